Background: an optimization exercise with open tools, aiming at small area. Do not read the settings as production practice. RTL that was checked went through simulation tests only; none was proved equivalent to the original. Order is by start time. A run may have started before the one above it ended, and the first run may already hold edits. Some runs may be left out. An edit can pass the tests and still lose a function that they never use. For run 4, only the layout was checked, not whether the RTL still works. The clock cells of run 14 come from the design's own scripts or RTL, not from TritonCTS. The clock input has no modelled driver; a real chip could not lean on it and would need a root buffer or a full tree.

--- flow/config.mk ---
export PLATFORM = sky130hd
export DESIGN_NAME = onewire_controller
export DESIGN_NICKNAME = onewire_controller
export VERILOG_FILES = /design/flow/design.v
export SDC_FILE = /design/flow/constraint.sdc
export NUM_CORES = 4
export LEC_CHECK = 0
export CAP_MARGIN = 20
export CORE_MARGIN = 2
export CORE_UTILIZATION = 40
export SLEW_MARGIN = 20
--- flow/constraint.sdc ---
create_clock -name core_clock -period 10.0 [get_ports {clk}]
set_input_delay 2.0000 -clock core_clock [delete_from_list [all_inputs] [get_ports {clk}]]
set_output_delay 2.0000 -clock core_clock [all_outputs]
set_load 0.01 [all_outputs]
--- flow/design.v ---
module onewire_master_Tx_Rx( 
    input       clk, 
    input       rst, 
    input [1:0] cmd,      
    input       start,    
    output reg  busy,     
    output reg  done,     
    output reg  presence, 
    input  wire dq_in,    
    output wire dq_oe,    
    output reg  data_out  
); 
    parameter IDLE            = 3'd0; 
    parameter RESET_LOW       = 3'd1; 
    parameter PRESENCE_DETECT = 3'd2; 
    parameter WRITE_SLOT      = 3'd3; 
    parameter READ_SLOT       = 3'd4; 
    parameter DONE            = 3'd5; 
    localparam integer t_resetL  = 480;  
    localparam integer t_resetH  = 480; 
    localparam integer t_write1L = 1;      
    localparam integer t_write0L = 60;     
    localparam integer t_slot    = 70;     
    localparam integer t_rdSamp  = 15;     
    reg dq_out_en; 
    assign dq_oe = dq_out_en; 
    reg [2:0] current_state, next_state; 
    reg [31:0] timer; 
    always @(posedge clk or posedge rst) begin 
        if(rst) 
            current_state <= IDLE; 
        else 
            current_state <= next_state; 
    end 
    always @(*) begin 
        next_state = current_state; 
        case(current_state) 
            IDLE: begin 
                if(start) begin 
                    case(cmd) 
                        2'b00: next_state = RESET_LOW; 
                        2'b01: next_state = WRITE_SLOT; 
                        2'b10: next_state = WRITE_SLOT; 
                        2'b11: next_state = READ_SLOT; 
                    endcase 
                end  
            end 
            RESET_LOW: 
                if(timer >= t_resetL) 
                    next_state = PRESENCE_DETECT; 
            PRESENCE_DETECT: 
                if(timer >= t_resetH) 
                    next_state = DONE; 
            WRITE_SLOT: 
                if(timer >= t_slot) 
                    next_state = DONE; 
            READ_SLOT: 
                if(timer >= t_slot) 
                    next_state = DONE; 
            DONE: 
                next_state = IDLE; 
            default: 
                next_state = IDLE; 
        endcase 
    end 
    always @(posedge clk or posedge rst) begin 
        if(rst) begin 
            presence <= 0; 
            data_out <= 0; 
        end else begin 
            case(current_state) 
                RESET_LOW: 
                    presence <= 0;   
                PRESENCE_DETECT: 
                    if(!dq_in) presence <= 1;  
                READ_SLOT: 
                    if(timer == t_rdSamp) data_out <= dq_in;  
            endcase 
        end 
    end 
    always @(*) begin 
        dq_out_en = 0; 
        busy      = 0; 
        done      = 0; 
        case(current_state) 
            RESET_LOW: begin 
                dq_out_en = 1;  
                busy      = 1; 
            end 
            PRESENCE_DETECT: 
                busy = 1; 
            WRITE_SLOT: begin 
                busy = 1; 
                if(cmd==2'b01) dq_out_en = (timer < t_write1L);  
                else if(cmd==2'b10) dq_out_en = (timer < t_write0L);  
            end 
            READ_SLOT: begin 
                busy      = 1; 
                dq_out_en = (timer < t_write1L);  
            end 
            DONE: 
                done = 1; 
        endcase 
    end 
    always @(posedge clk or posedge rst) begin 
        if (rst)  
            timer <= 0; 
        else if(current_state != next_state) 
            timer <= 0; 
        else if(current_state != IDLE) 
            timer <= timer + 1; 
    end 
endmodule
module onewire_controller (
    input        clk,
    input        rst,
    input        start,         
    input        led_on,        
    input [55:0] rom_code,      
    output reg   busy,
    output reg   done,
    output reg   error,         
    input  wire  dq_in,         
    output wire  dq_oe          
);
    reg [1:0] cmd;
    reg       cmd_start;
    wire      cmd_busy, cmd_done;
    wire      presence;
    wire      data_out;
    onewire_master_Tx_Rx bit_fsm (
        .clk(clk),
        .rst(rst),
        .cmd(cmd),
        .start(cmd_start),
        .busy(cmd_busy),
        .done(cmd_done),
        .presence(presence),
        .dq_in(dq_in),
        .dq_oe(dq_oe),
        .data_out(data_out)
    );
       parameter IDLE          = 4'd0;
       parameter RESET_PULSE   = 4'd1;
       parameter CHECK_PRES    = 4'd2;
       parameter SEND_MATCHROM = 4'd3;
       parameter SEND_ROM      = 4'd4;
       parameter SEND_CRC      = 4'd5;
       parameter WAIT_SLAVE    = 4'd6;
       parameter SEND_COMMAND  = 4'd7;
       parameter FINISH        = 4'd8;
       parameter ERROR_STATE   = 4'd9;
    reg [3:0] current_state, next_state;
    localparam [7:0]  MATCH_ROM = 8'h55;
    reg [5:0] bit_cnt;
    reg [55:0] rom_shift;
    reg [7:0] crc;             
    wire issue_ok = !cmd_busy && !cmd_start;
    always @(posedge clk or posedge rst) begin
        if (rst) current_state <= IDLE;
        else     current_state <= next_state;
    end
    always @(*) begin
        next_state = current_state;
        case (current_state)
            IDLE: if (start) next_state = RESET_PULSE;
            RESET_PULSE: if (cmd_done) next_state = CHECK_PRES;
            CHECK_PRES: begin
                if (!presence) next_state = ERROR_STATE;
                else           next_state = SEND_MATCHROM;
            end
            SEND_MATCHROM: if (bit_cnt==8 && cmd_done) next_state = SEND_ROM;
            SEND_ROM: if (bit_cnt==56 && cmd_done) next_state = SEND_CRC;
            SEND_CRC: if (bit_cnt==8 && cmd_done) next_state = WAIT_SLAVE;
            WAIT_SLAVE: next_state = SEND_COMMAND;  
            SEND_COMMAND: if (bit_cnt==8 && cmd_done) next_state = FINISH;
            FINISH: next_state = IDLE;
            ERROR_STATE: next_state = IDLE;
            default: next_state = IDLE;
        endcase
    end
    always @(posedge clk or posedge rst) begin
        if (rst) begin
            busy   <= 0;
            done   <= 0;
            error  <= 0;
            cmd    <= 0;
            cmd_start <= 0;
            bit_cnt   <= 0;
            rom_shift <= 0;
            crc       <= 0;
        end else begin
            cmd_start <= 0;
            done <= 0;
            case (current_state)
                IDLE: begin
                    busy <= 0;
                    error <= 0;
                    if (start) begin
                        busy      <= 1;
                        cmd       <= 2'b00;   
                        cmd_start <= 1;
                        bit_cnt   <= 0;
                        rom_shift <= rom_code;
                        crc       <= 0;
                    end
                end
                RESET_PULSE: begin
                    busy <= 1;
                end
                CHECK_PRES: begin
                    if (!presence) error <= 1;
                end
                SEND_MATCHROM: begin
                    if (issue_ok && bit_cnt < 8) begin
                        cmd <= (MATCH_ROM[bit_cnt[2:0]]) ? 2'b01 : 2'b10;
                        cmd_start <= 1;
                        bit_cnt <= bit_cnt + 1;
                    end
                    if (bit_cnt==8 && cmd_done) bit_cnt <= 0;
                end
                SEND_ROM: begin
                    if (issue_ok && bit_cnt < 56) begin
                        cmd <= (rom_shift[0]) ? 2'b01 : 2'b10;
                        cmd_start <= 1;
                        rom_shift <= rom_shift >> 1;
                        crc <= (crc >> 1) ^ ((crc[0] ^ rom_shift[0]) ? 8'h8C : 8'h00);
                        bit_cnt <= bit_cnt + 1;
                    end
                    if (bit_cnt==56 && cmd_done) bit_cnt <= 0;
                end
                SEND_CRC: begin
                    if (issue_ok && bit_cnt < 8) begin
                        cmd <= (crc[bit_cnt[2:0]]) ? 2'b01 : 2'b10;
                        cmd_start <= 1;
                        bit_cnt <= bit_cnt + 1;
                    end
                    if (bit_cnt==8 && cmd_done) bit_cnt <= 0;
                end
                WAIT_SLAVE: begin
                    bit_cnt <= 0;
                end
                SEND_COMMAND: begin
                    if (issue_ok && bit_cnt < 8) begin
                        cmd <= (led_on)? 2'b01 : 2'b10;
                        cmd_start <= 1;
                        bit_cnt <= bit_cnt + 1;
                    end
                end
                FINISH: begin
                    busy <= 0;
                    done <= 1;
                end
                ERROR_STATE: begin
                    busy <= 0;
                    error <= 1;
                end
            endcase
        end
    end
endmodule
--- flow/run.sh ---
#!/bin/bash
# synth_recipe.tcl (not shown) runs the flow's synth.tcl, then flattens the netlist and writes it again
# the make line also repeats each setting of config.mk as NAME=value (left out here)
make -C /OpenROAD-flow-scripts/flow DESIGN_CONFIG=/design/flow/config.mk WORK_HOME=/design/flow/orfs CLKGATE_MAP_FILE= SYNTH_SCRIPT=/design/flow/synth_recipe.tcl finish
==> flow_summary.json, run 1 <==
{
  "die_w_um": 128,
  "clk_latency_ns": 0.42,
  "avgSynthCellArea_um2": 9.51,
  "syn2layout_area_growth_pct": 21.6,
  "cts_tree": "yes",
  "io_pins": 65,
  "postRouteAntennaNets": 0,
  "async_reset_ff_share_pct": 100,
  "num-nets-final": 758,
  "cts_buffers": 17,
  "cts.repair.resized": 0,
  "antenna_cells": 0,
  "finalCritPeriodShare_pct": 45.0,
  "routabilityCongestion": 0.818,
  "gr-total-overflow": 0,
  "max_freq_ghz": 0.222,
  "syn-num-nets": 719,
  "outcome": "timing/DRC/antenna clean",
  "grt_pass1_vias": 4590,
  "synth_seq_cells": 116,
  "setup_viol": 0,
  "yosysUniqueCellTypes": 64,
  "synth_ff_type": "dfrtp_1",
  "start_util_pct": 40.7,
  "netlist_area_um2": 6170,
  "drt_iter0_markers": 370,
  "synth_edf_count": 0,
  "cts.sinks": 116,
  "drc_errors": 0,
  "period_needed_ns": 4.50,
  "rsz0062_at_grt": "no",
  "clkSlewWorstSetupHoldPaths_ns": 0.06,
  "finalMaxSlewViolations": 0,
  "synth_cells": 649,
  "dieHeight_um": 128,
  "slew_headroom_pct": 28.5,
  "wl_per_cell_um": 14.4,
  "cts_root_buf": "clkbuf_16",
  "cts_hold_buf": 0,
  "cts_buffer_depth": 2,
  "required_ns": 8.00,
  "port_buffers": 64,
  "hp-class": "register to register",
  "antenna_found_initial": 0,
  "worst_slew_pin_slew_ns": 1.07,
  "finalHoldViolCount": 0,
  "skew_ns": 0.00755,
  "htreeDepth": 4,
  "drive_above_1_share_pct": 7.28,
  "worstSetupStartpointType": "register",
  "std_cell_rows": 45,
  "ys_warn_count": 2,
  "cp_max_fo": 8,
  "drt-total-wl_mm": 12.8,
  "grt_pass1_wl_mm": 22.1,
  "hpwl_mm": 8.60,
  "vias": 4722,
  "crit_type": "register to output port",
  "die_area_um2": 16400,
  "post_drt_via_cell_ratio": 5.31,
  "cp.arrival_ns": 2.50,
  "core_area_um2": 15100,
  "setup-tns-final_ns": 0,
  "cap_violations": 0,
  "postCtsSetupRepairBufs": 0,
  "grt_max_degree": 129,
  "grt_use_total_pct": 16.7,
  "ys_seq_area_share_pct": 47.0,
  "endpoint_kind": "output port",
  "dr.pass1.iters": 5
}
[stage by stage]
stage,hold WS (ns),instances,instance area (um2),worst slack [ns],util (%)
detailed placement,0.475,857,6900,5.75,45.6
global route,0.507,889,7500,5.27,49.5
CTS,0.488,889,7500,5.51,49.5
floorplan,0.455,649,6170,4.93,-
finish,0.481,889,7500,5.50,49.5
global placement,0.465,857,6900,5.78,45.6
[sequential cells by signal, indices dropped and copies added (netlist names)]
signal	flops
bit_fsm.presence	1
bit_fsm.timer	32
crc	8
busy	1
cmd_start	1
current_state	4
cmd	2
done	1
error	1
bit_cnt	6
rom_shift	56
bit_fsm.current_state	3
[final timing paths]
check	startpoint	end	cells past startpoint	slack, ns
worst max-delay path	bit_fsm.timer[18]	dq_oe	5	5.50
worst min-delay path	rom_shift[9]	rom_shift[9]	2	0.48
worst max register to register	current_state[0]	bit_cnt[2]	5	7.21
worst min register to register	rom_shift[9]	rom_shift[9]	2	0.48
max in group asynchronous	rst	bit_fsm.timer[13]	3	6.68
min in group asynchronous	rst	rom_shift[34]	2	1.97
[synthesized netlist by cell type, types with 3 or more instances]
cell	number	area, um2
o31ai_1	6	45.0
nand3_1	14	70.1
o21ai_0	11	55.1
buf_2	6	30.0
xnor2_1	24	210
nand4bb_1	3	33.8
buf_1	5	18.8
and3_1	9	56.3
nand2b_1	8	50.1
nor3_1	23	115
clkbuf_1	34	128
nand4_1	7	43.8
nor4_1	11	68.8
inv_1	14	52.6
ha_1	9	113
a21oi_1	12	60.1
nor2_1	54	203
o21ai_1	65	325
nor3b_1	4	30.0
a31oi_1	4	25.0
nand2_1	88	330
xor2_1	7	61.3
dfrtp_1	116	2900
nor2b_1	4	25.0
a22o_1	4	35.0
mux2i_1	57	571
[worst max-delay path, stage by stage, from the launching register on]
cell	delay, ns
dfrtp_1	0.46
nor4_1	0.32
nand4_1	0.34
nor2_1	0.26
a31o_2	0.17
clkdlybuf4s50_1	0.53
[layout make-up]
type	count	area, um2
clock inverters	11	125
multi-input cells	471	3040
repair buffers	67	667
inverters	15	58.8
flip-flops and latches	116	2900
fillers	1397	7640
clock buffers	21	470
well taps	188	235
[layout by cell type, fill, tap and decap left out, types with 8 or more instances in the layout]
cell / Yosys / layout
xnor2_1: 24 / 24
nor4_1: 11 / 11
nor3_1: 23 / 23
o21ai_1: 65 / 65
nand2_1: 88 / 88
ha_1: 9 / 9
clkbuf_16: 0 / 17
o21ai_0: 11 / 11
mux2i_1: 57 / 57
nand2b_1: 8 / 8
nor2_1: 54 / 54
nand3_1: 14 / 14
and3_1: 9 / 9
a21oi_1: 12 / 12
clkdlybuf4s50_1: 0 / 64
inv_1: 14 / 13
dfrtp_1: 116 / 116
[logic make-up (layout without fill, tap and decap cells)]
kind of cell	Yosys count	in the layout	synth area share [%]
AND/OR/NAND/NOR	241	241	19.2
AO/OA/AOI/OAI	130	130	13.3
flip-flops	116	116	47.0
buffers and inverters	62	114	4.03
multiplexers	60	60	10.2
XOR/XNOR	31	31	4.40
adder cells (fa/ha/maj)	9	9	1.82
[per-layer routing]
layer  vias up  GRT usage, %  part of all wire [%]  wire length (um)
met5         -             0                     0                 0
met3        10          6.93                   7.5               964
met2       122          25.3                    45              5780
met1      2224          22.0                    46              5950
met4         0          4.91                  0.91               116
li1       2366             -                     -                 -
Power of run 1 is not shown: the default activity estimate is doubtful for this run.
==> run 2: changes to the inputs <==
==> flow/design.v (replaced) <==
module onewire_controller (
    input        clk,
    input        rst,
    input        start,
    input        led_on,
    input [55:0] rom_code,
    output reg   busy,
    output reg   done,
    output reg   error,
    input  wire  dq_in,
    output wire  dq_oe
);
    reg [6:0] t;
    reg [6:0] b;
    reg [7:0] crc;
    reg       pres;
    wire wrap = t[6] & t[3] & ~t[2];             
    wire rph  = b[6] & b[5];                      
    wire [63:0] tbl = {rom_code, 8'h55};
    wire dbit = b[6] ? (b[3] ? led_on : crc[0]) : tbl[b[5:0]];
    wire fb = (crc[0] ^ dbit) & (b[6:3] != 4'd0);
    reg [6:0] reload;
    always @(*) begin
        case (b)
            7'd118, 7'd119: reload = 7'd30;
            7'd126:         reload = 7'd69;
            7'd7, 7'd63:    reload = 7'd127;
            7'd71:          reload = 7'd126;
            default:        reload = 7'd0;
        endcase
    end
    wire end_ok  = (b == 7'd79) & wrap;
    wire b127    = (b == 7'd127);
    wire end_err = b127 & (t == 7'd71) & ~pres;
    always @(posedge clk) begin
        if (!busy) begin
            t <= 7'd72;
            b <= 7'd112;
        end else begin
            t <= wrap ? reload : t + 7'd1;
            b <= b + {6'd0, wrap};
        end
        if (wrap)    
            crc <= {fb, crc[7:5], crc[4:3] ^ {2{fb}}, crc[2:1]};
        pres <= (b[5:3] == 3'b111) & (pres | (~dq_in & (b[2:0] != 3'b111)));
    end
    always @(posedge clk or posedge rst) begin
        if (rst) begin
            busy  <= 1'b0;
            done  <= 1'b0;
            error <= 1'b0;
        end else begin
            busy  <= busy ? ~(end_ok | end_err) : start;
            done  <= busy & end_ok;
            error <= busy & b127 & ~pres & ((t == 7'd70) | (t == 7'd71));
        end
    end
    wire rst_pulse = rph & ~b[3] & (b[2:0] != 3'd0);
    wire slot_oe = ~rph & ((t == 7'd0) | (~dbit & ~t[6] & ~(t[5] & t[4] & t[3] & t[2])));
    assign dq_oe = busy & (rst_pulse | slot_oe);
endmodule
--- a/flow/config.mk
+++ b/flow/config.mk
@@ -5,6 +5,7 @@
 export SDC_FILE = /design/flow/constraint.sdc
 export NUM_CORES = 4
 export LEC_CHECK = 0
+export ABC_AREA = 1
 export CAP_MARGIN = 20
 export CORE_MARGIN = 2
 export CORE_UTILIZATION = 40
==> run 2 against run 1 <==
Against the previous run:
- still clean on timing, DRC and antenna
- setup slack got worse by 1.5 ns
- sequential share of layout area fell by 16 points
- wire length fell by 58%
- largest cell class unchanged
==> flow_summary.json, run 2 <==
{
  "io_pins": 65,
  "required_ns": 8.00,
  "cp_max_fo": 3,
  "seq_area_um2": 616,
  "cap_violations": 0,
  "skew_ns": 0.00697,
  "rr_endpoint": "crc[3]",
  "final_cell_mix": "nand2_1, clkdlybuf4s50_1, inv_1",
  "final.fill_count": 468,
  "path_cells": "clkdlybuf4s50_1 > nand2_1 > nand2_1 > nand2_1 > nand2_1 > nand2_1 > nand2_1 > nor2_1 > nor2_1 > nand2_1 > nand2_1 > nand2_1 > nand3_1 > nand2_1 > nand2_1 > a21oi_1 > clkdlybuf4s50_1",
  "period_needed_ns": 5.99,
  "drt_iter0_markers": 91,
  "synth_top_family_by_area": "simple AND/OR/NAND/NOR gates",
  "largest_register_ffs": 8,
  "dieHeight_um": 74.0,
  "cp.depth": 17,
  "netlist_area_um2": 1960,
  "worst_slew_pin_slew_ns": 0.794,
  "cts.repair.resized": 0,
  "cts_tree": "yes",
  "die_w_um": 74.0,
  "synth_seq_cells": 26,
  "antenna_found_initial": 0,
  "worstReg2RegStart": "b[1]",
  "grt_use_total_pct": 21.0,
  "slew_headroom_pct": 47.0,
  "top_register": "crc",
  "dr.pass1.iters": 4,
  "dp_cells": 447,
  "setup-tns-final_ns": 0,
  "cts_hold_buf": 0,
  "synth_common_cells": "nand2_1, inv_1, nor2_1",
  "wl_per_cell_um": 12.0,
  "multi_input_area_um2": 1110,
  "core_area_um2": 4720,
  "yosysMostFrequentCell": "nand2_1",
  "clkSlewWorstSetupHoldPaths_ns": 0.08,
  "async_reset_ff_share_pct": 11.5,
  "hpwl_mm": 4.09,
  "finalCritPeriodShare_pct": 59.9,
  "reg2regPathDepth": 13,
  "post_drt_via_cell_ratio": 4.82,
  "worstSetupStartpointType": "input pin",
  "grt_pass1_vias": 2006,
  "synth_fa_ha_area_share_pct": 3.19,
  "avgSynthCellArea_um2": 6.00,
  "num-nets-final": 451,
  "routabilityCongestion": 0.877,
  "hp-class": "register to register",
  "ys_seq_area_share_pct": 31.4,
  "drc_errors": 0,
  "vias": 2176,
  "synth_top_cells_by_area": "nand2_1, dfxtp_1, edfxtp_1, inv_1, nand3_1",
  "outcome": "timing/DRC/antenna clean",
  "crit_path_end": "dq_oe",
  "syn2layout_area_growth_pct": 37.3,
  "port_buffers": 64,
  "std_cell_rows": 25,
  "critPathBufInv": 2,
  "synthMuxAreaShare_pct": 0,
  "instances_no_fill": 451,
  "gr-total-overflow": 0,
  "ys_warn_count": 1,
  "cts_buffer_depth": 2,
  "synth_top_area_share_pct": 22.6,
  "postRouteAntennaNets": 0,
  "antenna_cells": 0,
  "die_area_um2": 5480,
  "crit_top_cell": "nand2_1",
  "postCtsSetupRepairBufs": 0,
  "synth_cells": 327,
  "cts_buffers": 3,
  "yosys.area_share.simple_pct": 41.5,
  "endpoint_kind": "output port",
  "r2r_slack_ns": 7.37,
  "syn-num-nets": 393,
  "synth_edf_count": 8,
  "setup_viol": 0,
  "final_common_cell": "nand2_1",
  "cts.sinks": 26,
  "synth_xor_area_share_pct": 0.893,
  "grt_pass1_wl_mm": 8.97,
  "start_util_pct": 41.5,
  "grt_max_degree": 34,
  "max_freq_ghz": 0.167,
  "synth_area_leader_cell": "nand2_1",
  "largestRegisters": "crc: 8 flops, b: 7 flops, t: 7 flops",
  "synth_ff_type": "dfxtp_1",
  "finalMaxSlewViolations": 0,
  "finalHoldViolCount": 0,
  "cp.arrival_ns": 3.99,
  "yosysUniqueCellTypes": 31,
  "synth_compound_area_share_pct": 11.0,
  "cp_slowest_cell": "clkdlybuf4s50_1",
  "drt-total-wl_mm": 5.40,
  "rsz0062_at_grt": "no",
  "worstSetupStartpoint": "rom_code[7]",
  "crit_family": "buffers and inverters",
  "htreeDepth": 1,
  "cts_root_buf": "clkbuf_8",
  "cpPeakStageDelay_ns": 0.56,
  "clk_latency_ns": 0.27,
  "drive_above_1_share_pct": 4.17,
  "crit_type": "input pin to output port"
}
==> run 2: kinds of logic (layout without fill, tap and decap cells) <==
logic type / Yosys count / after routing
DFF: 26 / 26
and+or+nand+nor: 196 / 196
AOI/OAI and AO/OA: 39 / 39
xor gates and xnor gates: 2 / 2
buffers and inverters: 59 / 116
adders and majority gates: 5 / 5
==> run 2: final cells by class <==
cell class	instances	area share (%)
clock buffer	4	2.04
inverter	46	6.41
multi-input combinational	242	41.2
sequential	26	22.9
tap	67	3.11
timing repair buffer	66	24.3
==> run 2: metal layers <==
metal	share of wire [%]	global-route usage (%)	vias up	wire length, um
li1	-	-	1150	-
met1	49	28.0	987	2660
met2	46	35.8	34	2510
met3	3.5	3.25	5	188
met4	0.78	5.05	0	42
met5	0	0	-	0
==> run 2: how the worst min path moves through the flow <==
stage	start	endpoint	slack (ns)	depth (start not counted)
3_3_place_gp	crc[7]	crc[6]	0.40	0
5_1_grt	crc[6]	crc[5]	0.44	0
3_5_place_dp	crc[7]	crc[6]	0.41	0
2_1_floorplan	crc[1]	crc[0]	0.40	0
4_1_cts	crc[2]	crc[1]	0.43	0
6_report	crc[2]	crc[1]	0.42	0
==> run 2: per-stage QoR <==
stage                     hold WS (ns)  utilization [%]  worst slack, ns  area (um2)
after floorplan                  0.400                -             5.00        1960
after global placement           0.404             55.9             4.01        2640
after detailed placement         0.406             55.9             3.99        2640
after CTS                        0.425             57.0             3.99        2690
after global routing             0.444             57.0             3.76        2690
final                            0.423             57.0             4.01        2690
Power of run 2 is not shown: the default activity estimate is doubtful for this run.
==> run 3: changes to the inputs <==
==> flow/flow/run.sh (new file) <==
#!/bin/bash
# Standard ORFS layout, with the ports buffered by the smallest buffer (buf_1)
# instead of the default clkdlybuf4s50_1.
set -euo pipefail
bash standard.sh 'BUFFER_PORTS_ARGS=-buffer_cell sky130_fd_sc_hd__buf_1' finish > make_finish.log 2>&1
==> flow/standard.sh (new file) <==
#!/bin/bash
# synth_recipe.tcl (not shown) runs the flow's synth.tcl, then flattens the netlist and writes it again
# the make line also repeats each setting of config.mk as NAME=value (left out here)
make -C /OpenROAD-flow-scripts/flow DESIGN_CONFIG=/design/flow/config.mk WORK_HOME=/design/flow/orfs CLKGATE_MAP_FILE= SYNTH_SCRIPT=/design/flow/synth_recipe.tcl "${@:-finish}"
removed: flow/run.sh
==> run 3 against run 2 <==
Against the previous run:
- still clean
- critical endpoint unchanged
- final area fell by 14%
- highest routed layer unchanged
- clock skew rose by 0.0082 ns
- fmax rose by 14%
- synthesized area did not move
- critical path depth did not move
==> flow_summary.json, run 3 <==
{
  "vias": 2164,
  "max_freq_ghz": 0.190,
  "setup-tns-final_ns": 0,
  "die_w_um": 74.0,
  "grt_pass1_wl_mm": 8.51,
  "top_register": "crc",
  "synth_common_cells": "nand2_1, inv_1, nor2_1",
  "synth_edf_count": 8,
  "dr.pass1.iters": 4,
  "num-nets-final": 451,
  "drt-total-wl_mm": 4.97,
  "worstSetupStartpointType": "input pin",
  "synth_top_area_share_pct": 22.6,
  "cts_hold_buf": 0,
  "cts_buffers": 3,
  "endpoint_kind": "output port",
  "port_buffers": 64,
  "clkSlewWorstSetupHoldPaths_ns": 0.08,
  "crit_type": "input pin to output port",
  "drive_above_1_share_pct": 4.17,
  "cts_buffer_depth": 2,
  "period_needed_ns": 5.26,
  "drc_errors": 0,
  "skew_ns": 0.0152,
  "cp_max_fo": 3,
  "gr-total-overflow": 0,
  "clk_latency_ns": 0.28,
  "seq_area_um2": 616,
  "final_cell_mix": "nand2_1, buf_1, inv_1",
  "grt_pass1_vias": 2009,
  "ys_warn_count": 1,
  "synth_fa_ha_area_share_pct": 3.19,
  "synth_seq_cells": 26,
  "routabilityCongestion": 0.837,
  "slew_headroom_pct": 50.2,
  "finalHoldViolCount": 0,
  "multi_input_area_um2": 1110,
  "wl_per_cell_um": 11.0,
  "core_area_um2": 4720,
  "syn-num-nets": 393,
  "outcome": "timing/DRC/antenna clean",
  "postRouteAntennaNets": 0,
  "finalCritPeriodShare_pct": 52.6,
  "syn2layout_area_growth_pct": 17.5,
  "die_area_um2": 5480,
  "largest_register_ffs": 8,
  "netlist_area_um2": 1960,
  "hpwl_mm": 3.76,
  "yosys.area_share.simple_pct": 41.5,
  "synth_top_cells_by_area": "nand2_1, dfxtp_1, edfxtp_1, inv_1, nand3_1",
  "avgSynthCellArea_um2": 6.00,
  "htreeDepth": 1,
  "synthMuxAreaShare_pct": 0,
  "required_ns": 8.00,
  "cts.repair.resized": 0,
  "yosysMostFrequentCell": "nand2_1",
  "largestRegisters": "crc: 8 flops, b: 7 flops, t: 7 flops",
  "setup_viol": 0,
  "worst_hold_slack_ns": 0.427,
  "synth_top_family_by_area": "simple AND/OR/NAND/NOR gates",
  "antenna_cells": 0,
  "cts_root_buf": "clkbuf_8",
  "final_common_cell": "nand2_1",
  "synth_area_leader_cell": "nand2_1",
  "grt_use_total_pct": 19.5,
  "cap_violations": 0,
  "async_reset_ff_share_pct": 11.5,
  "cp.arrival_ns": 3.26,
  "postCtsSetupRepairBufs": 0,
  "yosysUniqueCellTypes": 31,
  "cts.sinks": 26,
  "post_drt_via_cell_ratio": 4.80,
  "start_util_pct": 41.5,
  "synth_compound_area_share_pct": 11.0,
  "std_cell_rows": 25,
  "synth_ff_type": "dfxtp_1",
  "ys_seq_area_share_pct": 31.4,
  "dieHeight_um": 74.0,
  "rsz0062_at_grt": "no",
  "synth_cells": 327,
  "worst_slew_pin_slew_ns": 0.747,
  "io_pins": 65,
  "finalMaxSlewViolations": 0,
  "final.fill_count": 522,
  "cts_tree": "yes",
  "hp-class": "register to register",
  "synth_xor_area_share_pct": 0.893,
  "drt_iter0_markers": 135,
  "antenna_found_initial": 0,
  "grt_max_degree": 34
}
[run 3: cell families (layout without fill, tap and decap cells)]
family,count (synthesis),after routing
adders and majority gates,5,5
xor gates and xnor gates,2,2
and+or+nand+nor,196,196
AOI/OAI and AO/OA,39,39
DFF,26,26
buffers and inverters,59,116
[run 3: worst max-delay path, stage by stage]
cell and delay, ns:
buf_1 0.07, inv_1 0.05, nand2_1 0.04, nand3_1 0.09, nand2_1 0.07, nand2_1 0.08, nand2_1 0.05, nor2_1 0.09
nor2_1 0.04, nand2_1 0.06, nand2_1 0.06, nand2_1 0.09, nand3_1 0.07, nand2_1 0.06, nand2_1 0.04, a21oi_1 0.12
buf_1 0.17
[run 3: worst paths after layout]
kind / start / endpoint / slack [ns] / cells past startpoint
worst max-delay path: rom_code[5] / dq_oe / 4.74 / 17
worst min-delay path: crc[2] / crc[1] / 0.43 / 0
worst max register to register: b[1] / crc[3] / 7.46 / 13
worst min register to register: crc[2] / crc[1] / 0.43 / 0
max in group asynchronous: rst / done / 8.31 / 2
min in group asynchronous: rst / error / 1.54 / 2
[run 3: layout make-up]
cell class                      instances  share of cell area [%]
Clock buffer                            4                    2.88
Inverter                               46                    7.49
Multi-Input combinational cell        242                    48.2
Sequential cell                        26                    26.7
Tap cell                               67                    3.64
Timing Repair Buffer                   66                    11.1
[run 3: layer usage]
layer  track usage (%)  routed length (um)  up-vias
met1              26.2                2420      950
met4              4.44                  48        0
met5                 0                   0        -
li1                  -                   -     1148
met3              4.07                 244        6
met2              32.2                2260       60
[run 3: metrics by stage]
step	std cells	setup WS, ns	area [um2]	utilization [%]
floorplan	327	5.00	1960	-
finish	451	4.74	2300	48.8
global route	451	4.49	2300	48.8
global placement	447	4.72	2240	47.4
CTS	451	4.70	2300	48.8
detailed placement	447	4.71	2240	47.4
Power of run 3 is not shown: the default activity estimate is doubtful for this run.
==> run 4: changes to the inputs <==
--- a/flow/design.v
+++ b/flow/design.v
@@ -5,8 +5,8 @@
     input        led_on,
     input [55:0] rom_code,
     output reg   busy,
-    output reg   done,
-    output reg   error,
+    output wire  done,
+    output wire  error,
     input  wire  dq_in,
     output wire  dq_oe
 );
@@ -32,29 +32,25 @@
     wire end_ok  = (b == 7'd79) & wrap;
     wire b127    = (b == 7'd127);
     wire end_err = b127 & (t == 7'd71) & ~pres;
+    wire [6:0] b_next = busy ? b + {6'd0, wrap} : 7'd112;
     always @(posedge clk) begin
-        if (!busy) begin
-            t <= 7'd72;
-            b <= 7'd112;
-        end else begin
-            t <= wrap ? reload : t + 7'd1;
-            b <= b + {6'd0, wrap};
-        end
+        t <= busy ? (wrap ? reload : t + 7'd1) : 7'd72;
+        {b[6:5], b[3:0]} <= {b_next[6:5], b_next[3:0]};
         if (wrap)    
             crc <= {fb, crc[7:5], crc[4:3] ^ {2{fb}}, crc[2:1]};
         pres <= (b[5:3] == 3'b111) & (pres | (~dq_in & (b[2:0] != 3'b111)));
     end
     always @(posedge clk or posedge rst) begin
         if (rst) begin
-            busy  <= 1'b0;
-            done  <= 1'b0;
-            error <= 1'b0;
+            busy <= 1'b0;
+            b[4] <= 1'b0;
         end else begin
-            busy  <= busy ? ~(end_ok | end_err) : start;
-            done  <= busy & end_ok;
-            error <= busy & b127 & ~pres & ((t == 7'd70) | (t == 7'd71));
+            busy <= busy ? ~(end_ok | end_err) : start;
+            b[4] <= b_next[4];
         end
     end
+    assign done  = b[6] & ~b[5] & b[4];
+    assign error = b127 & ~pres & (t[3] | (t[1] & t[0]));
     wire rst_pulse = rph & ~b[3] & (b[2:0] != 3'd0);
     wire slot_oe = ~rph & ((t == 7'd0) | (~dbit & ~t[6] & ~(t[5] & t[4] & t[3] & t[2])));
     assign dq_oe = busy & (rst_pulse | slot_oe);
==> flow/flow/run.sh (replaced) <==
#!/bin/bash
# Standard ORFS layout with an own combinational mapping in synthesis
# (flow/synth.tcl) and the ports buffered by buf_1.
set -euo pipefail
HERE=$(cd "$(dirname "${BASH_SOURCE[0]}")" && pwd)
export FLOW_SYNTH_TCL=$PWD/synth_recipe.tcl
bash standard.sh "SYNTH_SCRIPT=$HERE/synth.tcl" 'BUFFER_PORTS_ARGS=-buffer_cell sky130_fd_sc_hd__buf_1' 'CTS_ARGS=-sink_clustering_enable -repair_clock_nets -dont_use_dummy_load -buf_list sky130_fd_sc_hd__clkbuf_4 -root_buf sky130_fd_sc_hd__clkbuf_4 -sink_clustering_size 30' finish > make_finish.log 2>&1
==> flow/flow/abc.script (new file) <==
strash; dch -f; amap; strash; dch -f; amap
==> flow/flow/mux4map.v (new file) <==
module \$_MUX4_ (A, B, C, D, S, T, Y);
input A, B, C, D, S, T; output Y;
sky130_fd_sc_hd__mux4_2 _TECHMAP_REPLACE_ (.A0(A), .A1(B), .A2(C), .A3(D), .S0(S), .S1(T), .X(Y));
endmodule
==> flow/flow/synth.tcl (new file) <==
# The standard synthesis (synth_recipe.tcl), with two changes to the
# combinational mapping: 4:1 multiplexers are mapped to mux4 cells before ABC,
# and ABC runs an area-oriented script (abc.script beside this file).
set ::own_dir [file dirname [file normalize [info script]]]
proc abc {args} {
  yosys muxcover -mux4=200 -nopartial -nodecode
  yosys techmap -map $::own_dir/mux4map.v
  set i [lsearch -exact $args -script]
  if { $i >= 0 } { set args [lreplace $args [expr {$i + 1}] [expr {$i + 1}] $::own_dir/abc.script] }
  yosys abc {*}$args
}
source $::env(FLOW_SYNTH_TCL)
==> run 4 against run 3 <==
Against the previous run:
- sequential share of layout area is 3.7 points higher
- still clean
- synthesized cell count fell by 53%
- highest routed layer unchanged
- die area shrank 19%
- critical path depth shrank 8
==> flow_summary.json, run 4 <==
{
  "critPathBufInv": 2,
  "synth_compound_area_share_pct": 13.5,
  "worst_slew_pin_slew_ns": 0.769,
  "top_register": "crc",
  "clk_latency_ns": 0.31,
  "syn-num-nets": 218,
  "final_cell_mix": "buf_1, nor2_1, clkinv_1, mux4_2, dfxtp_1",
  "cts_hold_buf": 0,
  "finalCritPeriodShare_pct": 64.0,
  "cts.sinks": 24,
  "hold_end": "crc[1]",
  "largestRegisters": "crc: 8 flops, b: 7 flops, t: 7 flops",
  "cts_buffers": 3,
  "synth_top_cells_by_area": "mux4_2, dfxtp_1, edfxtp_1, nor2_1, clkinv_1",
  "setup-tns-final_ns": 0,
  "ys_seq_area_share_pct": 36.6,
  "htreeDepth": 1,
  "slew_headroom_pct": 48.6,
  "vias": 1493,
  "post_drt_via_cell_ratio": 5.57,
  "finalMaxSlewViolations": 0,
  "cp_slowest_cell": "mux4_2",
  "drt-total-wl_mm": 3.99,
  "worstReg2RegStart": "b[0]",
  "syn2layout_area_growth_pct": 20.8,
  "cpPeakStageDelay_ns": 0.49,
  "grt_pass1_wl_mm": 7.15,
  "async_reset_ff_share_pct": 8.33,
  "cp_max_fo": 3,
  "finalHoldViolCount": 0,
  "dr.pass1.iters": 4,
  "clkSlewWorstSetupHoldPaths_ns": 0.12,
  "gr-total-overflow": 0,
  "synth_fa_ha_area_share_pct": 3.21,
  "synth_ff_type": "dfxtp_1",
  "postCtsSetupRepairBufs": 0,
  "synth_cells": 153,
  "holdCritStartpoint": "crc[2]",
  "cts_buffer_depth": 2,
  "grt_pass1_vias": 1594,
  "crit_top_cell": "mux4_2",
  "drt_iter0_markers": 159,
  "reg2regPathDepth": 8,
  "grt_max_degree": 20,
  "num-nets-final": 287,
  "rr_endpoint": "crc[3]",
  "cts_root_buf": "clkbuf_4",
  "yosysUniqueCellTypes": 27,
  "final.fill_count": 370,
  "worstSetupStartpointType": "input pin",
  "required_ns": 8.00,
  "cp.arrival_ns": 4.40,
  "synth_seq_cells": 24,
  "die_area_um2": 4410,
  "dieHeight_um": 66.4,
  "synth_area_leader_cell": "mux4_2",
  "rsz0062_at_grt": "no",
  "hpwl_mm": 3.18,
  "start_util_pct": 42.0,
  "antenna_cells": 0,
  "setup_viol": 0,
  "yosysMostFrequentCell": "nor2_1",
  "instances_no_fill": 268,
  "drc_errors": 0,
  "core_area_um2": 3720,
  "endpoint_kind": "output port",
  "synth_top_area_share_pct": 26.0,
  "routabilityCongestion": 0.925,
  "wl_per_cell_um": 14.9,
  "outcome": "timing/DRC/antenna clean",
  "cts.repair.resized": 0,
  "path_cells": "buf_1 > mux4_2 > mux4_2 > mux4_2 > a21oi_1 > a21oi_1 > o32a_1 > nor2_1 > buf_1",
  "synth_top_family_by_area": "multiplexers",
  "std_cell_rows": 22,
  "grt_use_total_pct": 21.2,
  "cap_violations": 0,
  "largest_register_ffs": 8,
  "synth_edf_count": 8,
  "hp-class": "register to register",
  "dp_cells": 265,
  "synth_common_cells": "nor2_1, clkinv_1, mux4_2",
  "ys_warn_count": 1,
  "cts_tree": "yes",
  "drive_above_1_share_pct": 10.0,
  "r2r_slack_ns": 6.79,
  "avgSynthCellArea_um2": 10.2,
  "antenna_found_initial": 0,
  "synthMuxAreaShare_pct": 26.0,
  "port_buffers": 64,
  "die_w_um": 66.4,
  "max_freq_ghz": 0.156,
  "period_needed_ns": 6.40,
  "final_common_cell": "buf_1",
  "postLayoutCoreUtil_pct": 50.7,
  "skew_ns": 0.00707,
  "postRouteAntennaNets": 0,
  "io_pins": 65,
  "synth_xor_area_share_pct": 0,
  "netlist_area_um2": 1560,
  "yosys.area_share.simple_pct": 16.4,
  "crit_type": "input pin to output port",
  "hold-path-cell-count": 0,
  "crit_family": "multiplexers"
}
run 4: changes by cell type after synthesis, moves of 5 or more:
| cell | delta |
|---|---|
| nand3_1 | -22 |
| o21ai_0 | -7 |
| buf_2 | -8 |
| inv_1 | -37 |
| inv_2 | -8 |
| nand2_1 | -106 |
| clkinv_1 | +17 |
| nand4_1 | -5 |
| nor2_1 | -10 |
| mux4_2 | +18 |
| a21oi_1 | -6 |
run 4: stage by stage:
step	hold WS, ns	instance area (um2)	setup WS, ns
finish	0.438	1880	3.60
global route	0.445	1880	3.50
CTS	0.442	1880	3.59
detailed placement	0.411	1860	3.59
global placement	0.404	1860	3.61
floorplan	0.400	1560	3.92
run 4: worst max path at each step:
stage / startpoint / to / cells past startpoint
after global routing: rom_code[38] / dq_oe / 9
after detailed placement: rom_code[38] / dq_oe / 9
final: rom_code[36] / dq_oe / 9
after CTS: rom_code[38] / dq_oe / 9
after floorplan: rom_code[55] / dq_oe / 7
after global placement: rom_code[51] / dq_oe / 9
run 4: cell families (layout without fill, tap and decap cells):
| family | count (synthesis) | in the layout |
|---|---|---|
| and+or+nand+nor | 57 | 57 |
| AOI/OAI and AO/OA | 32 | 32 |
| DFF | 24 | 24 |
| muxes | 18 | 18 |
| buffers and inverters | 18 | 85 |
| adders and majority gates | 4 | 4 |
run 4: layout make-up:
class                           count  area [um2]  area share [%]
Multi-Input combinational cell    111         921            48.9
Sequential cell                    24         572            30.4
Timing Repair Buffer               64         240            12.8
Inverter                           18        67.6            3.59
Tap cell                           48        60.1            3.19
Clock buffer                        3        22.5            1.20
run 4: metal layers:
metal  GRT usage, %  part of all wire (%)
met1           26.1                    44
met2           35.9                    50
met3           5.11                   4.1
met4           7.65                   1.8
met5              0                     0
Power of run 4 is not shown: the default activity estimate is doubtful for this run.
==> run 5: changes to the inputs <==
==> flow/design.v (replaced) <==
module onewire_controller (
    input        clk,
    input        rst,
    input        start,
    input        led_on,
    input [55:0] rom_code,
    output reg   busy,
    output wire  done,
    output wire  error,
    input  wire  dq_in,
    output wire  dq_oe
);
    reg [6:0] t;
    reg [6:0] b;
    reg [7:0] crc;
    reg       pres;
    wire wrap   = t[6] & t[3] & ~t[2];                
    wire rph    = b[6] & b[5];                         
    wire window = rph & b[4] & (b[3] | b[2] | (b[1] & b[0]));    
    wire pulse  = rph & ~window;                       
    wire ext    = b[2] & b[1] & b[0] & ((b[5] & b[4] & b[3]) | ~(b[5] | b[4] | b[3]));
    wire [63:0] tbl = {rom_code, 8'h55};
    wire dbit = b[6] ? (b[3] ? led_on : crc[0]) : tbl[b[5:0]];
    wire fb   = (crc[0] ^ dbit) & (b[6] | b[5] | b[4] | b[3]);
    wire [6:0] reload = {ext, ext | rph, ext, ext, ext | rph, ext & ~rph, ext & ~b[6]};
    wire b0      = ~(b[6] | b[5] | b[4] | b[3] | b[2] | b[1] | b[0]);
    wire end_ok  = b[6] & ~b[5] & b[3] & b[2] & b[1] & b[0] & wrap;    
    wire late    = b0 & t[6] & t[5] & t[1];                            
    wire end_err = late & ~t[0] & ~pres;
    wire [6:0] b_next = busy ? b + {6'd0, wrap} : 7'd102;
    always @(posedge clk) begin
        t <= busy ? (wrap ? reload : t + 7'd1) : 7'd35;
        {b[6], b[4:0]} <= {b_next[6], b_next[4:0]};
        if (wrap)    
            crc <= {fb, crc[7:5], crc[4:3] ^ {2{fb}}, crc[2:1]};
        pres <= ~busy | (~pulse & (pres | (~dq_in & window)));
    end
    always @(posedge clk or posedge rst) begin
        if (rst) begin
            busy <= 1'b0;
            b[5] <= 1'b1;
        end else begin
            busy <= busy ? ~(end_ok | end_err) : start;
            b[5] <= b_next[5];
        end
    end
    assign done  = b[6] & ~b[5] & b[4];        
    assign error = late & ~pres;
    wire slot_oe = ~rph & ((t == 7'd0) | (~dbit & ~t[6] & ~(t[5] & t[4] & t[3] & t[2])));
    assign dq_oe = busy & ((pulse & ~pres) | slot_oe);
endmodule
==> flow/flow/run.sh (replaced) <==
#!/bin/bash
# Standard ORFS layout with an own combinational mapping in synthesis
# (flow/synth.tcl) and the ports buffered by buf_1.
set -euo pipefail
HERE=$(cd "$(dirname "${BASH_SOURCE[0]}")" && pwd)
export FLOW_SYNTH_TCL=$PWD/synth_recipe.tcl
bash standard.sh "SYNTH_SCRIPT=$HERE/synth.tcl" 'BUFFER_PORTS_ARGS=-buffer_cell sky130_fd_sc_hd__buf_1' 'CTS_ARGS=-sink_clustering_enable -repair_clock_nets -dont_use_dummy_load -buf_list sky130_fd_sc_hd__clkbuf_8 -root_buf sky130_fd_sc_hd__clkbuf_8' finish > make_finish.log 2>&1
==> run 5 against run 4 <==
Against the previous run:
- still clean on timing, DRC and antenna
- sequential cell count stayed put
- core utilization rose by 0.32 points
- hold slack about the same
- non-clock buffer count unchanged
- via count shrank 0.60%
- critical endpoint unchanged
- global-route usage decreased by 1.2 points
- fmax increased by 1.0%
- cell count down 1.9%
- die area is 2.1% lower
- critical path depth rose by 3
- highest routed layer unchanged
- first-iteration DRC count is 64% lower
- register-to-register slack got worse by 0.35 ns
==> flow_summary.json, run 5 <==
{
  "dr.pass1.iters": 4,
  "required_ns": 8.00,
  "start_util_pct": 41.6,
  "hpwl_mm": 3.10,
  "endpoint_kind": "output port",
  "cts_tree": "yes",
  "final_common_cell": "buf_1",
  "wl_per_cell_um": 14.6,
  "clkSlewWorstSetupHoldPaths_ns": 0.09,
  "yosys.area_share.simple_pct": 14.0,
  "finalMaxSlewViolations": 0,
  "crit_type": "input pin to output port",
  "cts.repair.resized": 0,
  "finalHoldViolCount": 0,
  "skew_ns": 0.0131,
  "ys_seq_area_share_pct": 37.5,
  "outcome": "timing/DRC/antenna clean",
  "clk_latency_ns": 0.27,
  "postPlaceCellArea_um2": 1820,
  "cts_root_buf": "clkbuf_8",
  "dieHeight_um": 65.7,
  "syn-num-nets": 213,
  "period_needed_ns": 6.34,
  "drt-total-wl_mm": 3.84,
  "grt_use_total_pct": 20.0,
  "synth_seq_cells": 24,
  "yosysMostFrequentCell": "clkinv_1",
  "grt_pass1_vias": 1492,
  "synth_xor_area_share_pct": 0.575,
  "synth_compound_area_share_pct": 12.9,
  "synth_top_area_share_pct": 26.6,
  "synth_cells": 148,
  "max_freq_ghz": 0.158,
  "avgSynthCellArea_um2": 10.3,
  "ys_warn_count": 1,
  "port_buffers": 64,
  "synth_area_leader_cell": "mux4_2",
  "yosysUniqueCellTypes": 26,
  "synth_fa_ha_area_share_pct": 3.28,
  "std_cell_rows": 22,
  "num-nets-final": 282,
  "vias": 1484,
  "synth_edf_count": 8,
  "grt_max_degree": 19,
  "gr-total-overflow": 0,
  "largestRegisters": "crc: 8 flops, b: 7 flops, t: 7 flops",
  "cts_buffers": 3,
  "syn2layout_area_growth_pct": 22.5,
  "synth_top_family_by_area": "multiplexers",
  "drive_above_1_share_pct": 10.7,
  "finalCritPeriodShare_pct": 63.4,
  "antenna_found_initial": 0,
  "cap_violations": 0,
  "top_register": "crc",
  "async_reset_ff_share_pct": 8.33,
  "netlist_area_um2": 1520,
  "worst_slew_pin_slew_ns": 0.750,
  "routabilityCongestion": 0.832,
  "htreeDepth": 1,
  "setup-tns-final_ns": 0,
  "antenna_cells": 0,
  "drt_iter0_markers": 57,
  "postCtsSetupRepairBufs": 0,
  "cp.arrival_ns": 4.34,
  "synth_common_cells": "clkinv_1, mux4_2, nor2_1",
  "slew_headroom_pct": 49.9,
  "die_area_um2": 4320,
  "cts.sinks": 24,
  "post_drt_via_cell_ratio": 5.64,
  "cts_hold_buf": 0,
  "postRouteAntennaNets": 0,
  "cts_buffer_depth": 2,
  "die_w_um": 65.7,
  "core_area_um2": 3660,
  "largest_register_ffs": 8,
  "postLayoutCoreUtil_pct": 51.0,
  "setup_viol": 0,
  "drc_errors": 0,
  "fin_area_um2": 1870,
  "io_pins": 65,
  "synth_top_cells_by_area": "mux4_2, dfxtp_1, edfxtp_1, clkinv_1, nor2_1",
  "final_cell_mix": "buf_1, clkinv_1, nor2_1, mux4_2, dfxtp_1",
  "worstSetupStartpointType": "input pin",
  "grt_pass1_wl_mm": 6.69,
  "rsz0062_at_grt": "no",
  "hp-class": "register to register",
  "cp_max_fo": 3,
  "synth_ff_type": "dfxtp_1",
  "synthMuxAreaShare_pct": 26.6
}
==> run 5: area by class of cell <==
type / count / area [um2]
multi-input combinational: 103 / 873
fill: 359 / 1790
tap: 48 / 60.1
timing repair buffer: 64 / 240
sequential: 24 / 573
inverter: 21 / 78.8
clock buffer: 3 / 41.3
==> run 5: final timing paths <==
path,from,end,slack [ns],depth (start not counted)
setup / recovery,rom_code[35],dq_oe,3.66,12
hold reg to reg,crc[7],crc[6],0.44,0
hold / removal,crc[7],crc[6],0.44,0
setup reg to reg,b[0],crc[3],6.44,7
max in group asynchronous,rst,b[5],8.28,2
min in group asynchronous,rst,busy,1.53,2
==> run 5: metal layers <==
metal,wire (um),track usage (%)
met1,1600,25.2
met2,2010,35.2
met3,194,3.42
met4,31,5.47
met5,0,0
==> run 5: cell families after synthesis <==
group	Yosys count
XOR/XNOR	1
buffers and inverters	21
flip-flops	24
AO/OA/AOI/OAI	32
multiplexers	18
adder cells (fa/ha/maj)	4
AND/OR/NAND/NOR	48
==> run 5: critical path: stages <==
cell and delay, ns:
buf_1 0.08, mux4_2 0.46, mux4_2 0.46, mux4_2 0.47, nand2_1 0.06, o21ai_0 0.15, nor2_1 0.13, a31oi_1 0.05
nor3_1 0.13, a21oi_1 0.06, nor2_1 0.11, buf_1 0.16
==> run 5: stage by stage <==
stage               hold slack [ns]  instances  setup slack, ns
floorplan                     0.400        148             3.98
global placement              0.405        260             3.71
detailed placement            0.406        260             3.67
CTS                           0.441        263             3.67
global route                  0.447        263             3.48
finish                        0.438        263             3.66
Power of run 5 is not shown: the default activity estimate is doubtful for this run.
==> run 6: changes to the inputs <==
==> flow/flow/run.sh (replaced) <==
#!/bin/bash
# Standard ORFS layout (standard.sh) with these changes:
#  - synthesis: flow/synth.tcl maps 4:1 multiplexers to mux4 cells and runs an
#    area-oriented ABC script; no adder extraction (ADDER_MAP_FILE empty), so ABC
#    maps the counters' incrementers itself;
#  - ports are buffered by buf_1 instead of clkdlybuf4s50_1;
#  - the clock tree is built from clkbuf_8 only, without dummy loads.
set -euo pipefail
HERE=$(cd "$(dirname "${BASH_SOURCE[0]}")" && pwd)
export FLOW_SYNTH_TCL=$PWD/synth_recipe.tcl
bash standard.sh \
  "SYNTH_SCRIPT=$HERE/synth.tcl" \
  'ADDER_MAP_FILE=' \
  'BUFFER_PORTS_ARGS=-buffer_cell sky130_fd_sc_hd__buf_1' \
  'CTS_ARGS=-sink_clustering_enable -repair_clock_nets -dont_use_dummy_load -buf_list sky130_fd_sc_hd__clkbuf_8 -root_buf sky130_fd_sc_hd__clkbuf_8' \
  finish > make_finish.log 2>&1
==> run 6 against run 5 <==
Against the previous run:
- highest routed layer unchanged
- critical endpoint unchanged
- count of clock-buffer cells in the layout did not move
- hold slack lost 0.0067 ns
- synthesized cell count fell by 4.7%
- global-route usage decreased by 2.5 points
- critical path type unchanged
- still clean
- via count fell by 7.3%
- wire length decreased by 11%
==> flow_summary.json, run 6 <==
{
  "outcome": "timing/DRC/antenna clean",
  "synth_ff_type": "dfxtp_1",
  "num-nets-final": 272,
  "grt_use_total_pct": 17.5,
  "largest_register_ffs": 8,
  "synth_cells": 141,
  "cpPeakStageDelay_ns": 0.48,
  "synth_edf_count": 8,
  "rsz0062_at_grt": "no",
  "antenna_cells": 0,
  "finalHoldViolCount": 0,
  "htreeDepth": 1,
  "postCtsSetupRepairBufs": 0,
  "post_drt_via_cell_ratio": 5.40,
  "syn2layout_area_growth_pct": 24.0,
  "required_ns": 8.00,
  "finalMaxSlewViolations": 0,
  "hold_end": "crc[6]",
  "hp-class": "register to register",
  "drt-total-wl_mm": 3.41,
  "path_cells": "buf_1 > mux4_2 > mux4_2 > mux4_2 > a21oi_1 > clkinv_1 > o21a_1 > nor4_1 > a21oi_1 > nor2_1 > buf_1",
  "worstSetupStartpointType": "input pin",
  "cp_slowest_cell": "mux4_2",
  "routabilityCongestion": 0.899,
  "start_util_pct": 42.5,
  "async_reset_ff_share_pct": 8.33,
  "die_area_um2": 4130,
  "crit_top_cell": "mux4_2",
  "setup_viol": 0,
  "period_needed_ns": 6.61,
  "drive_above_1_share_pct": 11.5,
  "holdCritStartpoint": "crc[7]",
  "multi_input_area_um2": 793,
  "cts_root_buf": "clkbuf_8",
  "synth_top_area_share_pct": 27.9,
  "postLayoutCoreUtil_pct": 52.7,
  "cp_max_fo": 3,
  "vias": 1376,
  "std_cell_rows": 21,
  "finalCritPeriodShare_pct": 66.1,
  "synth_top_cells_by_area": "mux4_2, dfxtp_1, edfxtp_1, nor2_1, clkinv_1",
  "synth_area_leader_cell": "mux4_2",
  "grt_max_degree": 20,
  "worst_slew_pin_slew_ns": 0.680,
  "cts_hold_buf": 0,
  "max_freq_ghz": 0.151,
  "port_buffers": 64,
  "ys_seq_area_share_pct": 39.4,
  "synth_common_cells": "nor2_1, clkinv_1, mux4_2",
  "crit_type": "input pin to output port",
  "cap_violations": 0,
  "final_cell_mix": "buf_1, nor2_1, clkinv_1",
  "cts_buffers": 3,
  "cts.repair.resized": 0,
  "yosysUniqueCellTypes": 24,
  "slew_headroom_pct": 54.6,
  "cts_buffer_depth": 2,
  "yosysMostFrequentCell": "nor2_1",
  "dieHeight_um": 64.2,
  "seq_area_um2": 573,
  "syn-num-nets": 202,
  "top_register": "crc",
  "drt_iter0_markers": 107,
  "clkSlewWorstSetupHoldPaths_ns": 0.08,
  "gr-total-overflow": 0,
  "cp.arrival_ns": 4.61,
  "dr.pass1.iters": 4,
  "worstSetupStartpoint": "rom_code[55]",
  "io_pins": 65,
  "setup-tns-final_ns": 0,
  "synth_seq_cells": 24,
  "clk_latency_ns": 0.26,
  "largestRegisters": "crc: 8 flops, b: 7 flops, t: 7 flops",
  "cts_tree": "yes",
  "ys_warn_count": 1,
  "hold-path-cell-count": 0,
  "skew_ns": 0.00959,
  "avgSynthCellArea_um2": 10.3,
  "reg2regPathDepth": 7,
  "final.fill_count": 344,
  "netlist_area_um2": 1450,
  "endpoint_kind": "output port",
  "worstReg2RegStart": "b[0]",
  "cts.sinks": 24,
  "antenna_found_initial": 0,
  "drc_errors": 0,
  "wl_per_cell_um": 13.4,
  "final_common_cell": "buf_1",
  "grt_pass1_wl_mm": 5.76,
  "postRouteAntennaNets": 0,
  "grt_pass1_vias": 1360,
  "die_w_um": 64.2,
  "core_area_um2": 3420,
  "rr_endpoint": "crc[3]",
  "hpwl_mm": 2.79,
  "r2r_slack_ns": 6.51
}
run 6: kinds of logic (layout without fill, tap and decap cells):
kind of cell	count (synthesis)	count (layout)	synth area share (%)
buffers and inverters	23	91	5.95
AOI/OAI and AO/OA	33	33	14.0
muxes	18	18	27.9
DFF	24	24	39.4
and+or+nand+nor	43	43	12.8
run 6: stage by stage:
stage | hold WS, ns | instances | instance area [um2] | worst slack, ns
2_1_floorplan | 0.400 | 141 | 1450 | 3.74
3_3_place_gp | 0.402 | 252 | 1760 | 3.44
3_5_place_dp | 0.413 | 252 | 1760 | 3.39
4_1_cts | 0.438 | 255 | 1800 | 3.38
5_1_grt | 0.455 | 255 | 1800 | 3.14
6_report | 0.431 | 255 | 1800 | 3.39
run 6: worst max path at each step:
stage,depth (start not counted),endpoint,slack (ns)
after floorplan,9,dq_oe,3.74
after global placement,11,dq_oe,3.44
after detailed placement,11,dq_oe,3.39
after CTS,11,dq_oe,3.38
after global routing,11,dq_oe,3.14
final,11,dq_oe,3.39
run 6: area by class of cell:
cell class                      count  area share [%]
Tap cell                           46            3.20
Sequential cell                    24            31.8
Timing Repair Buffer               65            13.8
Clock buffer                        3            2.29
Inverter                           23            4.80
Multi-Input combinational cell     94            44.1
run 6: worst max-delay path, delay by kind of cell:
| kind | cells | cell delay, ns |
|---|---|---|
| and+or+nand+nor | 2 | 0.33 |
| buffers and inverters | 3 | 0.38 |
| muxes | 3 | 1.41 |
| AOI/OAI and AO/OA | 3 | 0.48 |
run 6: routing by layer:
layer	vias up	wire length, um	global-route usage (%)
met3	6	217	1.94
met4	0	44	6.91
met5	-	0	0
met1	637	1400	21.8
li1	669	-	-
met2	64	1740	31.1
Power of run 6 is not shown: the default activity estimate is doubtful for this run.
==> run 7: changes to the inputs <==
--- a/flow/design.v
+++ b/flow/design.v
@@ -4,7 +4,7 @@
     input        start,
     input        led_on,
     input [55:0] rom_code,
-    output reg   busy,
+    output wire  busy,
     output wire  done,
     output wire  error,
     input  wire  dq_in,
@@ -14,6 +14,7 @@
     reg [6:0] b;
     reg [7:0] crc;
     reg       pres;
+    reg       run;      
     wire wrap   = t[6] & t[3] & ~t[2];                
     wire rph    = b[6] & b[5];                         
     wire window = rph & b[4] & (b[3] | b[2] | (b[1] & b[0]));    
@@ -23,9 +24,7 @@
     wire dbit = b[6] ? (b[3] ? led_on : crc[0]) : tbl[b[5:0]];
     wire fb   = (crc[0] ^ dbit) & (b[6] | b[5] | b[4] | b[3]);
     wire [6:0] reload = {ext, ext | rph, ext, ext, ext | rph, ext & ~rph, ext & ~b[6]};
-    wire b0      = ~(b[6] | b[5] | b[4] | b[3] | b[2] | b[1] | b[0]);
-    wire end_ok  = b[6] & ~b[5] & b[3] & b[2] & b[1] & b[0] & wrap;    
-    wire late    = b0 & t[6] & t[5] & t[1];                            
+    wire late    = ~b[6] & ~b[5] & ~b[3] & t[6] & t[5] & t[1];
     wire end_err = late & ~t[0] & ~pres;
     wire [6:0] b_next = busy ? b + {6'd0, wrap} : 7'd102;
     always @(posedge clk) begin
@@ -37,14 +36,15 @@
     end
     always @(posedge clk or posedge rst) begin
         if (rst) begin
-            busy <= 1'b0;
+            run  <= 1'b0;
             b[5] <= 1'b1;
         end else begin
-            busy <= busy ? ~(end_ok | end_err) : start;
+            run  <= busy ? ~end_err : start;
             b[5] <= b_next[5];
         end
     end
     assign done  = b[6] & ~b[5] & b[4];        
+    assign busy  = run & ~done;
     assign error = late & ~pres;
     wire slot_oe = ~rph & ((t == 7'd0) | (~dbit & ~t[6] & ~(t[5] & t[4] & t[3] & t[2])));
     assign dq_oe = busy & ((pulse & ~pres) | slot_oe);
==> flow/flow/run.sh (replaced) <==
#!/bin/bash
# Standard ORFS layout (standard.sh) with these changes:
#  - synthesis: flow/synth.tcl maps 4:1 multiplexers to mux4 cells and runs an
#    area-oriented ABC script; no adder extraction (ADDER_MAP_FILE empty), so ABC
#    maps the counters' incrementers itself;
#  - ports are buffered by buf_1 instead of clkdlybuf4s50_1;
#  - CTS uses clkbuf_16 without dummy loads, and flow/post_cts.tcl then leaves
#    one clkbuf_16 driving all register clock pins.
set -euo pipefail
HERE=$(cd "$(dirname "${BASH_SOURCE[0]}")" && pwd)
export FLOW_SYNTH_TCL=$PWD/synth_recipe.tcl
bash standard.sh \
  "SYNTH_SCRIPT=$HERE/synth.tcl" \
  'ADDER_MAP_FILE=' \
  'BUFFER_PORTS_ARGS=-buffer_cell sky130_fd_sc_hd__buf_1' \
  'CTS_ARGS=-sink_clustering_enable -repair_clock_nets -dont_use_dummy_load -buf_list sky130_fd_sc_hd__clkbuf_16 -root_buf sky130_fd_sc_hd__clkbuf_16' \
  "POST_CTS_TCL=$HERE/post_cts.tcl" \
  finish > make_finish.log 2>&1
==> flow/flow/post_cts.tcl (new file) <==
# Run after CTS (POST_CTS_TCL): collapse the clock tree that CTS built into its
# root buffer, so one buffer drives every register clock pin, and move that buffer
# to the middle of its sinks.
set block [ord::get_db_block]
set clk_net [$block findNet clk]
set root ""
foreach it [$clk_net getITerms] {
  if { [$it isInputSignal] } { set root [$it getInst] }
}
if { $root ne "" } {
  set root_out [[$root findITerm X] getNet]
  set again 1
  while { $again } {
    set again 0
    foreach it [$root_out getITerms] {
      set inst [$it getInst]
      if { $inst eq $root } { continue }
      if { [string match sky130_fd_sc_hd__clkbuf_* [[$inst getMaster] getName]] } {
        set out [[$inst findITerm X] getNet]
        foreach s [$out getITerms] {
          if { [$s getInst] ne $inst } { $s disconnect; $s connect $root_out }
        }
        odb::dbInst_destroy $inst
        odb::dbNet_destroy $out
        set again 1
        break
      }
    }
  }
  set sx 0; set sy 0; set ns 0
  foreach it [$root_out getITerms] {
    set inst [$it getInst]
    if { $inst eq $root } { continue }
    set loc [$inst getLocation]
    incr sx [lindex $loc 0]; incr sy [lindex $loc 1]; incr ns
  }
  if { $ns > 0 } {
    $root setPlacementStatus PLACED
    $root setLocation [expr {$sx / $ns}] [expr {$sy / $ns}]
    detailed_placement
    check_placement -verbose
  }
  puts "post_cts: $ns sinks on [$root_out getName], driven by [$root getName] ([[$root getMaster] getName])"
  estimate_parasitics -placement
}
==> run 7 against run 6 <==
Against the previous run:
- still clean on timing, DRC and antenna
- cell count decreased by 2.7%
- setup slack improved by 0.19 ns
- sequential share of layout area increased by 0.42 points
- wire length increased by 3.0%
- count of clock-buffer cells in the layout decreased by 2
- hold slack got worse by 0.0021 ns
- final area decreased by 1.5%
- fmax increased by 2.9%
- critical path type unchanged
- largest cell class unchanged
- highest routed layer unchanged
==> flow_summary.json, run 7 <==
{
  "outcome": "timing/DRC/antenna clean",
  "std_cell_rows": 21,
  "synth_seq_cells": 24,
  "syn-num-nets": 196,
  "final_cell_mix": "buf_1, clkinv_1, nor2_1",
  "gr-total-overflow": 0,
  "cp.arrival_ns": 4.42,
  "syn2layout_area_growth_pct": 23.6,
  "avgSynthCellArea_um2": 10.6,
  "top_register": "crc",
  "rsz0062_at_grt": "no",
  "finalCritPeriodShare_pct": 64.2,
  "largest_register_ffs": 8,
  "worstSetupStartpointType": "input pin",
  "grt_pass1_vias": 1382,
  "wl_per_cell_um": 14.1,
  "vias": 1417,
  "clkSlewWorstSetupHoldPaths_ns": 0.10,
  "grt_pass1_wl_mm": 5.87,
  "hpwl_mm": 2.85,
  "max_freq_ghz": 0.156,
  "io_pins": 65,
  "ys_seq_area_share_pct": 39.9,
  "slew_headroom_pct": 37.2,
  "cts.sinks": 24,
  "yosysUniqueCellTypes": 26,
  "synth_ff_type": "dfxtp_1",
  "required_ns": 8.00,
  "postPlaceCellArea_um2": 1750,
  "synth_top_area_share_pct": 28.3,
  "endpoint_kind": "output port",
  "synth_area_leader_cell": "mux4_2",
  "finalHoldViolCount": 0,
  "grt_max_degree": 25,
  "place_ws_ns": 3.56,
  "drt-total-wl_mm": 3.51,
  "period_needed_ns": 6.42,
  "drc_errors": 0,
  "synth_cells": 135,
  "die_area_um2": 4080,
  "antenna_found_initial": 0,
  "fin_area_um2": 1770,
  "finalMaxSlewViolations": 0,
  "cp_max_fo": 3,
  "dr.pass1.iters": 5,
  "setup_ws_ns": 3.58,
  "dieHeight_um": 63.9,
  "cap_violations": 0,
  "synth_top_cells_by_area": "mux4_2, dfxtp_1, edfxtp_1, clkinv_1, nor2_1",
  "drive_above_1_share_pct": 10.9,
  "skew_ns": 0.00507,
  "postRouteAntennaNets": 0,
  "setup-tns-final_ns": 0,
  "worst_slew_pin_slew_ns": 0.941,
  "antenna_cells": 0,
  "clk_latency_ns": 0.16,
  "netlist_area_um2": 1430,
  "core_area_um2": 3390,
  "final.fill_count": 325,
  "post_drt_via_cell_ratio": 5.71,
  "start_util_pct": 42.3,
  "crit_type": "input pin to output port",
  "final_common_cell": "buf_1",
  "hp-class": "register to register",
  "grt_use_total_pct": 19.9,
  "drt_iter0_markers": 197,
  "num-nets-final": 265,
  "synth_common_cells": "clkinv_1, nor2_1, mux4_2",
  "ys_warn_count": 1,
  "largestRegisters": "crc: 8 flops, b: 7 flops, t: 7 flops",
  "port_buffers": 64,
  "setup_viol": 0,
  "die_w_um": 63.9,
  "async_reset_ff_share_pct": 8.33,
  "routabilityCongestion": 0.815,
  "synth_edf_count": 8
}
-- run 7: cell type report --
type                       count  area, um2  area share [%]
multi-input combinational     91        787            44.4
sequential                    24        572            32.3
timing repair buffer          66        255            14.4
inverter                      20       75.1            4.24
tap                           46       57.6            3.25
clock buffer                   1       25.0            1.41
-- run 7: critical path, stage by stage --
cell and delay, ns:
buf_1 0.07, mux4_2 0.46, mux4_2 0.48, mux4_2 0.47, nand2_1 0.07, o21ai_0 0.14, a41oi_1 0.20, a41oi_1 0.07
nor3_1 0.15, a21oi_1 0.06, nor2_1 0.09, buf_1 0.16
-- run 7: path summary, 6_finish.rpt --
| path | start | slack, ns | end | depth (start not counted) |
|---|---|---|---|---|
| max | rom_code[35] | 3.58 | dq_oe | 12 |
| min | crc[6] | 0.43 | crc[5] | 0 |
| max reg2reg | b[0] | 6.50 | crc[3] | 7 |
| min reg2reg | crc[6] | 0.43 | crc[5] | 0 |
| max in group asynchronous | rst | 8.18 | b[5] | 2 |
| min in group asynchronous | rst | 1.63 | run | 2 |
-- run 7: cells by family after synthesis --
logic type | synth area share [%]
mux | 28.3
buf+inv | 5.24
flops | 39.9
compound gates | 14.6
simple gates | 12.0
-- run 7: stage by stage --
stage	util (%)	std cells	hold WS, ns
6_report	52.3	248	0.429
5_1_grt	52.3	248	0.440
3_5_place_dp	51.5	247	0.407
3_3_place_gp	51.5	247	0.402
2_1_floorplan	-	135	0.400
-- run 7: routing by layer --
layer / track usage [%] / vias to the layer above / routed length, um
met3: 1.76 / 6 / 319
met4: 5.16 / 0 / 59
met2: 36.1 / 88 / 1780
met1: 25.5 / 666 / 1350
met5: 0 / - / 0
li1: - / 657 / -
Power of run 7 is not shown: the default activity estimate is doubtful for this run.
==> run 8: changes to the inputs <==
--- a/flow/config.mk
+++ b/flow/config.mk
@@ -9,4 +9,5 @@
 export CAP_MARGIN = 20
 export CORE_MARGIN = 2
 export CORE_UTILIZATION = 40
+export GPL_TIMING_DRIVEN = 0
 export SLEW_MARGIN = 20
==> run 8 against run 7 <==
Against the previous run:
- clock skew down 0.0025 ns
- core utilization decreased by 0.074 points
- setup slack lost 0.086 ns
- register-to-register slack is essentially flat
==> flow_summary.json, run 8 <==
{
  "required_ns": 8.00,
  "largest_register_ffs": 8,
  "final_cell_mix": "buf_1, clkinv_1, nor2_1",
  "grt_use_total_pct": 19.0,
  "grt_pass1_wl_mm": 5.60,
  "grt_max_degree": 25,
  "setup-tns-final_ns": 0,
  "wl_met1_mm": 1.31,
  "antenna_found_initial": 0,
  "dieHeight_um": 63.9,
  "hpwl_mm": 2.82,
  "cap_violations": 0,
  "syn-num-nets": 196,
  "synth_seq_cells": 24,
  "post_drt_via_cell_ratio": 5.52,
  "cp.arrival_ns": 4.51,
  "finalCritPeriodShare_pct": 65.1,
  "yosysUniqueCellTypes": 26,
  "avgSynthCellArea_um2": 10.6,
  "port_buffers": 64,
  "setup_viol": 0,
  "cts.sinks": 24,
  "hp-class": "register to register",
  "slew_headroom_pct": 36.5,
  "rsz0062_at_grt": "no",
  "top_register": "crc",
  "num-nets-final": 264,
  "dr_wl_met2_mm": 1.77,
  "period_needed_ns": 6.51,
  "netlist_area_um2": 1430,
  "io_pins": 65,
  "vias": 1363,
  "wl_met3_um": 254,
  "drt_iter0_markers": 152,
  "endpoint_kind": "output port",
  "routed.top_layer": "met4",
  "dp_cells": 246,
  "wl_per_cell_um": 13.6,
  "synth_top_cells_by_area": "mux4_2, dfxtp_1, edfxtp_1, clkinv_1, nor2_1",
  "dr.pass1.iters": 5,
  "cp_max_fo": 3,
  "synth_common_cells": "clkinv_1, nor2_1, mux4_2",
  "finalMaxSlewViolations": 0,
  "start_util_pct": 42.3,
  "grt_pass1_vias": 1334,
  "synth_top_area_share_pct": 28.3,
  "final.fill_count": 329,
  "std_cell_rows": 21,
  "finalHoldViolCount": 0,
  "postRouteAntennaNets": 0,
  "die_w_um": 63.9,
  "drc_errors": 0,
  "die_area_um2": 4080,
  "routabilityCongestion": 0.807,
  "ys_warn_count": 1,
  "crit_type": "input pin to output port",
  "worst_slew_pin_slew_ns": 0.950,
  "clk_latency_ns": 0.15,
  "antenna_cells": 0,
  "skew_ns": 0.00254,
  "ys_seq_area_share_pct": 39.9,
  "drive_above_1_share_pct": 10.9,
  "synth_edf_count": 8,
  "gr-total-overflow": 0,
  "outcome": "timing/DRC/antenna clean",
  "syn2layout_area_growth_pct": 23.4,
  "largestRegisters": "crc: 8 flops, b: 7 flops, t: 7 flops",
  "max_freq_ghz": 0.154,
  "async_reset_ff_share_pct": 8.33,
  "synth_ff_type": "dfxtp_1",
  "worst_hold_slack_ns": 0.426,
  "synth_cells": 135,
  "synth_area_leader_cell": "mux4_2",
  "drt-total-wl_mm": 3.36,
  "final_common_cell": "buf_1",
  "worstSetupStartpointType": "input pin",
  "clkSlewWorstSetupHoldPaths_ns": 0.09,
  "core_area_um2": 3390,
  "instances_no_fill": 247
}
[run 8: cell counts after synthesis]
Identical to the previous run, type by type.
[run 8: final timing paths]
kind | from | to | slack (ns) | cells past startpoint
worst min register to register | crc[5] | crc[4] | 0.43 | 0
worst max-delay path | rom_code[35] | dq_oe | 3.49 | 12
worst min-delay path | crc[5] | crc[4] | 0.43 | 0
max in group asynchronous | rst | b[5] | 8.17 | 2
worst max register to register | b[0] | crc[3] | 6.50 | 7
min in group asynchronous | rst | run | 1.64 | 2
[run 8: stage by stage]
step	util (%)	worst slack, ns	area (um2)
after floorplan	-	3.90	1430
after global placement	51.1	3.56	1730
after detailed placement	51.5	3.53	1740
after global routing	52.2	3.34	1770
final	52.2	3.49	1770
[run 8: cells by family (layout without fill, tap and decap cells)]
group | after synthesis | count (layout) | share of synthesized area [%]
simple gates | 40 | 40 | 12.0
flops | 24 | 24 | 39.9
mux | 18 | 18 | 28.3
compound gates | 33 | 33 | 14.6
buf+inv | 20 | 86 | 5.24
[run 8: routing by layer]
layer | vias to the layer above | GRT usage, %
li1 | 654 | -
met1 | 633 | 25.4
met2 | 74 | 34.5
met3 | 2 | 1.76
met4 | 0 | 1.90
met5 | - | 0
[run 8: cell type report]
| type | count | area, um2 | area share [%] |
|---|---|---|---|
| Clock buffer | 1 | 25.0 | 1.41 |
| Tap cell | 46 | 57.6 | 3.25 |
| Timing Repair Buffer | 65 | 248 | 14.0 |
| Sequential cell | 24 | 572 | 32.3 |
| Inverter | 20 | 75.1 | 4.24 |
| Multi-Input combinational cell | 91 | 792 | 44.8 |
[run 8: critical path: stages]
cell	delay (ns)
buf_1	0.07
mux4_2	0.46
mux4_2	0.47
mux4_2	0.47
nand2_1	0.07
o21ai_0	0.15
a41oi_1	0.23
a41oi_1	0.08
nor3_1	0.19
a21oi_1	0.06
nor2_1	0.09
buf_1	0.16
Power of run 8 is not shown: the default activity estimate is doubtful for this run.
==> run 9: changes to the inputs <==
--- a/flow/config.mk
+++ b/flow/config.mk
@@ -6,8 +6,8 @@
 export NUM_CORES = 4
 export LEC_CHECK = 0
 export ABC_AREA = 1
-export CAP_MARGIN = 20
+export CAP_MARGIN = 0
 export CORE_MARGIN = 2
 export CORE_UTILIZATION = 40
 export GPL_TIMING_DRIVEN = 0
-export SLEW_MARGIN = 20
+export SLEW_MARGIN = 0
==> run 9 against run 8 <==
Against the previous run:
- non-clock buffer count decreased by 1
- still clean
- via count increased by 1.0%
- sequential share of layout area increased by 0.14 points
- core utilization decreased by 0.22 points
- sequential cell count unchanged
- setup slack improved by 0.062 ns
- global-route usage decreased by 0.19 points
- fmax increased by 0.96%
- wire length decreased by 0.12%
- final area decreased by 0.42%
- clock skew increased by 0.00053 ns
==> flow_summary.json, run 9 <==
{
  "antenna_found_initial": 0,
  "final_cell_mix": "buf_1, clkinv_1, nor2_1",
  "crit_type": "input pin to output port",
  "skew_ns": 0.00307,
  "grt_pass1_vias": 1347,
  "wl_per_cell_um": 13.6,
  "synth_common_cells": "clkinv_1, nor2_1, mux4_2",
  "port_buffers": 64,
  "std_cell_rows": 21,
  "largestRegisters": "crc: 8 flops, b: 7 flops, t: 7 flops",
  "clk_latency_ns": 0.15,
  "die_w_um": 63.9,
  "largest_register_ffs": 8,
  "rr_endpoint": "t[2]",
  "fin_area_um2": 1760,
  "max_freq_ghz": 0.155,
  "synth_ff_type": "dfxtp_1",
  "yosysUniqueCellTypes": 26,
  "postPlaceCellArea_um2": 1740,
  "setup-tns-final_ns": 0,
  "start_util_pct": 42.3,
  "post_drt_via_cell_ratio": 5.60,
  "top_register": "crc",
  "finalMaxSlewViolations": 0,
  "ys_warn_count": 1,
  "antenna_cells": 0,
  "cap_violations": 0,
  "num-nets-final": 263,
  "outcome": "timing/DRC/antenna clean",
  "routabilityCongestion": 0.807,
  "synth_seq_cells": 24,
  "io_pins": 65,
  "syn-num-nets": 196,
  "synth_area_leader_cell": "mux4_2",
  "async_reset_ff_share_pct": 8.33,
  "worstSetupStartpointType": "input pin",
  "synth_top_area_share_pct": 28.3,
  "synth_edf_count": 8,
  "ys_seq_area_share_pct": 39.9,
  "avgSynthCellArea_um2": 10.6,
  "worstReg2RegStart": "t[3]",
  "period_needed_ns": 6.45,
  "rsz0062_at_grt": "no",
  "cp_max_fo": 3,
  "grt_max_degree": 25,
  "required_ns": 8.00,
  "drc_errors": 0,
  "drive_above_1_share_pct": 10.5,
  "synth_cells": 135,
  "cp.arrival_ns": 4.45,
  "reg2regPathDepth": 12,
  "cp_slowest_cell": "mux4_2",
  "die_area_um2": 4080,
  "synth_top_cells_by_area": "mux4_2, dfxtp_1, edfxtp_1, clkinv_1, nor2_1",
  "hpwl_mm": 2.79,
  "grt_pass1_wl_mm": 5.55,
  "grt_use_total_pct": 18.8,
  "gr-total-overflow": 0,
  "worst_hold_slack_ns": 0.425,
  "postRouteAntennaNets": 0,
  "clkSlewWorstSetupHoldPaths_ns": 0.09,
  "dieHeight_um": 63.9,
  "finalCritPeriodShare_pct": 64.5,
  "drt_iter0_markers": 80,
  "seq_area_um2": 572,
  "cts.sinks": 24,
  "vias": 1377,
  "drt-total-wl_mm": 3.35,
  "multi_input_area_um2": 792,
  "core_area_um2": 3390,
  "setup_viol": 0,
  "finalHoldViolCount": 0,
  "worst_slew_pin_slew_ns": 1.03,
  "netlist_area_um2": 1430,
  "r2r_slack_ns": 6.43,
  "endpoint_kind": "output port",
  "hp-class": "register to register",
  "dr.pass1.iters": 5,
  "path_cells": "buf_1 > mux4_2 > mux4_2 > mux4_2 > nand2_1 > o21ai_0 > a41oi_1 > a41oi_1 > nor3_1 > a21oi_1 > nor2_1 > buf_1",
  "syn2layout_area_growth_pct": 22.9,
  "final.fill_count": 316,
  "crit_top_cell": "mux4_2",
  "final_common_cell": "buf_1",
  "worstSetupStartpoint": "rom_code[39]",
  "slew_headroom_pct": 31.2,
  "cpPeakStageDelay_ns": 0.48,
  "crit_path_end": "dq_oe"
}
==> run 9: cell counts after synthesis <==
No cell type changed its count.
==> run 9: cell type report <==
class                      instances  area share, %
clock buffer                       1           1.42
inverter                          20           4.26
multi-input combinational         91           45.0
sequential                        24           32.5
tap                               46           3.27
timing repair buffer              64           13.6
==> run 9: worst min-delay path by stage <==
stage | start | to | slack, ns | cells past startpoint
3_5_place_dp | crc[5] | crc[4] | 0.41 | 0
3_3_place_gp | crc[6] | crc[5] | 0.40 | 0
6_report | crc[5] | crc[4] | 0.43 | 0
5_1_grt | crc[6] | crc[5] | 0.46 | 0
2_1_floorplan | crc[1] | crc[0] | 0.40 | 0
==> run 9: cell families (layout without fill, tap and decap cells) <==
group	count (synthesis)	count (layout)	share of synthesized area, %
mux	18	18	28.3
compound gates	33	33	14.6
simple gates	40	40	12.0
buf+inv	20	85	5.24
flops	24	24	39.9
==> run 9: routing by layer <==
layer  part of all wire, %  vias to the layer above  routed length [um]  GRT usage [%]
met5                     0                        -                   0              0
met4                  0.36                        0                  12           2.72
met3                   5.6                        2                 187           2.29
met2                    54                       58                1800           34.2
met1                    40                      663                1350           24.3
li1                      -                      654                   -              -
==> run 9: critical path, delay by kind of cell <==
| family | cells | cell delay (ns) |
|---|---|---|
| and+or+nand+nor | 3 | 0.31 |
| muxes | 3 | 1.40 |
| AOI/OAI and AO/OA | 4 | 0.51 |
| buffers and inverters | 2 | 0.24 |
==> run 9: per-stage QoR <==
step,instances,util [%],setup WS [ns]
5_1_grt,246,52.0,3.39
3_5_place_dp,245,51.2,3.54
3_3_place_gp,245,51.1,3.56
6_report,246,52.0,3.55
2_1_floorplan,135,-,3.90
Power of run 9 is not shown: the default activity estimate is doubtful for this run.
==> run 10: changes to the inputs <==
--- a/flow/design.v
+++ b/flow/design.v
@@ -15,10 +15,11 @@
     reg [7:0] crc;
     reg       pres;
     reg       run;      
-    wire wrap   = t[6] & t[3] & ~t[2];                
     wire rph    = b[6] & b[5];                         
+    wire acc    = rph & ~b[4] & ~b[3] & ~b[1];         
+    wire wrap   = (t[6] & t[3] & ~t[2]) | acc;        
     wire window = rph & b[4] & (b[3] | b[2] | (b[1] & b[0]));    
-    wire pulse  = rph & ~window;                       
+    wire early  = rph & ~window;                       
     wire ext    = b[2] & b[1] & b[0] & ((b[5] & b[4] & b[3]) | ~(b[5] | b[4] | b[3]));
     wire [63:0] tbl = {rom_code, 8'h55};
     wire dbit = b[6] ? (b[3] ? led_on : crc[0]) : tbl[b[5:0]];
@@ -26,13 +27,13 @@
     wire [6:0] reload = {ext, ext | rph, ext, ext, ext | rph, ext & ~rph, ext & ~b[6]};
     wire late    = ~b[6] & ~b[5] & ~b[3] & t[6] & t[5] & t[1];
     wire end_err = late & ~t[0] & ~pres;
-    wire [6:0] b_next = busy ? b + {6'd0, wrap} : 7'd102;
+    wire [6:0] b_next = busy ? b + {6'd0, wrap} : 7'd101;
     always @(posedge clk) begin
-        t <= busy ? (wrap ? reload : t + 7'd1) : 7'd35;
+        t <= wrap ? reload : t + 7'd1;
         {b[6], b[4:0]} <= {b_next[6], b_next[4:0]};
         if (wrap)    
             crc <= {fb, crc[7:5], crc[4:3] ^ {2{fb}}, crc[2:1]};
-        pres <= ~busy | (~pulse & (pres | (~dq_in & window)));
+        pres <= ~early & (pres | (~dq_in & window));
     end
     always @(posedge clk or posedge rst) begin
         if (rst) begin
@@ -47,5 +48,5 @@
     assign busy  = run & ~done;
     assign error = late & ~pres;
     wire slot_oe = ~rph & ((t == 7'd0) | (~dbit & ~t[6] & ~(t[5] & t[4] & t[3] & t[2])));
-    assign dq_oe = busy & ((pulse & ~pres) | slot_oe);
+    assign dq_oe = busy & ((early & ~acc) | slot_oe);
 endmodule
==> flow/flow/run.sh (replaced) <==
#!/bin/bash
# Standard ORFS layout (standard.sh) with these changes:
#  - synthesis: flow/synth.tcl maps 4:1 multiplexers to mux4 cells and keeps the
#    smallest of the area-oriented ABC mappings flow/abc_*.script; no adder
#    extraction (ADDER_MAP_FILE empty), so ABC maps the counters' incrementers itself;
#  - ports are buffered by buf_1 instead of clkdlybuf4s50_1;
#  - CTS uses clkbuf_8 without dummy loads, and flow/post_cts.tcl then removes
#    the tree's root buffer: the clock port drives the two leaf buffers.
set -euo pipefail
HERE=$(cd "$(dirname "${BASH_SOURCE[0]}")" && pwd)
export FLOW_SYNTH_TCL=$PWD/synth_recipe.tcl
bash standard.sh \
  "SYNTH_SCRIPT=$HERE/synth.tcl" \
  'ADDER_MAP_FILE=' \
  'BUFFER_PORTS_ARGS=-buffer_cell sky130_fd_sc_hd__buf_1' \
  'CTS_ARGS=-sink_clustering_enable -repair_clock_nets -dont_use_dummy_load -buf_list sky130_fd_sc_hd__clkbuf_8 -root_buf sky130_fd_sc_hd__clkbuf_8' \
  "POST_CTS_TCL=$HERE/post_cts.tcl" \
  finish > make_finish.log 2>&1
==> flow/flow/abc_a1.script (new file) <==
strash; dch -f; amap
==> flow/flow/abc_a3.script (new file) <==
strash; dch -f; amap; strash; dch -f; amap
==> flow/flow/abc_a6.script (new file) <==
strash; &get -n; &dch -f; &nf -a -R 1000; &put
==> flow/flow/abc_b1.script (new file) <==
strash; dch -f; amap; strash; dch -f; amap; strash; dch -f; amap
==> flow/flow/abc_s2.script (new file) <==
strash; &get -n; &dch; &nf -R 1000; &put
==> flow/flow/post_cts.tcl (replaced) <==
set block [ord::get_db_block]
set clk_net [$block findNet clk]
set roots {}
foreach it [$clk_net getITerms] {
  if { [$it isInputSignal] } { lappend roots [$it getInst] }
}
if { [llength $roots] == 1 } {
  set root [lindex $roots 0]
  set out [[$root findITerm X] getNet]
  set leaves {}
  foreach it [$out getITerms] {
    if { [$it getInst] ne $root } { lappend leaves $it }
  }
  if { [llength $leaves] <= 4 } {
    foreach it $leaves { $it disconnect; $it connect $clk_net }
    odb::dbInst_destroy $root
    odb::dbNet_destroy $out
    puts "post_cts: removed the clock root buffer; the clock port drives [llength $leaves] pins"
  }
}
estimate_parasitics -placement
==> flow/flow/synth.tcl (replaced) <==
# The standard synthesis (synth_recipe.tcl), with two changes to the
# combinational mapping: 4:1 multiplexers are mapped to mux4 cells before ABC,
# and ABC runs each area-oriented script abc_*.script beside this file; the
# mapping with the smallest area is kept.
set ::own_dir [file dirname [file normalize [info script]]]
proc abc_area_of {args} {
  set f [file join $::env(RESULTS_DIR) abc_try_stat.txt]
  set i [lsearch -exact $args -liberty]
  yosys tee -q -o $f stat -liberty [lindex $args [expr {$i + 1}]]
  set fh [open $f r]; set txt [read $fh]; close $fh
  regexp {Chip area for module[^:]*:\s*([0-9.]+)} $txt -> area
  return $area
}
proc abc {args} {
  yosys muxcover -mux4=200 -nopartial -nodecode
  yosys techmap -map $::own_dir/mux4map.v
  set i [lsearch -exact $args -script]
  set best ""
  set best_area 1e18
  yosys design -save own_pre_abc
  foreach s [lsort [glob -directory $::own_dir abc_*.script]] {
    yosys design -load own_pre_abc
    yosys abc {*}[lreplace $args [expr {$i + 1}] [expr {$i + 1}] $s]
    set a [abc_area_of {*}$args]
    puts "own abc: $s area $a"
    if { $a < $best_area } { set best_area $a; set best $s }
  }
  yosys design -load own_pre_abc
  puts "own abc: using $best"
  yosys abc {*}[lreplace $args [expr {$i + 1}] [expr {$i + 1}] $best]
}
source $::env(FLOW_SYNTH_TCL)
removed: flow/flow/abc.script
==> run 10 against run 9 <==
Against the previous run:
- clock skew increased by 0.0071 ns
- highest routed layer unchanged
- hold slack improved by 0.0017 ns
- setup slack got worse by 0.034 ns
- via count decreased by 9.3%
- cell count decreased by 5.3%
- count of clock-buffer cells in the layout increased by 1
- still clean on timing, DRC and antenna
- sequential share of layout area increased by 0.16 points
- synthesized cell count decreased by 10%
- final area decreased by 0.50%
- synthesized area decreased by 0.70%
- critical endpoint unchanged
- global-route usage decreased by 2.5 points
- critical path type unchanged
==> flow_summary.json, run 10 <==
{
  "gr-total-overflow": 0,
  "syn2layout_area_growth_pct": 23.1,
  "finalMaxSlewViolations": 0,
  "port_buffers": 64,
  "cp_slowest_cell": "mux4_2",
  "synth_top_area_share_pct": 28.5,
  "wl_per_cell_um": 13.4,
  "postRouteAntennaNets": 0,
  "num-nets-final": 250,
  "drt_iter0_markers": 110,
  "vias": 1249,
  "finalHoldViolCount": 0,
  "period_needed_ns": 6.48,
  "hpwl_mm": 2.51,
  "crit_type": "input pin to output port",
  "cpPeakStageDelay_ns": 0.49,
  "synth_area_leader_cell": "mux4_2",
  "dr.pass1.iters": 4,
  "grt_pass1_wl_mm": 5.26,
  "r2r_slack_ns": 6.31,
  "cts.sinks": 24,
  "dieHeight_um": 63.7,
  "final_cell_mix": "buf_1, mux4_2, nand2_1, dfxtp_1, o21ai_0",
  "synth_common_cells": "mux4_2, dfxtp_1, nand2_1",
  "grt_use_total_pct": 16.3,
  "worstSetupStartpointType": "input pin",
  "rsz0062_at_grt": "no",
  "synth_edf_count": 8,
  "hold-path-cell-count": 0,
  "synth_top_cells_by_area": "mux4_2, dfxtp_1, edfxtp_1, nand2_1, xnor2_1",
  "reg2regPathDepth": 7,
  "cp.arrival_ns": 4.48,
  "std_cell_rows": 21,
  "avgSynthCellArea_um2": 11.8,
  "top_register": "crc",
  "yosysMostFrequentCell": "mux4_2",
  "netlist_area_um2": 1420,
  "hold_end": "crc[5]",
  "cp_max_fo": 2,
  "yosysUniqueCellTypes": 30,
  "clk_latency_ns": 0.14,
  "async_reset_ff_share_pct": 8.33,
  "setup_viol": 0,
  "largestRegisters": "crc: 8 flops, b: 7 flops, t: 7 flops",
  "rr_endpoint": "crc[3]",
  "io_pins": 65,
  "setup-tns-final_ns": 0,
  "die_w_um": 63.7,
  "ys_seq_area_share_pct": 40.2,
  "syn-num-nets": 182,
  "antenna_cells": 0,
  "worstReg2RegStart": "b[0]",
  "crit_top_cell": "mux4_2",
  "path_cells": "buf_1 > mux4_2 > mux4_2 > mux4_2 > o21ai_0 > a21oi_1 > o32a_1 > nor2_1 > buf_1",
  "skew_ns": 0.0102,
  "grt_pass1_vias": 1211,
  "slew_headroom_pct": 30.6,
  "synth_ff_type": "dfxtp_1",
  "drive_above_1_share_pct": 11.8,
  "hp-class": "register to register",
  "ys_warn_count": 1,
  "die_area_um2": 4050,
  "grt_max_degree": 20,
  "start_util_pct": 42.0,
  "synth_cells": 121,
  "clkSlewWorstSetupHoldPaths_ns": 0.08,
  "max_freq_ghz": 0.154,
  "cap_violations": 0,
  "post_drt_via_cell_ratio": 5.36,
  "holdCritStartpoint": "crc[6]",
  "outcome": "timing/DRC/antenna clean",
  "synth_seq_cells": 24,
  "largest_register_ffs": 8,
  "core_area_um2": 3390,
  "drt-total-wl_mm": 3.13,
  "routabilityCongestion": 0.775,
  "required_ns": 8.00,
  "antenna_found_initial": 0,
  "worst_slew_pin_slew_ns": 1.04,
  "endpoint_kind": "output port",
  "finalCritPeriodShare_pct": 64.8,
  "drc_errors": 0,
  "final_common_cell": "buf_1"
}
[run 10: kinds of logic after synthesis]
family	after synthesis	synth area share [%]
flip-flops	24	40.2
multiplexers	19	29.2
XOR/XNOR	8	4.92
AO/OA/AOI/OAI	26	10.7
buffers and inverters	4	1.05
AND/OR/NAND/NOR	40	14.0
[run 10: worst max-delay path, delay by kind of cell]
family	cells	cell delay, ns
AND/OR/NAND/NOR	1	0.10
AO/OA/AOI/OAI	3	0.75
multiplexers	3	1.41
buffers and inverters	2	0.23
[run 10: how the worst max path moves through the flow]
| stage | startpoint | end |
|---|---|---|
| final | rom_code[55] | dq_oe |
| after global routing | rom_code[19] | dq_oe |
| after detailed placement | rom_code[43] | dq_oe |
| after global placement | rom_code[55] | dq_oe |
| after floorplan | rom_code[55] | dq_oe |
[run 10: stage by stage]
stage / setup WS (ns) / instances / hold WS, ns / util [%] / cell area (um2)
after detailed placement: 3.50 / 231 / 0.407 / 50.8 / 1720
after floorplan: 3.86 / 121 / 0.400 / - / 1420
after global routing: 3.35 / 233 / 0.443 / 51.7 / 1750
after global placement: 3.52 / 231 / 0.407 / 50.8 / 1720
final: 3.52 / 233 / 0.427 / 51.7 / 1750
[run 10: metal layers]
metal  share of wire (%)  global-route usage [%]  vias up
met1                  44                    22.2      569
met5                   0                       0        -
met3                 6.3                    1.43        3
li1                    -                       -      620
met4                 1.3                    4.89        0
met2                  48                    27.8       57
[run 10: cell type report]
cell class	instances	area, um2
multi-input cells	93	841
repair buffers	64	240
fillers	325	1640
inverters	4	15.0
clock buffers	2	27.5
well taps	46	57.6
flip-flops and latches	24	572
Power of run 10 is not shown: the default activity estimate is doubtful for this run.
==> run 11: changes to the inputs <==
==> flow/flow/abc_d3.script (new file) <==
strash; &get -n; &dch -f; &nf -a -R 1000; &put; strash; &get -n; &dch -f; &nf -a -R 1000; &put; strash; &get -n; &dch -f; &nf -a -R 1000; &put
==> flow/flow/abc_d7.script (new file) <==
strash; &get -n; &dch -f; &nf -a -R 1000; &put; strash; dch -f; amap; strash; &get -n; &dch -f; &nf -a -R 1000; &put
==> flow/flow/abc_e1.script (new file) <==
strash; &get -n; &dc2; &put; strash; &get -n; &dch -f; &nf -a -R 1000; &put; strash; &get -n; &dch -f; &nf -a -R 1000; &put; strash; &get -n; &dch -f; &nf -a -R 1000; &put
==> flow/flow/abc_e3.script (new file) <==
strash; &get -n; &dsdb; &put; strash; &get -n; &dch -f; &nf -a -R 1000; &put; strash; &get -n; &dch -f; &nf -a -R 1000; &put; strash; &get -n; &dch -f; &nf -a -R 1000; &put
==> flow/flow/abc_e4.script (new file) <==
strash; &get -n; &b -a; &put; strash; &get -n; &dch -f; &nf -a -R 1000; &put; strash; &get -n; &dch -f; &nf -a -R 1000; &put; strash; &get -n; &dch -f; &nf -a -R 1000; &put
removed: flow/flow/abc_a1.script
removed: flow/flow/abc_a3.script
removed: flow/flow/abc_b1.script
==> run 11 against run 10 <==
Against the previous run:
- still clean
- non-clock buffer count increased by 1
- via count is 3.3% higher
- critical path depth increased by 1
- count of clock-buffer cells in the layout unchanged
- synthesized cell count shrank 0.83%
- clock skew shrank 0.0015 ns
- fmax decreased by 3.3%
- setup slack got worse by 0.22 ns
- register-to-register slack better by 0.08 ns
==> flow_summary.json, run 11 <==
{
  "drive_above_1_share_pct": 11.8,
  "worstReg2RegStart": "b[0]",
  "cp.depth": 10,
  "grt_use_total_pct": 18.2,
  "worst_hold_slack_ns": 0.431,
  "holdCritStartpoint": "crc[6]",
  "period_needed_ns": 6.70,
  "synth_top_cells_by_area": "mux4_2, dfxtp_1, edfxtp_1, a21oi_1, o21ai_0",
  "setup_viol": 0,
  "postPlaceCellArea_um2": 1710,
  "dr.pass1.iters": 4,
  "cpPeakStageDelay_ns": 0.49,
  "largest_register_ffs": 8,
  "core_area_um2": 3360,
  "dieHeight_um": 63.3,
  "num-nets-final": 250,
  "drc_errors": 0,
  "std_cell_rows": 21,
  "cp_slowest_cell": "mux4_2",
  "synth_seq_cells": 24,
  "finalHoldViolCount": 0,
  "yosysUniqueCellTypes": 27,
  "place_ws_ns": 3.39,
  "reg2regPathDepth": 7,
  "ys_warn_count": 1,
  "outcome": "timing/DRC/antenna clean",
  "hpwl_mm": 2.69,
  "fin_area_um2": 1740,
  "use_met2_pct": 30.7,
  "hold-path-cell-count": 0,
  "hp-class": "register to register",
  "clkSlewWorstSetupHoldPaths_ns": 0.08,
  "synth_cells": 120,
  "r2r_slack_ns": 6.39,
  "syn-num-nets": 181,
  "worstSetupStartpointType": "input pin",
  "clk_latency_ns": 0.14,
  "rsz0062_at_grt": "no",
  "max_freq_ghz": 0.149,
  "die_w_um": 63.3,
  "top_register": "crc",
  "cap_violations": 0,
  "grtUsageMet3_pct": 3.75,
  "port_buffers": 64,
  "setup-tns-final_ns": 0,
  "gr-total-overflow": 0,
  "avgSynthCellArea_um2": 11.7,
  "slew_headroom_pct": 32.4,
  "use_met1_pct": 24.2,
  "path_cells": "buf_1 > mux4_2 > mux4_2 > mux4_2 > a21oi_1 > nand2_1 > a2111oi_0 > a31oi_1 > nor2_1 > buf_1",
  "rr_endpoint": "crc[3]",
  "endpoint_kind": "output port",
  "syn2layout_area_growth_pct": 24.0,
  "grt_pass1_vias": 1303,
  "synth_common_cells": "mux4_2, dfxtp_1, a21oi_1",
  "cts.sinks": 24,
  "drt_iter0_markers": 51,
  "synth_top_area_share_pct": 28.9,
  "final.fill_count": 326,
  "final_common_cell": "buf_1",
  "hold_end": "crc[5]",
  "critPathBufInv": 2,
  "wl_per_cell_um": 14.7,
  "vias": 1290,
  "drt-total-wl_mm": 3.42,
  "yosysMostFrequentCell": "mux4_2",
  "antenna_found_initial": 0,
  "async_reset_ff_share_pct": 8.33,
  "post_drt_via_cell_ratio": 5.54,
  "cp.arrival_ns": 4.70,
  "finalCritPeriodShare_pct": 67.0,
  "synth_area_leader_cell": "mux4_2",
  "crit_type": "input pin to output port",
  "largestRegisters": "crc: 8 flops, b: 7 flops, t: 7 flops",
  "crit_top_cell": "mux4_2",
  "cp_max_fo": 3,
  "grt_pass1_wl_mm": 5.89,
  "synth_edf_count": 8,
  "finalMaxSlewViolations": 0,
  "worst_slew_pin_slew_ns": 1.01,
  "netlist_area_um2": 1410,
  "required_ns": 8.00,
  "final_cell_mix": "buf_1, mux4_2, dfxtp_1",
  "io_pins": 65,
  "busiest_layer": "met2",
  "synth_ff_type": "dfxtp_1",
  "grt_max_degree": 20,
  "skew_ns": 0.00871,
  "routabilityCongestion": 0.816,
  "ys_seq_area_share_pct": 40.7,
  "setup_ws_ns": 3.30,
  "postRouteAntennaNets": 0,
  "start_util_pct": 41.8,
  "crit_family": "multiplexers",
  "die_area_um2": 4000,
  "antenna_cells": 0
}
## run 11: changes by cell type in the layout (fill, tap and decap cells not counted), sizes merged, moves of 3 or more
cell   previous run  this run
a21oi             7        12
nor2              3         8
xnor2             6         2
nand2            14        11
nor3              7         4
## run 11: layout make-up
type                       instances  area, um2  area share, %
inverter                           3       11.3          0.647
tap                               46       57.6           3.30
multi-input combinational         93        822           47.2
timing repair buffer              65        251           14.4
sequential                        24        572           32.8
clock buffer                       2       27.5           1.58
## run 11: through the flow
stage | util [%] | std cells
2_1_floorplan | - | 120
5_1_grt | 51.8 | 233
3_3_place_gp | 50.6 | 230
6_report | 51.8 | 233
3_5_place_dp | 51.0 | 231
## run 11: cells by family after synthesis
logic type                Yosys count  synth area share, %
AOI/OAI and AO/OA                  33                 13.4
xor gates and xnor gates            6                 3.74
buffers and inverters               3                0.801
DFF                                24                 40.7
muxes                              19                 29.6
and+or+nand+nor                    35                 11.8
## run 11: worst reg2reg max path, cell delays in order, from the launching register on
cell and delay [ns]:
dfxtp_1 0.99, mux4_2 0.61, mux4_2 0.49, mux4_2 0.46
a21oi_1 0.29, xor2_1 0.11, a21oi_1 0.29, xor2_1 0.11
## run 11: metal layers
metal  part of all wire [%]  up-vias  routed length (um)
li1                       -      618                   -
met1                     44      619                1520
met2                     49       41                1690
met3                    4.4       12                 149
met4                    1.7        0                  59
met5                      0        -                   0
## run 11: worst max path at each step
stage            startpoint  endpoint  slack [ns]
3_3_place_gp   rom_code[24]     dq_oe        3.38
5_1_grt        rom_code[22]     dq_oe        3.17
3_5_place_dp   rom_code[22]     dq_oe        3.39
6_report       rom_code[22]     dq_oe        3.30
2_1_floorplan  rom_code[55]     dq_oe        3.74
Power of run 11 is not shown: the default activity estimate is doubtful for this run.
==> run 12: changes to the inputs <==
--- a/flow/design.v
+++ b/flow/design.v
@@ -22,8 +22,9 @@
     wire early  = rph & ~window;                       
     wire ext    = b[2] & b[1] & b[0] & ((b[5] & b[4] & b[3]) | ~(b[5] | b[4] | b[3]));
     wire [63:0] tbl = {rom_code, 8'h55};
-    wire dbit = b[6] ? (b[3] ? led_on : crc[0]) : tbl[b[5:0]];
-    wire fb   = (crc[0] ^ dbit) & (b[6] | b[5] | b[4] | b[3]);
+    wire rbit = tbl[b[5:0]];
+    wire dbit = b[6] ? (b[3] ? led_on : crc[0]) : rbit;
+    wire fb   = (crc[0] ^ rbit) & ~b[6] & (b[5] | b[4] | b[3]);
     wire [6:0] reload = {ext, ext | rph, ext, ext, ext | rph, ext & ~rph, ext & ~b[6]};
     wire late    = ~b[6] & ~b[5] & ~b[3] & t[6] & t[5] & t[1];
     wire end_err = late & ~t[0] & ~pres;
==> run 12 against run 11 <==
Against the previous run:
- still clean on timing, DRC and antenna
- core utilization grew 0.26 points
- register-to-register slack gained 0.08 ns
- hold slack is essentially flat
- clock skew grew 0.0028 ns
- sequential cell count is the same
- fmax grew 7.7%
- synthesized area shrank 0.36%
- die area shrank 0.35%
- via count shrank 3.3%
- setup slack gained 0.48 ns
- critical endpoint unchanged
==> flow_summary.json, run 12 <==
{
  "rsz0062_at_grt": "no",
  "hpwl_mm": 2.61,
  "gr-total-overflow": 0,
  "final_cell_mix": "buf_1, mux4_2, dfxtp_1",
  "clkSlewWorstSetupHoldPaths_ns": 0.08,
  "synth_top_family_by_area": "multiplexers",
  "finalCritPeriodShare_pct": 62.2,
  "grt_pass1_vias": 1300,
  "synth_edf_count": 8,
  "synth_ff_type": "dfxtp_1",
  "cap_violations": 0,
  "clk_latency_ns": 0.14,
  "synth_area_leader_cell": "mux4_2",
  "vias": 1248,
  "wl_met1_mm": 1.40,
  "drive_above_1_share_pct": 12.0,
  "top_register": "crc",
  "netlist_area_um2": 1400,
  "async_reset_ff_share_pct": 8.33,
  "dr_wl_met2_mm": 1.65,
  "synth_fa_ha_area_share_pct": 0,
  "grt_max_degree": 21,
  "final_common_cell": "buf_1",
  "post_drt_via_cell_ratio": 5.43,
  "synth_common_cells": "mux4_2, dfxtp_1, a21oi_1, o21ai_0, nand2_1",
  "yosysUniqueCellTypes": 29,
  "synth_compound_area_share_pct": 13.5,
  "ys_seq_area_share_pct": 40.8,
  "period_needed_ns": 6.22,
  "synth_xor_area_share_pct": 3.13,
  "slew_headroom_pct": 35.1,
  "finalMaxSlewViolations": 0,
  "skew_ns": 0.0115,
  "wl_met3_um": 139,
  "cts.sinks": 24,
  "port_buffers": 64,
  "synth_top_cells_by_area": "mux4_2, dfxtp_1, edfxtp_1, a21oi_1, o21ai_0",
  "outcome": "timing/DRC/antenna clean",
  "synth_top_area_share_pct": 29.0,
  "wl_per_cell_um": 13.9,
  "io_pins": 65,
  "dieHeight_um": 63.2,
  "yosys.area_share.simple_pct": 12.1,
  "setup-tns-final_ns": 0,
  "largest_register_ffs": 8,
  "grt_pass1_wl_mm": 5.74,
  "grt_use_total_pct": 18.0,
  "drc_errors": 0,
  "synthMuxAreaShare_pct": 29.7,
  "worst_slew_pin_slew_ns": 0.972,
  "die_area_um2": 3990,
  "antenna_found_initial": 0,
  "ys_warn_count": 1,
  "finalHoldViolCount": 0,
  "crit_type": "input pin to output port",
  "final.fill_count": 330,
  "drt_iter0_markers": 50,
  "max_freq_ghz": 0.161,
  "start_util_pct": 42.0,
  "die_w_um": 63.2,
  "setup_viol": 0,
  "hp-class": "register to register",
  "syn2layout_area_growth_pct": 24.0,
  "routed.top_layer": "met4",
  "num-nets-final": 247,
  "syn-num-nets": 178,
  "core_area_um2": 3340,
  "routabilityCongestion": 0.767,
  "dr.pass1.iters": 2,
  "synth_cells": 117,
  "largestRegisters": "crc: 8 flops, b: 7 flops, t: 7 flops",
  "antenna_cells": 0,
  "synth_seq_cells": 24,
  "cp_max_fo": 2,
  "yosysMostFrequentCell": "mux4_2",
  "worstSetupStartpointType": "input pin",
  "avgSynthCellArea_um2": 12.0,
  "postRouteAntennaNets": 0,
  "std_cell_rows": 21,
  "cp.arrival_ns": 4.22,
  "required_ns": 8.00,
  "drt-total-wl_mm": 3.21,
  "endpoint_kind": "output port",
  "postLayoutCoreUtil_pct": 52.0
}
## run 12: changes by cell type in the layout (fill, tap and decap cells not counted), sizes merged, moves of 2 or more
cell and change:
nor2 -2, nand3 -2, nand2 -2, or4 +2
## run 12: final timing paths
path                                    from  endpoint  slack (ns)  cells after the start
min in group asynchronous                rst       run        1.67                      2
worst max-delay path            rom_code[55]     dq_oe        3.78                     10
max in group asynchronous                rst      b[5]        8.14                      2
worst max register to register          b[0]    crc[3]        6.47                      6
worst min register to register        crc[1]    crc[0]        0.43                      0
worst min-delay path                  crc[1]    crc[0]        0.43                      0
## run 12: cell families (layout without fill, tap and decap cells)
kind of cell    Yosys count  count (layout)
flops                    24              24
compound gates           33              33
xor+xnor                  5               5
mux                      19              19
buf+inv                   3              70
simple gates             33              33
## run 12: critical path: stages
cell,delay (ns)
buf_1,0.07
mux4_2,0.45
mux4_2,0.48
mux4_2,0.52
o32ai_1,0.15
a21oi_1,0.07
nor3_1,0.14
a22oi_1,0.10
nor2_1,0.09
buf_1,0.16
## run 12: layer usage
metal / vias up / global-route usage (%)
li1: 612 / -
met1: 602 / 23.0
met2: 32 / 31.1
met3: 2 / 3.75
met4: 0 / 4.17
met5: - / 0
## run 12: per-stage QoR
stage	worst slack (ns)	std cells	hold WS [ns]	cell area, um2
global route	3.64	230	0.451	1740
floorplan	4.06	117	0.400	1400
finish	3.78	230	0.430	1740
global placement	3.79	227	0.413	1700
detailed placement	3.77	228	0.408	1710
## run 12: cell type report
class / instances / area, um2 / share of cell area (%)
Multi-Input combinational cell: 90 / 817 / 47.0
Tap cell: 46 / 57.6 / 3.31
Timing Repair Buffer: 65 / 251 / 14.5
Clock buffer: 2 / 27.5 / 1.59
Inverter: 3 / 11.3 / 0.648
Sequential cell: 24 / 572 / 32.9
Power of run 12 is not shown: the default activity estimate is doubtful for this run.
==> run 13: changes to the inputs <==
--- a/flow/flow/run.sh
+++ b/flow/flow/run.sh
@@ -5,7 +5,9 @@
 #    extraction (ADDER_MAP_FILE empty), so ABC maps the counters' incrementers itself;
 #  - ports are buffered by buf_1 instead of clkdlybuf4s50_1;
 #  - CTS uses clkbuf_8 without dummy loads, and flow/post_cts.tcl then removes
-#    the tree's root buffer: the clock port drives the two leaf buffers.
+#    the tree's root buffer: the clock port drives the two leaf buffers;
+#  - before repair_design after global placement, flow/pre_resize.tcl sizes up
+#    gates whose output slew is near the limit, instead of a buffer being added.
 set -euo pipefail
 HERE=$(cd "$(dirname "${BASH_SOURCE[0]}")" && pwd)
 export FLOW_SYNTH_TCL=$PWD/synth_recipe.tcl
@@ -15,4 +17,5 @@
   'BUFFER_PORTS_ARGS=-buffer_cell sky130_fd_sc_hd__buf_1' \
   'CTS_ARGS=-sink_clustering_enable -repair_clock_nets -dont_use_dummy_load -buf_list sky130_fd_sc_hd__clkbuf_8 -root_buf sky130_fd_sc_hd__clkbuf_8' \
   "POST_CTS_TCL=$HERE/post_cts.tcl" \
+  "PRE_RESIZE_TCL=$HERE/pre_resize.tcl" \
   finish > make_finish.log 2>&1
==> flow/flow/pre_resize.tcl (new file) <==
# Run before ORFS's repair_design after global placement (PRE_RESIZE_TCL): size up
# the gates whose output slew is near the library limit (1.5 ns), so repair_design
# does not need to insert a buffer to fix it.
estimate_parasitics -placement
set limit 1.35
foreach inst [get_cells *] {
  set m [get_property $inst ref_name]
  if { ![regexp {^(sky130_fd_sc_hd__[a-z0-9]+)_([0-9]+)$} $m -> base size] } { continue }
  if { [string match sky130_fd_sc_hd__df* $m] || [string match sky130_fd_sc_hd__edf* $m] } { continue }
  foreach p [get_pins -of_objects $inst -filter "direction==output"] {
    if { [get_property $p slew_max] <= $limit } { continue }
    foreach s {1 2 4 8} {
      if { $s <= $size } { continue }
      set lc [get_lib_cells -quiet ${base}_$s]
      if { [llength $lc] == 0 } { continue }
      replace_cell $inst $lc
      estimate_parasitics -placement
      puts "pre_resize: [get_full_name $inst] $m -> ${base}_$s, slew [get_property $p slew_max]"
      if { [get_property $p slew_max] <= $limit } { break }
    }
  }
}
==> run 13 against run 12 <==
Against the previous run:
- fmax about the same
- hold slack worse by 0.0053 ns
- setup slack about the same
- clock skew is 0.00096 ns higher
- global-route usage is 0.63 points lower
- core utilization down 0.22 points
- register-to-register slack lost 0.02 ns
- highest routed layer unchanged
- still clean on timing, DRC and antenna
- critical path depth stayed put
==> flow_summary.json, run 13 <==
{
  "crit_type": "input pin to output port",
  "final_common_cell": "buf_1",
  "antenna_found_initial": 0,
  "synth_top_area_share_pct": 29.0,
  "top_register": "crc",
  "vias": 1250,
  "rsz0062_at_grt": "no",
  "avgSynthCellArea_um2": 12.0,
  "dieHeight_um": 63.2,
  "period_needed_ns": 6.22,
  "endpoint_kind": "output port",
  "die_area_um2": 3990,
  "routed.top_layer": "met4",
  "ys_warn_count": 1,
  "place_ws_ns": 3.76,
  "outcome": "timing/DRC/antenna clean",
  "antenna_cells": 0,
  "setup_ws_ns": 3.78,
  "wl_met3_um": 149,
  "core_area_um2": 3340,
  "largestRegisters": "crc: 8 flops, b: 7 flops, t: 7 flops",
  "postRouteAntennaNets": 0,
  "std_cell_rows": 21,
  "grt_max_degree": 21,
  "slew_headroom_pct": 36.0,
  "setup_viol": 0,
  "io_pins": 65,
  "async_reset_ff_share_pct": 8.33,
  "final_cell_mix": "buf_1, mux4_2, dfxtp_1",
  "synth_top_cells_by_area": "mux4_2, dfxtp_1, edfxtp_1, a21oi_1, o21ai_0",
  "wl_met1_mm": 1.35,
  "setup-tns-final_ns": 0,
  "synth_ff_type": "dfxtp_1",
  "grt_use_total_pct": 17.3,
  "hpwl_mm": 2.59,
  "seq_area_um2": 572,
  "start_util_pct": 42.0,
  "drt_iter0_markers": 52,
  "dr.pass1.iters": 4,
  "worst_slew_pin_slew_ns": 0.959,
  "clkSlewWorstSetupHoldPaths_ns": 0.09,
  "routabilityCongestion": 0.767,
  "cts.sinks": 24,
  "finalMaxSlewViolations": 0,
  "synth_cells": 117,
  "finalHoldViolCount": 0,
  "worstSetupStartpointType": "input pin",
  "worstReg2RegStart": "b[0]",
  "grt_pass1_vias": 1258,
  "dr_wl_met2_mm": 1.68,
  "yosysUniqueCellTypes": 29,
  "clk_latency_ns": 0.15,
  "drt-total-wl_mm": 3.20,
  "multi_input_area_um2": 821,
  "post_drt_via_cell_ratio": 5.46,
  "synth_common_cells": "mux4_2, dfxtp_1, a21oi_1, o21ai_0, nand2_1",
  "ys_seq_area_share_pct": 40.8,
  "syn2layout_area_growth_pct": 23.5,
  "gr-total-overflow": 0,
  "largest_register_ffs": 8,
  "drc_errors": 0,
  "netlist_area_um2": 1400,
  "num-nets-final": 246,
  "grt_pass1_wl_mm": 5.57,
  "wl_per_cell_um": 14.0,
  "holdCritStartpoint": "crc[5]",
  "port_buffers": 64,
  "worstSetupStartpoint": "rom_code[55]",
  "cp.arrival_ns": 4.22,
  "die_w_um": 63.2,
  "skew_ns": 0.0125,
  "synth_area_leader_cell": "mux4_2",
  "syn-num-nets": 178,
  "synth_seq_cells": 24,
  "required_ns": 8.00,
  "final.fill_count": 328,
  "hp-class": "register to register",
  "yosysMostFrequentCell": "mux4_2",
  "max_freq_ghz": 0.161,
  "cp_max_fo": 2,
  "synth_edf_count": 8,
  "finalCritPeriodShare_pct": 62.2,
  "drive_above_1_share_pct": 12.0,
  "cap_violations": 0
}
## run 13: cell counts after synthesis
Identical to the previous run, type by type.
## run 13: worst paths after layout
path                       slack [ns]      to  cells after the start
min                              0.43  crc[4]                      0
max reg2reg                      6.45  crc[3]                      6
min in group asynchronous        1.67     run                      2
max in group asynchronous        8.14    b[5]                      2
min reg2reg                      0.43  crc[4]                      0
max                              3.78   dq_oe                     10
## run 13: critical path, cell delays in order
cell	delay (ns)
buf_1	0.07
mux4_2	0.45
mux4_2	0.48
mux4_2	0.52
o32ai_1	0.15
a21oi_1	0.07
nor3_1	0.14
a22oi_1	0.10
nor2_1	0.10
buf_1	0.15
## run 13: cell families after synthesis
family	Yosys count	share of synthesized area, %
compound gates	33	13.5
flops	24	40.8
mux	19	29.7
simple gates	33	12.1
xor+xnor	5	3.13
buf+inv	3	0.804
## run 13: final cells by class
cell class	count	area share (%)
Timing Repair Buffer	64	13.9
Inverter	3	0.651
Sequential cell	24	33.1
Clock buffer	2	1.59
Multi-Input combinational cell	90	47.5
Tap cell	46	3.33
## run 13: metrics by stage
stage,util (%),std cells,hold slack (ns),instance area (um2)
finish,51.8,229,0.425,1730
global route,51.8,229,0.446,1730
detailed placement,50.9,227,0.408,1700
global placement,50.9,227,0.413,1700
floorplan,-,117,0.400,1400
## run 13: layer usage
metal | global-route usage [%] | up-vias
met3 | 3.21 | 2
li1 | - | 605
met5 | 0 | -
met4 | 3.06 | 0
met2 | 30.5 | 35
met1 | 22.5 | 608
Power of run 13 is not shown: the default activity estimate is doubtful for this run.
==> run 14: changes to the inputs <==
--- a/flow/flow/run.sh
+++ b/flow/flow/run.sh
@@ -4,8 +4,8 @@
 #    smallest of the area-oriented ABC mappings flow/abc_*.script; no adder
 #    extraction (ADDER_MAP_FILE empty), so ABC maps the counters' incrementers itself;
 #  - ports are buffered by buf_1 instead of clkdlybuf4s50_1;
-#  - CTS uses clkbuf_8 without dummy loads, and flow/post_cts.tcl then removes
-#    the tree's root buffer: the clock port drives the two leaf buffers;
+#  - CTS runs as usual, and flow/post_cts.tcl then replaces its tree by 3 clkbuf_4
+#    buffers that the clock port drives, each for an equal group of registers;
 #  - before repair_design after global placement, flow/pre_resize.tcl sizes up
 #    gates whose output slew is near the limit, instead of a buffer being added.
 set -euo pipefail
==> flow/flow/post_cts.tcl (replaced) <==
set nleaf 3
set leaf_cell sky130_fd_sc_hd__clkbuf_4
set block [ord::get_db_block]
set clk_net [$block findNet clk]
# remove CTS's buffers: every clock buffer in the fanout of the clock port
set again 1
while { $again } {
  set again 0
  foreach it [$clk_net getITerms] {
    set inst [$it getInst]
    if { [string match sky130_fd_sc_hd__clkbuf_* [[$inst getMaster] getName]] } {
      set out [[$inst findITerm X] getNet]
      foreach s [$out getITerms] {
        if { [$s getInst] ne $inst } { $s disconnect; $s connect $clk_net }
      }
      odb::dbInst_destroy $inst
      odb::dbNet_destroy $out
      set again 1
      break
    }
  }
}
set pts {}
foreach it [$clk_net getITerms] {
  set l [[$it getInst] getLocation]
  lappend pts [list [lindex $l 0] [lindex $l 1] $it]
}
set pts [lsort -integer -index 0 $pts]
set n [llength $pts]
set master [[ord::get_db] findMaster $leaf_cell]
for {set k 0} {$k < $nleaf} {incr k} {
  set group [lrange $pts [expr {$k * $n / $nleaf}] [expr {($k + 1) * $n / $nleaf - 1}]]
  set inst [odb::dbInst_create $block $master clkbuf_leaf_$k]
  set net [odb::dbNet_create $block clknet_leaf_$k]
  $net setSigType CLOCK
  [$inst findITerm A] connect $clk_net
  [$inst findITerm X] connect $net
  set sx 0; set sy 0
  foreach p $group {
    incr sx [lindex $p 0]; incr sy [lindex $p 1]
    set it [lindex $p 2]
    $it disconnect
    $it connect $net
  }
  $inst setLocation [expr {$sx / [llength $group]}] [expr {$sy / [llength $group]}]
  $inst setPlacementStatus PLACED
  puts "post_cts: clkbuf_leaf_$k ($leaf_cell) drives [llength $group] clock pins"
}
detailed_placement
check_placement -verbose
estimate_parasitics -placement
==> run 14 against run 13 <==
Against the previous run:
- still clean on timing, DRC and antenna
- cell count increased by 0.44%
- sequential share of layout area increased by 0.096 points
- setup slack got worse by 0.0061 ns
- register-to-register slack about the same
- synthesized area unchanged
- first-iteration DRC count fell by 9.6%
==> flow_summary.json, run 14 <==
{
  "outcome": "timing/DRC/antenna clean",
  "synthMuxAreaShare_pct": 29.7,
  "grt_max_degree": 21,
  "r2r_slack_ns": 6.46,
  "cpPeakStageDelay_ns": 0.52,
  "port_buffers": 64,
  "cp_max_fo": 2,
  "synth_cells": 117,
  "hold-path-cell-count": 0,
  "finalCritPeriodShare_pct": 62.3,
  "period_needed_ns": 6.23,
  "worst_hold_slack_ns": 0.424,
  "antenna_found_initial": 0,
  "synth_ff_type": "dfxtp_1",
  "synth_fa_ha_area_share_pct": 0,
  "synth_top_area_share_pct": 29.0,
  "avgSynthCellArea_um2": 12.0,
  "finalMaxSlewViolations": 0,
  "yosysMostFrequentCell": "mux4_2",
  "die_w_um": 63.2,
  "antenna_cells": 0,
  "drt_iter0_markers": 47,
  "synth_common_cells": "mux4_2, dfxtp_1, a21oi_1, o21ai_0, nand2_1",
  "worstReg2RegStart": "b[0]",
  "drc_errors": 0,
  "vias": 1252,
  "clkSlewWorstSetupHoldPaths_ns": 0.08,
  "hp-class": "register to register",
  "finalHoldViolCount": 0,
  "synth_top_family_by_area": "multiplexers",
  "yosysUniqueCellTypes": 29,
  "gr-total-overflow": 0,
  "grt_pass1_vias": 1264,
  "ys_warn_count": 1,
  "clk_latency_ns": 0.15,
  "setup_viol": 0,
  "start_util_pct": 42.0,
  "cp.arrival_ns": 4.23,
  "async_reset_ff_share_pct": 8.33,
  "syn-num-nets": 178,
  "synth_xor_area_share_pct": 3.13,
  "synth_compound_area_share_pct": 13.5,
  "setup-tns-final_ns": 0,
  "wl_per_cell_um": 14.0,
  "synth_edf_count": 8,
  "core_area_um2": 3340,
  "path_cells": "buf_1 > mux4_2 > mux4_2 > mux4_2 > o32ai_1 > a21oi_1 > nor3_1 > a22oi_1 > nor2_1 > buf_1",
  "grt_use_total_pct": 17.8,
  "worstSetupStartpointType": "input pin",
  "netlist_area_um2": 1400,
  "drive_above_1_share_pct": 12.5,
  "top_register": "crc",
  "skew_ns": 0.00589,
  "largestRegisters": "crc: 8 flops, b: 7 flops, t: 7 flops",
  "synth_top_cells_by_area": "mux4_2, dfxtp_1, edfxtp_1, a21oi_1, o21ai_0",
  "dr.pass1.iters": 4,
  "std_cell_rows": 21,
  "max_freq_ghz": 0.161,
  "synth_seq_cells": 24,
  "final.fill_count": 332,
  "reg2regPathDepth": 6,
  "synth_area_leader_cell": "mux4_2",
  "hpwl_mm": 2.59,
  "die_area_um2": 3990,
  "rr_endpoint": "crc[3]",
  "yosys.area_share.simple_pct": 12.1,
  "postLayoutCoreUtil_pct": 51.7,
  "slew_headroom_pct": 36.2,
  "endpoint_kind": "output port",
  "final_common_cell": "buf_1",
  "io_pins": 65,
  "largest_register_ffs": 8,
  "hold_end": "crc[4]",
  "critPathBufInv": 2,
  "rsz0062_at_grt": "no",
  "num-nets-final": 247,
  "cp_slowest_cell": "mux4_2",
  "ys_seq_area_share_pct": 40.8,
  "drt-total-wl_mm": 3.22,
  "crit_type": "input pin to output port",
  "holdCritStartpoint": "crc[5]",
  "routabilityCongestion": 0.767,
  "worst_slew_pin_slew_ns": 0.955,
  "syn2layout_area_growth_pct": 23.1,
  "cap_violations": 0,
  "grt_pass1_wl_mm": 5.66,
  "postRouteAntennaNets": 0,
  "post_drt_via_cell_ratio": 5.44,
  "crit_family": "multiplexers",
  "required_ns": 8.00,
  "crit_top_cell": "mux4_2",
  "dieHeight_um": 63.2,
  "final_cell_mix": "buf_1, mux4_2, dfxtp_1",
  "cts.sinks": 24
}
## run 14: cell count changes in the layout (fill, tap and decap cells not counted), sizes merged
| cell | delta |
|---|---|
| clkbuf | +1 |
## run 14: worst reg2reg max path: cells and delay by family (launching register included)
family / cells / cell delay [ns]
multiplexers: 3 / 1.60
XOR/XNOR: 2 / 0.28
flip-flops: 1 / 0.95
AND/OR/NAND/NOR: 1 / 0.44
## run 14: through the flow
step / std cells / worst slack, ns / cell area [um2]
floorplan: 117 / 4.06 / 1400
global placement: 227 / 3.79 / 1700
detailed placement: 227 / 3.76 / 1700
global route: 230 / 3.61 / 1720
finish: 230 / 3.77 / 1720
## run 14: logic make-up after synthesis
kind of cell,after synthesis
and+or+nand+nor,33
buffers and inverters,3
muxes,19
xor gates and xnor gates,5
DFF,24
AOI/OAI and AO/OA,33
## run 14: worst max path at each step
| stage | from | endpoint | slack (ns) | cells past startpoint |
|---|---|---|---|---|
| floorplan | rom_code[55] | dq_oe | 4.06 | 8 |
| global placement | rom_code[55] | dq_oe | 3.79 | 10 |
| detailed placement | rom_code[55] | dq_oe | 3.76 | 10 |
| global route | rom_code[55] | dq_oe | 3.61 | 10 |
| finish | rom_code[55] | dq_oe | 3.77 | 10 |
## run 14: layer usage
layer / part of all wire (%) / track usage, %
met3: 5.2 / 4.64
met4: 0.53 / 2.50
met5: 0 / 0
met1: 41 / 22.3
met2: 53 / 31.5
## run 14: layout make-up
| cell class | instances | area (um2) | area share [%] |
|---|---|---|---|
| buffer | 3 | 22.5 | 1.31 |
| tap | 46 | 57.6 | 3.34 |
| sequential | 24 | 572 | 33.2 |
| timing repair buffer | 64 | 240 | 13.9 |
| multi-input combinational | 90 | 821 | 47.6 |
| inverter | 3 | 11.3 | 0.653 |
Power of run 14 is not shown: the default activity estimate is doubtful for this run.

==> re-timing with driven ports <==
How much do the figures lean on ideal ports? The routed layouts below were timed once more, with nothing changed but the port constraints. Step 1: set_driving_cell puts a clkbuf_16 on clk and a buf_2 on each other input, an assumption about the parent block. Step 2 adds t to the input delays and takes it off the output delays; t is the mean of the earliest and latest rising clock arrival at the registers after step 1. Input paths then give back, and output paths get back, about the clock's delay inside the block. a / b / c = no drivers / after step 1 / after step 2; a / b = the first two.
run | t, ns | slack for setup (ns) | slew at the worst register clock pin (ns)
run 1 | 0.454 | 5.501 / 5.460 / 5.914 | 0.06 / 0.06
run 2 | 0.296 | 4.012 / 3.987 / 3.987 | 0.09 / 0.09
run 3 | 0.295 | 4.736 / 4.714 / 4.714 | 0.10 / 0.10
run 4 | 0.331 | 3.599 / 3.575 / 3.575 | 0.12 / 0.12
run 5 | 0.279 | 3.663 / 3.639 / 3.639 | 0.09 / 0.09
run 6 | 0.280 | 3.392 / 3.372 / 3.372 | 0.08 / 0.08
run 7 | 0.189 | 3.578 / 3.559 / 3.559 | 0.10 / 0.10
run 8 | 0.177 | 3.492 / 3.469 / 3.469 | 0.09 / 0.09
run 9 | 0.178 | 3.554 / 3.533 / 3.533 | 0.09 / 0.09
run 10 | 0.169 | 3.520 / 3.496 / 3.496 | 0.08 / 0.08
run 11 | 0.169 | 3.299 / 3.278 / 3.278 | 0.08 / 0.08
run 12 | 0.168 | 3.779 / 3.756 / 3.756 | 0.08 / 0.08
run 13 | 0.168 | 3.779 / 3.755 / 3.755 | 0.09 / 0.09
run 14 | 0.181 | 3.773 / 3.754 / 3.754 | 0.09 / 0.09
After both steps every run listed still meets setup and hold. For run 2, which loses most, drivers alone change the setup slack by -0.025 ns; drivers and shift together by -0.025 ns.
